Source: an optimization exercise on an open RTL-to-GDS flow (aim: small area). Production flows keep margins and buffers that such runs may drop. RTL that was checked went through simulation tests only; none was proved equivalent to the original. The runs stand in the order in which they began. Some may have run side by side, so a run need not build on the results above it, and the first need not be the original design. Some runs may be left out. An edit can pass the tests and still lose a function that they never use. The RTL of run 2 was laid out without a check of its function. No activity file was given, so power comes from the tool's default toggle rates.

==> flow/design.v <==
module ppm_decoder(clk, rst, ppm, ch_flat);
input logic clk;
input logic rst;
input logic ppm;
output logic [155:0] ch_flat;
logic [11:0] ch [0:12];
logic [11:0] ch1 [0:12];
logic [11:0] ch2 [0:12];
logic [11:0] ch3 [0:12];
genvar gi;
generate
	for (gi = 0; gi < 13; gi = gi + 1) begin : g_flat
		assign ch_flat[gi*12 +: 12] = ch[gi];
	end
endgenerate
logic [63:0] micros;
logic [63:0] t0;
wire [63:0] dt = micros - t0;
logic last_ppm;
logic [3:0] chi;
integer i;
always @(posedge clk) begin
	if(~rst) begin
		for (i = 0; i < 13; i = i + 1) begin
			ch[i] <= 12'b0;
			ch1[i] <= 12'b0;
			ch2[i] <= 12'b0;
			ch3[i] <= 12'b0;
		end
		micros <= 64'b0;
		t0 <= 64'b0;
		last_ppm <= 1'b1;
		chi <= 4'b0;
	end else begin
		last_ppm <= ppm;
		if(ppm & ~last_ppm) begin
			t0 <= micros;
			if(dt > 5000) begin
				chi <= 4'b0;
			end else if(chi < 4'd13) begin
				ch[chi] <= (
					(ch1[chi] <= ch2[chi]) && (ch2[chi] <= ch3[chi]) ? ch2[chi] :
					(ch1[chi] <= ch3[chi]) && (ch3[chi] <= ch2[chi]) ? ch3[chi] :
					(ch2[chi] <= ch1[chi]) && (ch1[chi] <= ch3[chi]) ? ch1[chi] :
					(ch2[chi] <= ch3[chi]) && (ch3[chi] <= ch1[chi]) ? ch3[chi] :
					(ch3[chi] <= ch1[chi]) && (ch1[chi] <= ch2[chi]) ? ch1[chi] :
					                                                   ch2[chi]
				);
				ch1[chi] <= (
					dt[11:0] < 1000 ? 12'd0 :
					dt[11:0] >= 2000 ? 12'd999 :
					dt[11:0] - 1000
				);
				ch2[chi] <= ch1[chi];
				ch3[chi] <= ch2[chi];
				chi <= chi + 1;
			end else begin
				chi <= chi + 1;
			end
		end
		micros <= micros + 1;
	end
end
endmodule
==> flow/run.sh <==
#!/bin/bash
# synth_recipe.tcl (not shown) runs the flow's synth.tcl, then flattens the netlist and writes it again
# the make line also repeats each setting of config.mk as NAME=value (left out here)
make -C /OpenROAD-flow-scripts/flow DESIGN_CONFIG=/design/flow/config.mk WORK_HOME=/design/flow/orfs CLKGATE_MAP_FILE= SYNTH_SCRIPT=/design/flow/synth_recipe.tcl finish
==> flow/config.mk <==
export PLATFORM = sky130hd
export DESIGN_NAME = ppm_decoder
export DESIGN_NICKNAME = ppm_decoder
export VERILOG_FILES = /design/flow/design.v
export SDC_FILE = /design/flow/constraint.sdc
export NUM_CORES = 4
export LEC_CHECK = 0
export CAP_MARGIN = 20
export CORE_MARGIN = 2
export CORE_UTILIZATION = 40
export SLEW_MARGIN = 20
==> flow/constraint.sdc <==
create_clock -name core_clock -period 10.0 [get_ports {clk}]
set_input_delay 2.0000 -clock core_clock [delete_from_list [all_inputs] [get_ports {clk}]]
set_output_delay 2.0000 -clock core_clock [all_outputs]
set_load 0.01 [all_outputs]
==> results of run 1 <==
==> Yosys cell counts (26+ instances only) <==
cell,number
a21oi_1,181
buf_2,48
clkbuf_1,210
dfxtp_1,137
edfxtp_1,732
ha_1,106
inv_1,150
mux2i_1,30
mux4_2,156
nand2_1,311
nand3_1,59
nand4_1,59
nor2_1,151
nor3_1,615
nor3_2,32
o21a_1,26
o21ai_0,102
o21ai_1,39
xnor2_1,37
xor2_1,45
==> cell families after synthesis <==
| family | Yosys count |
|---|---|
| AOI/OAI and AO/OA | 527 |
| muxes | 211 |
| adders and majority gates | 107 |
| other | 1 |
| DFF | 869 |
| buffers and inverters | 459 |
| xor gates and xnor gates | 82 |
| and+or+nand+nor | 1345 |
==> worst max path at each step <==
stage	to	cells after the start
5_1_grt	ch3[4][10]	15
4_1_cts	ch3[4][10]	15
3_3_place_gp	ch[0][3]	18
6_report	ch3[4][10]	15
2_1_floorplan	ch1[2][0]	16
3_5_place_dp	ch1[4][6]	15
==> power groups by stage <==
stage / sequential [mW] / clock [mW] / combinational, mW
4_1_cts: 4.08 / 3.33 / 0.659
6_report: 4.08 / 3.28 / 0.663
3_3_place_gp: 4.15 / 0 / 0.656
2_1_floorplan: 4.17 / 0 / 0.363
5_1_grt: 4.09 / 3.47 / 0.706
3_5_place_dp: 4.15 / 0 / 0.656
==> registers in the layout, summed over array words and instances, names as in the netlist, named ones only <==
signal	cells
ch2	192
micros	64
chi	4
ch1	192
t0	64
ch3	192
ch	156
last_ppm	1
==> final cells by class <==
type,instances,area share
well taps,1391,0.03586
repair buffers,240,0.04594
multi-input cells,2288,0.3381
flip-flops and latches,869,0.5097
inverters,150,0.01165
clock buffers,114,0.04934
clock inverters,54,0.009460
==> metrics by stage <==
stage	setup WS [ns]	total power [mW]	area, um2
floorplan	2.602	4.534	42800
global placement	3.372	4.807	45670
detailed placement	3.401	4.811	45680
CTS	3.364	8.063	48530
global route	2.863	8.262	48540
finish	3.232	8.021	48540
==> per-layer routing <==
layer	vias to the layer above	track usage	wire length, um
li1	13680	-	-
met1	15390	0.3334	54200
met2	1336	0.3690	60690
met3	235	0.03342	10000
met4	0	0.06884	3650
met5	-	0	0
==> worst max-delay path, delay by kind of cell, from the launching register on <==
family                     cells  cell delay [ns]
AOI/OAI and AO/OA              7             2.82
buffers and inverters          4             1.34
and+or+nand+nor                2             1.24
adders and majority gates      2             0.60
DFF                            1             0.34
==> results.json, run 1 <==
{
  "status": "no timing/DRC/antenna violations",
  "setup_viol": 0,
  "report.final.slew_viol_count": 0,
  "rrSetupSlack_ns": 3.23,
  "multi_input_area_mm2": 0.01641,
  "ant_nets": 0,
  "die_area_mm2": 0.1095,
  "final_cell_mix": "edfxtp_1, nor3_1, nand2_1",
  "p_sw_frac": 0.2421,
  "drive_gt1_frac": 0.1311,
  "max_slew_margin": 0.2579,
  "final.setup.tns_ns": 0,
  "fp.coreArea_mm2": 0.1057,
  "die_w_um": 330.9,
  "p_switching_mw": 1.942,
  "cts_buffers": 92,
  "htree_num_levels": 3,
  "grt_pass1_wl_mm": 192.2,
  "yosysSeqAreaShare": 0.5784,
  "synth_top_area_cell": "edfxtp_1",
  "wl_mm": 128.5,
  "synth_area_mm2": 0.04275,
  "firstDrtPassIters": 6,
  "synth_top_family_by_area": "simple AND/OR/NAND/NOR gates",
  "dp_hpwl_mm": 74.26,
  "worstPathRequired_ns": 10.30,
  "intPower_mw": 6.079,
  "final_nets": 3751,
  "synth_adder_area_share": 0.03150,
  "clock_skew_ns": 0.05686,
  "holdWs_ns": 0.4525,
  "clkSlewWorstSetupHoldPaths_ns": 0.06,
  "hold_depth": 2,
  "seq_area_mm2": 0.02474,
  "grt_use_total": 0.2329,
  "gp_congestion": 0.9801,
  "synth_compound_area_frac": 0.07757,
  "ioPinCount": 159,
  "post_cts_resized": 0,
  "dp_cells": 4938,
  "dr_total_vias": 30640,
  "synth-seq-cells": 869,
  "hold_start": "t0[10]",
  "yosys.area_share.simple": 0.1553,
  "wire_per_inst_um": 25.17,
  "synth_xor_area_frac": 0.01680,
  "cts_buffer_depth": 3,
  "root_buffer": "clkbuf_16",
  "die_h_um": 330.9,
  "p_comb_frac": 0.083,
  "cpPeakStageDelay_ns": 0.78,
  "synthesis.instances": 3601,
  "timing.fmax_ghz": 0.1478,
  "slowest_stage": "o21ai_4",
  "cp-end-kind": "flop",
  "synth_area_leaders": "edfxtp_1, mux4_2, nor3_1, dfxtp_1, ha_1",
  "hold_class": "flop to flop",
  "first_iter_violations": 3507,
  "p_clk_frac": 0.409,
  "hold_violations": 0,
  "portBuffers": 158,
  "num_rows": 119,
  "whs_endpoint": "t0[10]",
  "crit_arrival_ns": 7.07,
  "start_kind": "flop",
  "r2r_end": "ch3[4][10]",
  "ys_types": 84,
  "worst-r2r-cell-count": 15,
  "crit-reg2reg-launch": "micros[0]",
  "diodes": 0,
  "clock_latency_ns": 0.69,
  "worstPathCellList": "inv_1, ha_1, inv_1, fa_1, a211oi_1, o21ai_1, a22oi_1, a21oi_1, a2111oi_0, o2111ai_1, nor4_1, nand4_4, buf_4, o21ai_4, buf_4",
  "cellLeakagePower_nw": 15.87,
  "grt_max_degree": 210,
  "grt_pass1_vias": 29620,
  "synth_top_area_frac": 0.5142,
  "fin_crit_sh": 0.6768,
  "finalCriticalPeriod_ns": 6.768,
  "p_per_area_mw_per_mm2": 165.3,
  "cts_sinks": 869,
  "holdBufCountCts": 0,
  "cts_tree": "yes",
  "drc_errors": 0,
  "cp-startpoint": "micros[0]",
  "syn2layout_area_growth_pct": 13.55,
  "worstMarginPinSlew_ns": 1.113,
  "worstSetupPathType": "flop to flop",
  "vias_per_cell": 6.001,
  "final_util": 0.4591,
  "fill_cells": 9659,
  "syn_area_per_cell_um2": 11.87,
  "ys_async_sr_fraction": 0,
  "drv_cap": 0,
  "final_cells": 5106,
  "grt_overflow": 0,
  "worstPathMaxFanout": 69,
  "post_cts_buffers": 0,
  "synth_edf_count": 732,
  "synth_ff_type": "edfxtp_1",
  "rsz0062_at_grt": "false",
  "initial_utilization": 0.4044,
  "final_common_cell": "edfxtp_1",
  "yosys_warnings": 1,
  "antenna_found_initial": 1,
  "synth_mux_area_frac": 0.09580,
  "ir_drop_v": 0.0001581,
  "seqPwrFrac": 0.508
}
==> run 2, diff against run 1 <==
==> flow/design.v (replaced) <==
module ppm_decoder(clk, rst, ppm, ch_flat);
input logic clk;
input logic rst;
input logic ppm;
output logic [155:0] ch_flat;
logic [9:0] ch [0:12];
logic [9:0] pm [0:12];
logic [9:0] h1 [0:12];
logic [9:0] h2 [0:12];
genvar gi;
generate
	for (gi = 0; gi < 13; gi = gi + 1) begin : g_flat
		assign ch_flat[gi*12 +: 12] = {2'b00, ch[gi]};
	end
endgenerate
logic [12:0] dt;
logic last_ppm;
logic [3:0] chi;
wire edge_p = ppm & ~last_ppm;
wire sync = dt > 13'd5000;
wire we = edge_p & ~sync & (chi < 4'd13);
wire [11:0] d12 = dt[11:0];
wire [9:0] x = (d12 < 12'd1000) ? 10'd0 :
               (d12 >= 12'd2000) ? 10'd999 :
               d12[9:0] + 10'd24;  
wire [9:0] a = h1[chi];
wire [9:0] b = h2[chi];
wire ab = a <= b;
wire xa = x <= a;
wire xb = x <= b;
wire [9:0] med = (xa ^ xb) ? x : ((ab ^ xa) ? b : a);
wire [12:0] wr;
wire [12:0] keep;
genvar gc;
generate
	for (gc = 0; gc < 13; gc = gc + 1) begin : g_ch
		assign wr[gc] = rst & we & (chi == gc);
		assign keep[gc] = rst & ~(we & (chi == gc));
		always @(posedge clk) begin
			ch[gc] <= ({10{wr[gc]}} & pm[gc]) | ({10{keep[gc]}} & ch[gc]);
			pm[gc] <= ({10{wr[gc]}} & med) | ({10{keep[gc]}} & pm[gc]);
			h1[gc] <= ({10{wr[gc]}} & x) | ({10{keep[gc]}} & h1[gc]);
			h2[gc] <= ({10{wr[gc]}} & h1[gc]) | ({10{keep[gc]}} & h2[gc]);
		end
	end
endgenerate
always @(posedge clk) begin
	if (~rst) begin
		dt <= 13'd0;
		last_ppm <= 1'b1;
		chi <= 4'd0;
	end else begin
		last_ppm <= ppm;
		if (edge_p) begin
			dt <= 13'd1;
			if (sync) chi <= 4'd0;
			else chi <= chi + 4'd1;
		end else if (!sync) begin
			dt <= dt + 13'd1;
		end
	end
end
endmodule
==> results.json, run 2 <==
{
  "start_kind": "flop",
  "vias_per_cell": 5.897,
  "cpPeakStageDelay_ns": 1.10,
  "holdBufCountCts": 0,
  "drive_gt1_frac": 0.09305,
  "rsz0062_at_grt": "false",
  "cellLeakagePower_nw": 8.598,
  "clock_latency_ns": 0.63,
  "yosys_warnings": 5,
  "grt_use_total": 0.2666,
  "fp.coreArea_mm2": 0.04885,
  "slowest_stage": "dfxtp_1",
  "clock_skew_ns": 0.02281,
  "wl_mm": 68.59,
  "place_area_mm2": 0.02178,
  "syn_area_per_cell_um2": 10.09,
  "finalPower_mw": 4.309,
  "hold_violations": 0,
  "dp_hpwl_mm": 44.36,
  "synth.most_common_cell": "dfxtp_1",
  "worstPathCellList": "nand3b_1, o41ai_2, buf_4, a221oi_1, o211ai_1, ha_1, and3_1, a221o_1, a21oi_1, o31ai_1, a211oi_2, a41oi_4, mux2i_2, a222oi_1, buf_4, o21ai_0",
  "crit_arrival_ns": 6.98,
  "grt_pass1_vias": 15400,
  "cp-end-kind": "flop",
  "cts_buffer_depth": 3,
  "worstPathMaxFanout": 22,
  "post-route-cell-area_mm2": 0.02361,
  "worstSetupPathType": "flop to flop",
  "cts_sinks": 538,
  "antenna_found_initial": 1,
  "grt_overflow": 0,
  "final_common_cell": "dfxtp_1",
  "root_buffer": "clkbuf_16",
  "ys_async_sr_fraction": 0,
  "rrSetupSlack_ns": 3.48,
  "synth_area_leaders": "dfxtp_1, a22o_1, nand2_1, o21ai_0, clkbuf_1",
  "max_slew_margin": 0.2179,
  "worst-r2r-cell-count": 16,
  "holdWs_ns": 0.4453,
  "yosysSeqAreaShare": 0.5454,
  "synth-seq-cells": 538,
  "synth_ff_type": "dfxtp_1",
  "gp_congestion": 0.9159,
  "synthesis.instances": 1958,
  "die_w_um": 226.2,
  "htree_num_levels": 2,
  "portBuffers": 132,
  "initial_utilization": 0.4042,
  "die_h_um": 226.2,
  "diodes": 0,
  "wire_per_inst_um": 24.95,
  "worstMarginPinSlew_ns": 1.172,
  "hold_start": "pm[8][1]",
  "fin_crit_sh": 0.6521,
  "post_cts_resized": 0,
  "yosys-top-cells-count": "dfxtp_1, a22o_1, nand2_1, clkbuf_1, o21ai_0",
  "die_area_mm2": 0.05116,
  "synth_top_area_cell": "dfxtp_1",
  "setup_viol": 0,
  "crit-reg2reg-launch": "chi[3]",
  "drc_errors": 0,
  "grt_max_degree": 41,
  "critPathCapture": "pm[12][9]",
  "report.final.slew_viol_count": 0,
  "clkSlewWorstSetupHoldPaths_ns": 0.06,
  "worstPathRequired_ns": 10.46,
  "ir_drop_v": 0.0001282,
  "dr_total_vias": 16210,
  "final.setup.tns_ns": 0,
  "post_cts_buffers": 0,
  "syn2layout_area_growth_pct": 19.55,
  "firstDrtPassIters": 8,
  "status": "no timing/DRC/antenna violations",
  "hold_class": "flop to flop",
  "cts_tree": "yes",
  "r2r_end": "pm[12][9]",
  "grt_pass1_wl_mm": 101.4,
  "synth_edf_count": 0,
  "first_iter_violations": 1588,
  "finalCriticalPeriod_ns": 6.521,
  "cp_common_cell": "buf_4",
  "p_per_area_mw_per_mm2": 182.5,
  "ys_types": 68,
  "final_cell_mix": "dfxtp_1, a22o_1, nand2_1",
  "drv_cap": 0,
  "synth_area_mm2": 0.01975,
  "num_rows": 81,
  "ioPinCount": 159,
  "final_nets": 2082,
  "cts_buffers": 55,
  "synth_top_area_frac": 0.5454,
  "cp-startpoint": "chi[3]",
  "ant_nets": 0,
  "timing.fmax_ghz": 0.1534
}
[run 2: power by group]
group          total, mW  switching, mW  internal (mW)
Combinational     0.0809         0.0686         0.0122
Sequential          2.15        0.00179           2.14
Clock               2.08          0.899           1.18
[run 2: final cells by class]
cell class                 count  area (um2)
clock buffer                  73        1524
clock inverter                27       292.8
tap                          664       830.8
sequential                   538       10770
multi-input combinational   1214        8252
inverter                      35       131.4
fill                        4597       25240
timing repair buffer         198        1807
[run 2: worst min-delay path by stage]
stage               depth (start not counted)       end
CTS                                         2  pm[8][9]
global route                                2  pm[3][9]
detailed placement                          2  pm[8][9]
global placement                            2  pm[1][5]
finish                                      2  pm[8][1]
floorplan                                   2  pm[0][0]
[run 2: cell families (layout without fill, tap and decap cells)]
group / after synthesis / in the layout / share of synthesized area
other: 1 / 26 / 0.0001899
buffers and inverters: 231 / 333 / 0.05221
muxes: 10 / 10 / 0.005576
xor gates and xnor gates: 17 / 17 / 0.007540
DFF: 538 / 538 / 0.5454
and+or+nand+nor: 390 / 390 / 0.08858
AOI/OAI and AO/OA: 734 / 734 / 0.2770
adders and majority gates: 37 / 37 / 0.02344
[run 2: through the flow]
| stage | setup slack, ns | instances | util |
|---|---|---|---|
| 5_1_grt | 3.137 | 2749 | 0.4833 |
| 4_1_cts | 3.256 | 2748 | 0.4830 |
| 3_3_place_gp | 2.622 | 2645 | 0.4455 |
| 2_1_floorplan | 5.363 | 1983 | - |
| 3_5_place_dp | 3.253 | 2648 | 0.4458 |
| 6_report | 3.479 | 2749 | 0.4833 |
[run 2: per-layer routing]
layer	wire [um]	part of all wire	GRT usage
met2	30340	0.44	0.4117
met5	13	0.00019	0
met3	6211	0.091	0.05686
met1	29280	0.43	0.3614
met4	2747	0.040	0.1099
[run 2: critical path: cells and delay by family (launching register included)]
kind / cells / cell delay [ns]
buf+inv: 2 / 0.77
flops: 1 / 1.10
compound gates: 10 / 2.68
simple gates: 2 / 1.15
fa+ha+maj: 1 / 0.36
mux: 1 / 0.27
==> run 3, diff against run 2 <==
--- a/flow/design.v
+++ b/flow/design.v
@@ -13,21 +13,29 @@
 		assign ch_flat[gi*12 +: 12] = {2'b00, ch[gi]};
 	end
 endgenerate
-logic [12:0] dt;
+logic [9:0] v;
+logic [2:0] ph;
 logic last_ppm;
 logic [3:0] chi;
 wire edge_p = ppm & ~last_ppm;
-wire sync = dt > 13'd5000;
+wire sync = ph[2] & ph[1];
 wire we = edge_p & ~sync & (chi < 4'd13);
-wire [11:0] d12 = dt[11:0];
-wire [9:0] x = (d12 < 12'd1000) ? 10'd0 :
-               (d12 >= 12'd2000) ? 10'd999 :
-               d12[9:0] + 10'd24;  
+wire v_wrap = (v == 10'd999) | (ph == 3'd5);
+wire x_hi = (ph == 3'd2) | (ph == 3'd3) | ((ph == 3'd4) & (v < 10'd96));
+wire [9:0] x = (ph == 3'd1) ? v : (x_hi ? 10'd999 : 10'd0);
 wire [9:0] a = h1[chi];
 wire [9:0] b = h2[chi];
-wire ab = a <= b;
-wire xa = x <= a;
-wire xb = x <= b;
+function automatic logic le10(input logic [9:0] p, input logic [9:0] q);
+	logic r;
+	integer k;
+	r = 1'b1;
+	for (k = 0; k < 10; k = k + 1)
+		r = (p[k] == q[k]) ? r : q[k];
+	le10 = r;
+endfunction
+wire ab = le10(a, b);
+wire xa = le10(x, a);
+wire xb = le10(x, b);
 wire [9:0] med = (xa ^ xb) ? x : ((ab ^ xa) ? b : a);
 wire [12:0] wr;
 wire [12:0] keep;
@@ -46,17 +54,24 @@
 endgenerate
 always @(posedge clk) begin
 	if (~rst) begin
-		dt <= 13'd0;
+		v <= 10'd0;
+		ph <= 3'd0;
 		last_ppm <= 1'b1;
 		chi <= 4'd0;
 	end else begin
 		last_ppm <= ppm;
 		if (edge_p) begin
-			dt <= 13'd1;
+			v <= 10'd1;
+			ph <= 3'd0;
 			if (sync) chi <= 4'd0;
 			else chi <= chi + 4'd1;
 		end else if (!sync) begin
-			dt <= dt + 13'd1;
+			if (v_wrap) begin
+				v <= 10'd0;
+				ph <= ph + 3'd1;
+			end else begin
+				v <= v + 10'd1;
+			end
 		end
 	end
 end
==> flow/flow/run.sh (new file) <==
#!/bin/bash
# Own layout flow: the standard flow (standard.sh) with
#  - synthesis mapped by an area-oriented ABC script (flow/synth.tcl, flow/abc.script),
#  - minimum-size buffers on the ports,
#  - a clock tree of small buffers without dummy loads.
# Each tool's full output is in the ORFS logs under orfs/logs; make's own output is in
# flow_make.log in the work folder.
set -euo pipefail
W=$(pwd)
export OWN_WORK=$W
export OWN_ABC_SCRIPT=$W/flow/abc.script
CTS="-sink_clustering_enable -repair_clock_nets -dont_use_dummy_load"
CTS="$CTS -buf_list sky130_fd_sc_hd__clkbuf_4 -sink_clustering_size 8 -sink_clustering_max_diameter 40"
bash standard.sh \
  SYNTH_SCRIPT=$W/flow/synth.tcl \
  "BUFFER_PORTS_ARGS=-buffer_cell sky130_fd_sc_hd__buf_1" \
  "CTS_ARGS=$CTS" \
  finish > $W/flow_make.log 2>&1
==> flow/flow/abc.script (new file) <==
&get -n
&st
&dch
&nf -R 1000
&put
topo
dnsize -c
==> flow/flow/synth.tcl (new file) <==
# The standard synthesis (synth_recipe.tcl, unchanged), with ABC run on an
# area-oriented mapping script instead of ORFS's speed script. Only the
# combinational mapping differs: registers, their names and cells are the
# standard synthesis's.
proc abc {args} {
  set i [lsearch -exact $args -script]
  if {$i >= 0 && [info exists ::env(OWN_ABC_SCRIPT)]} {
    lset args [expr {$i + 1}] $::env(OWN_ABC_SCRIPT)
  }
  yosys abc {*}$args
}
source $::env(OWN_WORK)/synth_recipe.tcl
==> flow/standard.sh (new file) <==
#!/bin/bash
# synth_recipe.tcl (not shown) runs the flow's synth.tcl, then flattens the netlist and writes it again
# the make line also repeats each setting of config.mk as NAME=value (left out here)
make -C /OpenROAD-flow-scripts/flow DESIGN_CONFIG=/design/flow/config.mk WORK_HOME=/design/flow/orfs CLKGATE_MAP_FILE= SYNTH_SCRIPT=/design/flow/synth_recipe.tcl "${@:-finish}"
--- a/flow/config.mk
+++ b/flow/config.mk
@@ -7,5 +7,5 @@
 export LEC_CHECK = 0
 export CAP_MARGIN = 20
 export CORE_MARGIN = 2
-export CORE_UTILIZATION = 40
+export CORE_UTILIZATION = 45
 export SLEW_MARGIN = 20
removed: flow/run.sh
==> results.json, run 3 <==
{
  "status": "no timing/DRC/antenna violations",
  "p_per_area_mw_per_mm2": 166.3,
  "p_sw_frac": 0.2503,
  "fp.coreArea_mm2": 0.03982,
  "drv_cap": 0,
  "ys_types": 37,
  "clkSlewWorstSetupHoldPaths_ns": 0.09,
  "clock_latency_ns": 0.78,
  "clock_skew_ns": 0.05923,
  "finalCriticalPeriod_ns": 8.058,
  "syn2layout_area_growth_pct": 12.18,
  "p_clk_frac": 0.312,
  "start_kind": "flop",
  "dp_cells": 2461,
  "max_slew_margin": 0.1904,
  "die_area_mm2": 0.04213,
  "final_common_cell": "dfxtp_1",
  "grt_pass1_vias": 13980,
  "final_cell_mix": "dfxtp_1, nand2_1, a22o_1",
  "num_rows": 73,
  "dp_hpwl_mm": 35.97,
  "holdBufCountCts": 0,
  "cp-end-kind": "flop",
  "final_cells": 2542,
  "seqPwrFrac": 0.631,
  "ys_async_sr_fraction": 0,
  "fin_crit_sh": 0.8058,
  "worstSetupPathType": "flop to flop",
  "wl_mm": 57.25,
  "worstMarginPinSlew_ns": 1.214,
  "setup_viol": 0,
  "intPower_mw": 2.549,
  "synth_edf_count": 0,
  "synth-seq-cells": 538,
  "synth.most_common_cell": "dfxtp_1",
  "gp_congestion": 0.9736,
  "wire_per_inst_um": 22.52,
  "hold_class": "flop to flop",
  "grt_max_degree": 41,
  "ioPinCount": 159,
  "cts_tree": "yes",
  "post_cts_buffers": 0,
  "die_h_um": 205.3,
  "drive_gt1_frac": 0.07937,
  "syn_area_per_cell_um2": 10.40,
  "ir_drop_v": 0.00007713,
  "yosysSeqAreaShare": 0.5909,
  "synth_area_mm2": 0.01823,
  "synth_ff_type": "dfxtp_1",
  "grt_overflow": 0,
  "cts_buffer_depth": 3,
  "grt_use_total": 0.2711,
  "p_comb_frac": 0.057,
  "final_nets": 2031,
  "p_switching_mw": 0.8509,
  "cellLeakagePower_nw": 7.350,
  "cts_buffers": 79,
  "final.setup.tns_ns": 0,
  "synthesis.instances": 1752,
  "portBuffers": 132,
  "dr_total_vias": 15030,
  "crit_arrival_ns": 8.67,
  "initial_utilization": 0.4577,
  "firstDrtPassIters": 8,
  "first_iter_violations": 1402,
  "synth_area_leaders": "dfxtp_1, a22o_1, o21ai_0, nand2_1, a222oi_1",
  "ant_nets": 0,
  "drc_errors": 0,
  "timing.fmax_ghz": 0.1241,
  "grt_pass1_wl_mm": 87.13,
  "antenna_found_initial": 4,
  "cts_sinks": 538,
  "worstPathMaxFanout": 27,
  "hold_violations": 0,
  "synth_top_area_frac": 0.5909,
  "yosys-top-cells-count": "dfxtp_1, nand2_1, a22o_1, o21ai_0, a21oi_1",
  "post_cts_resized": 0,
  "htree_num_levels": 3,
  "synth_top_area_cell": "dfxtp_1",
  "root_buffer": "clkbuf_4",
  "yosys_warnings": 5,
  "rsz0062_at_grt": "false",
  "worstPathRequired_ns": 10.61,
  "report.final.slew_viol_count": 0,
  "vias_per_cell": 5.911,
  "die_w_um": 205.3
}
[run 3: cell count changes in the layout (fill, tap and decap cells not counted), sizes merged, moves of 27 or more]
cell and delta:
o21ai +45, a22o -51, buf +121, inv -39, a222oi +27, nand2 +49, ha -27, clkdlybuf4s50 -132
[run 3: power by group through the flow]
stage / Clock (mW) / Sequential, mW / Combinational, mW
2_1_floorplan: 0 / 2.20 / 0.0936
3_3_place_gp: 0 / 2.20 / 0.189
3_5_place_dp: 0 / 2.20 / 0.193
4_1_cts: 1.09 / 2.15 / 0.193
5_1_grt: 1.19 / 2.15 / 0.205
6_report: 1.06 / 2.15 / 0.195
[run 3: path summary, 6_finish.rpt]
check,from,endpoint,slack (ns),cells after the start
worst max-delay path,chi[0],pm[0][8],1.94,23
worst min-delay path,pm[12][4],ch[12][4],0.45,1
worst min register to register,pm[12][4],ch[12][4],0.45,1
worst max register to register,chi[0],pm[0][8],1.94,23
[run 3: cells by family after synthesis]
group | share of synthesized area
xor+xnor | 0.003844
mux | 0.004393
simple gates | 0.09720
other cells | 0.0002057
buf+inv | 0.01462
flops | 0.5909
fa+ha+maj | 0.01181
compound gates | 0.2770
[run 3: layout make-up]
cell class	instances	area (um2)
Multi-Input combinational cell	1194	7412
Sequential cell	538	10770
Antenna cell	1	2.502
Tap cell	525	656.9
Clock buffer	79	593.1
Timing Repair Buffer	186	940.9
Fill cell	3801	19380
Inverter	19	71.32
[run 3: layer usage]
layer | vias up | wire [um] | GRT usage
met3 | 90 | 4200 | 0.04815
met1 | 7221 | 26380 | 0.3874
li1 | 7116 | - | -
met5 | - | 0 | 0
met4 | 0 | 1403 | 0.09712
met2 | 600 | 25260 | 0.4106
[run 3: through the flow]
step / worst slack (ns) / util / instance area (um2) / power, mW / hold WS (ns)
2_1_floorplan: 2.469 / - / 18320 / 2.289 / 0.4249
3_3_place_gp: 2.200 / 0.4970 / 19790 / 2.385 / 0.4333
3_5_place_dp: 2.091 / 0.4977 / 19820 / 2.388 / 0.4419
4_1_cts: 2.034 / 0.5126 / 20410 / 3.433 / 0.4462
5_1_grt: 1.555 / 0.5134 / 20450 / 3.546 / 0.4638
6_report: 1.942 / 0.5134 / 20450 / 3.400 / 0.4481
[run 3: worst max-delay path, stage by stage (launching register included)]
cell and delay, ns:
dfxtp_1 0.42, clkinv_1 0.15, ha_1 0.32, and3_1 0.43, buf_4 0.29, nor4_1 0.29, nand3_1 0.74, a21oi_1 0.49
nand2b_1 0.09, maj3_1 0.35, maj3_1 0.36, maj3_1 0.37, maj3_1 0.36, maj3_1 0.36, maj3_1 0.36, maj3_1 0.36
maj3_1 0.36, maj3_1 0.37, xor2_1 0.15, buf_4 0.21, mux2i_1 0.15, a21oi_2 0.47, buf_4 0.31, o21ai_0 0.11
==> run 4, diff against run 3 <==
==> flow/design.v (replaced) <==
module ppm_decoder(clk, rst, ppm, ch_flat);
input logic clk;
input logic rst;
input logic ppm;
output logic [155:0] ch_flat;
logic [9:0] ch [0:12];
logic [9:0] pm [0:12];
logic [19:0] ring [0:12];  
genvar gi;
generate
	for (gi = 0; gi < 13; gi = gi + 1) begin : g_flat
		assign ch_flat[gi*12 +: 12] = {2'b00, ch[gi]};
	end
endgenerate
logic [9:0] v;
logic [2:0] ph;
logic last_ppm;
logic [3:0] chi;
wire edge_p = ppm & ~last_ppm;
wire sync = ph[2] & ph[1];
wire we = edge_p & ~sync & (chi < 4'd13);
wire v_wrap = (v == 10'd999) | (ph == 3'd5);
wire x_hi = (ph == 3'd2) | (ph == 3'd3) | ((ph == 3'd4) & (v < 10'd96));
wire [9:0] x = (ph == 3'd1) ? v : (x_hi ? 10'd999 : 10'd0);
logic [3:0] phase;
logic [3:0] sp;
logic sweep;
wire [3:0] rq = (chi < 4'd13) ? chi : 4'd0;
wire svc = (sp != rq) & (phase == sp);
wire [9:0] r_h1 = sweep ? 10'd0 : ring[0][9:0];
wire [9:0] r_h2 = sweep ? 10'd0 : ring[0][19:10];
wire [9:0] px = pm[phase];
function automatic logic le10(input logic [9:0] p, input logic [9:0] q);
	logic r;
	integer k;
	r = 1'b1;
	for (k = 0; k < 10; k = k + 1)
		r = (p[k] == q[k]) ? r : q[k];
	le10 = r;
endfunction
wire ab = le10(r_h1, r_h2);
wire xa = le10(px, r_h1);
wire xb = le10(px, r_h2);
wire [9:0] med = (xa ^ xb) ? px : ((ab ^ xa) ? r_h2 : r_h1);
wire [12:0] wr;
wire [12:0] sv;
wire [12:0] kc;
wire [12:0] kp;
genvar gc;
generate
	for (gc = 0; gc < 13; gc = gc + 1) begin : g_ch
		assign wr[gc] = rst & we & (chi == gc);
		assign sv[gc] = rst & svc & (phase == gc);
		assign kc[gc] = rst & ~(we & (chi == gc));
		assign kp[gc] = rst & ~(we & (chi == gc)) & ~(svc & (phase == gc));
		always @(posedge clk) begin
			ch[gc] <= ({10{wr[gc]}} & pm[gc]) | ({10{kc[gc]}} & ch[gc]);
			pm[gc] <= ({10{wr[gc]}} & x) | ({10{sv[gc]}} & med) | ({10{kp[gc]}} & pm[gc]);
		end
	end
endgenerate
integer k;
always @(posedge clk) begin
	for (k = 0; k < 12; k = k + 1)
		ring[k] <= ring[k + 1];
	ring[12] <= svc ? {r_h1, px} : {r_h2, r_h1};
end
always @(posedge clk) begin
	if (~rst) begin
		v <= 10'd0;
		ph <= 3'd0;
		last_ppm <= 1'b1;
		chi <= 4'd0;
		phase <= 4'd0;
		sp <= 4'd0;
		sweep <= 1'b1;
	end else begin
		last_ppm <= ppm;
		phase <= (phase == 4'd12) ? 4'd0 : phase + 4'd1;
		if (phase == 4'd12) sweep <= 1'b0;
		if (edge_p) begin
			v <= 10'd1;
			ph <= 3'd0;
			if (sync) begin
				chi <= 4'd0;
				sp <= 4'd0;
			end else begin
				chi <= chi + 4'd1;
			end
		end else if (!sync) begin
			if (v_wrap) begin
				v <= 10'd0;
				ph <= ph + 3'd1;
			end else begin
				v <= v + 10'd1;
			end
		end
		if (svc) sp <= (sp == 4'd12) ? 4'd0 : sp + 4'd1;
	end
end
endmodule
==> results.json, run 4 <==
{
  "syn2layout_area_growth_pct": 11.90,
  "cp_common_cell": "a21oi_1",
  "num_rows": 71,
  "yosysSeqAreaShare": 0.6441,
  "place_area_mm2": 0.01832,
  "p_comb_frac": 0.075,
  "final_util": 0.5086,
  "status": "no timing/DRC/antenna violations",
  "dpl_worst_slack_ns": 3.702,
  "die_area_mm2": 0.03935,
  "final_cell_mix": "dfxtp_1, nor2_1, a22o_1",
  "cts_buffers": 83,
  "synth_top_area_frac": 0.6441,
  "grt_overflow": 0,
  "ir_drop_v": 0.00009510,
  "setup_viol": 0,
  "crit_buf_inv": 2,
  "synth-seq-cells": 547,
  "worstMarginPinSlew_ns": 1.194,
  "first_iter_violations": 1287,
  "final_common_cell": "dfxtp_1",
  "ys_async_sr_fraction": 0,
  "cp-end-kind": "flop",
  "grt_pass1_vias": 12170,
  "grt_max_degree": 65,
  "slowest_stage": "o21ai_0",
  "ant_nets": 0,
  "final_nets": 1706,
  "final.setup.tns_ns": 0,
  "crit-reg2reg-launch": "phase[0]",
  "synth.most_common_cell": "dfxtp_1",
  "clock_skew_ns": 0.07981,
  "rsz0062_at_grt": "false",
  "vias_per_cell": 5.866,
  "holdWs_ns": 0.2828,
  "antenna_found_initial": 1,
  "syn_area_per_cell_um2": 11.83,
  "yosys-top-cells-count": "dfxtp_1, nor2_1, a22o_1, a221o_1, nand2_1",
  "yosys_warnings": 4,
  "largest_reg_flops": 260,
  "synth_top_area_cell": "dfxtp_1",
  "top_register": "ring",
  "cts_sinks": 547,
  "dp_hpwl_mm": 32.86,
  "ioPinCount": 159,
  "clock_latency_ns": 0.79,
  "critPathCapture": "pm[6][6]",
  "post_cts_buffers": 0,
  "portBuffers": 132,
  "worst-r2r-cell-count": 19,
  "die_h_um": 198.4,
  "cp_num_cells": 19,
  "worstPathRequired_ns": 10.64,
  "cts_tree": "yes",
  "p_switching_mw": 0.9440,
  "p_sw_frac": 0.2513,
  "max_slew_margin": 0.2043,
  "firstDrtPassIters": 8,
  "cp-startpoint": "phase[0]",
  "ys_types": 40,
  "synth_area_leaders": "dfxtp_1, a221o_1, a22o_1, nor2_1, a21oi_1",
  "hold_violations": 0,
  "hold_class": "flop to flop",
  "p_clk_frac": 0.284,
  "drive_gt1_frac": 0.08017,
  "report.final.slew_viol_count": 0,
  "holdBufCountCts": 0,
  "worstPathCellList": "clkinv_1, ha_1, and2_0, nor4_1, nand3_1, o21ai_0, a22oi_1, a21oi_1, a221oi_1, o21ai_0, o221ai_1, a21oi_1, a21oi_1, xor2_2, mux2_1, nand2_1, o21ai_1, buf_4, a221o_1",
  "synthesis.instances": 1437,
  "p_per_area_mw_per_mm2": 197.5,
  "start_kind": "flop",
  "die_w_um": 198.4,
  "rrSetupSlack_ns": 4.03,
  "critPathTopFamily": "compound AO/OA/AOI/OAI gates",
  "grt_pass1_wl_mm": 72.39,
  "reg_top3": "ring x260, ch x130, pm x130",
  "drc_errors": 0,
  "cellLeakagePower_nw": 7.075,
  "r2r_end": "pm[6][6]",
  "wl_mm": 48.47,
  "fin_crit_sh": 0.5975,
  "crit_arrival_ns": 6.62,
  "seqPwrFrac": 0.641,
  "post-route-cell-area_mm2": 0.01902,
  "drv_cap": 0,
  "synth_area_mm2": 0.01700,
  "dr_total_vias": 12880,
  "grt_use_total": 0.2451,
  "worstPathMaxFanout": 20,
  "synth_edf_count": 0,
  "root_buffer": "clkbuf_4",
  "fp.coreArea_mm2": 0.03740,
  "layout_setup_ws_ns": 4.025,
  "synth_ff_type": "dfxtp_1",
  "clkSlewWorstSetupHoldPaths_ns": 0.10,
  "wire_per_inst_um": 22.07,
  "post_cts_resized": 0,
  "finalCriticalPeriod_ns": 5.975,
  "worstSetupPathType": "flop to flop",
  "cts_buffer_depth": 3,
  "cpPeakStageDelay_ns": 0.77,
  "gp_congestion": 0.8888,
  "initial_utilization": 0.4546,
  "intPower_mw": 2.813,
  "htree_num_levels": 3,
  "timing.fmax_ghz": 0.1674
}
==> run 4: changes by cell type in the layout (fill, tap and decap cells not counted), sizes merged, moves of 13 or more <==
| cell | change |
|---|---|
| a221o | +129 |
| a222oi | -21 |
| a22o | -150 |
| a22oi | -13 |
| buf | -22 |
| nand2 | -253 |
| nor2 | +149 |
| nor2b | +23 |
| nor3 | +15 |
| o21ai | -244 |
==> run 4: cell type report <==
cell class / instances / area, um2
Inverter: 17 / 63.81
Timing Repair Buffer: 165 / 738.2
Fill cell: 3451 / 18380
Antenna cell: 1 / 2.502
Clock buffer: 83 / 623.1
Tap cell: 511 / 639.4
Multi-Input combinational cell: 872 / 6006
Sequential cell: 547 / 10950
==> run 4: per-layer routing <==
layer / GRT usage / part of all wire
met1: 0.3422 / 0.44
met2: 0.3496 / 0.42
met3: 0.06830 / 0.096
met4: 0.1142 / 0.042
met5: 0 / 0
==> run 4: cells by family (layout without fill, tap and decap cells) <==
logic type / count (synthesis) / after routing / share of synthesized area
DFF: 547 / 547 / 0.6441
AOI/OAI and AO/OA: 431 / 431 / 0.2116
and+or+nand+nor: 360 / 360 / 0.09524
buffers and inverters: 43 / 265 / 0.01524
adders and majority gates: 25 / 25 / 0.01722
xor gates and xnor gates: 19 / 19 / 0.009789
muxes: 11 / 11 / 0.006551
other: 1 / 27 / 0.0002206
==> run 4: how the worst min path moves through the flow <==
stage / from / to / slack, ns / cells after the start
floorplan: ring[1][0] / ring[0][0] / 0.31 / 0
global placement: ring[11][3] / ring[10][3] / 0.31 / 0
detailed placement: ring[1][8] / ring[0][8] / 0.31 / 0
CTS: ring[11][8] / ring[10][8] / 0.28 / 0
global route: ring[1][10] / ring[0][10] / 0.28 / 0
finish: ring[11][8] / ring[10][8] / 0.28 / 0
==> run 4: power by group through the flow <==
stage | clock network, mW | logic, mW | registers (mW)
after floorplan | 0 | 0.162 | 2.44
after global placement | 0 | 0.267 | 2.45
after detailed placement | 0 | 0.271 | 2.46
after CTS | 1.10 | 0.272 | 2.41
after global routing | 1.20 | 0.296 | 2.43
final | 1.07 | 0.282 | 2.41
==> run 4: stage by stage <==
stage	power, mW	instances
floorplan	2.600	1462
global placement	2.720	2109
detailed placement	2.730	2110
CTS	3.783	2193
global route	3.917	2196
finish	3.757	2196
==> run 5, diff against run 4 <==
==> flow/flow/run.sh (replaced) <==
#!/bin/bash
# Own layout flow: the standard flow (standard.sh) with
#  - synthesis mapped by an area-oriented ABC script (flow/synth.tcl, flow/abc.script);
#    registers, their names and cells are the standard synthesis's,
#  - the constant-0 outputs driven by one tie cell instead of one per port
#    (flow/merge_ties.tcl, run on the floorplan),
#  - minimum-size buffers on the ports,
#  - a clock tree of small buffers without dummy loads.
# Logs: make's output in flow_make_*.log, the tie step's in merge_ties.log, and each
# ORFS tool's full log under orfs/logs.
set -euo pipefail
W=$(pwd)
export OWN_WORK=$W
export OWN_ABC_SCRIPT=$W/flow/abc.script
CTS="-sink_clustering_enable -repair_clock_nets -dont_use_dummy_load"
CTS="$CTS -buf_list sky130_fd_sc_hd__clkbuf_4 -sink_clustering_size 9 -sink_clustering_max_diameter 45"
ARGS=(SYNTH_SCRIPT=$W/flow/synth.tcl
  "BUFFER_PORTS_ARGS=-buffer_cell sky130_fd_sc_hd__buf_1"
  "CTS_ARGS=$CTS")
bash standard.sh "${ARGS[@]}" floorplan > $W/flow_make_1.log 2>&1
R=$W/orfs/results/sky130hd/ppm_decoder/base
ODB_IN=$R/2_floorplan.odb ODB_OUT=$R/2_floorplan.odb \
  openroad -no_init -exit $W/flow/merge_ties.tcl > $W/merge_ties.log 2>&1
bash standard.sh "${ARGS[@]}" finish > $W/flow_make_2.log 2>&1
==> flow/flow/merge_ties.tcl (new file) <==
# Drive every constant-0 output from one tie cell instead of one tie cell per port.
read_db $::env(ODB_IN)
set block [ord::get_db_block]
set ties {}
foreach inst [$block getInsts] {
  if {[[$inst getMaster] getName] eq "sky130_fd_sc_hd__conb_1"} { lappend ties $inst }
}
puts "tie cells: [llength $ties]"
if {[llength $ties] > 1} {
  set keep [lindex $ties 0]
  set keepnet [[$keep findITerm LO] getNet]
  foreach t [lrange $ties 1 end] {
    set it [$t findITerm HI]
    if {$it ne "NULL" && [$it getNet] ne "NULL"} { puts "skip [$t getName]: HI used"; continue }
    set net [[$t findITerm LO] getNet]
    foreach bt [$net getBTerms] { $bt connect $keepnet }
    foreach it [$net getITerms] {
      if {[$it getInst] ne $t} { $it connect $keepnet }
    }
    odb::dbInst_destroy $t
    odb::dbNet_destroy $net
  }
}
set n 0
foreach inst [$block getInsts] { if {[[$inst getMaster] getName] eq "sky130_fd_sc_hd__conb_1"} { incr n } }
puts "tie cells now: $n, ports on tie net: [llength [$keepnet getBTerms]]"
write_db $::env(ODB_OUT)
--- a/flow/config.mk
+++ b/flow/config.mk
@@ -7,5 +7,5 @@
 export LEC_CHECK = 0
 export CAP_MARGIN = 20
 export CORE_MARGIN = 2
-export CORE_UTILIZATION = 45
+export CORE_UTILIZATION = 50
 export SLEW_MARGIN = 20
==> results.json, run 5 <==
{
  "status": "no timing/DRC/antenna violations",
  "dr_total_vias": 12650,
  "die_h_um": 188.4,
  "worstSetupPathType": "flop to flop",
  "wl_mm": 47.02,
  "ys_types": 40,
  "yosys-top-cells-count": "dfxtp_1, nor2_1, a22o_1, a221o_1, nand2_1",
  "cts_buffer_depth": 3,
  "report.final.slew_viol_count": 0,
  "use_met2": 0.3761,
  "p_per_area_mw_per_mm2": 196.4,
  "drv_cap": 0,
  "critPathTopFamily": "compound AO/OA/AOI/OAI gates",
  "cellLeakagePower_nw": 6.927,
  "die_w_um": 188.4,
  "ant_nets": 0,
  "ys_async_sr_fraction": 0,
  "clock_latency_ns": 0.75,
  "timing.fmax_ghz": 0.1681,
  "dp_hpwl_mm": 31.68,
  "htree_num_levels": 3,
  "synth_area_leaders": "dfxtp_1, a221o_1, a22o_1, nor2_1, a21oi_1",
  "grt_use_total": 0.2612,
  "gp_congestion": 0.8953,
  "worstPathRequired_ns": 10.61,
  "drive_gt1_frac": 0.07365,
  "ioPinCount": 159,
  "dp_cells": 2019,
  "initial_utilization": 0.5070,
  "crit_buf_inv": 2,
  "grt_pass1_vias": 11670,
  "worstPathMaxFanout": 20,
  "start_kind": "flop",
  "final_cells": 2093,
  "reg_top3": "ring x260, ch x130, pm x130",
  "clock_skew_ns": 0.05478,
  "hold_violations": 0,
  "final.setup.tns_ns": 0,
  "yosys_warnings": 4,
  "fp.coreArea_mm2": 0.03353,
  "synth_ff_type": "dfxtp_1",
  "ir_drop_v": 0.0001044,
  "root_buffer": "clkbuf_4",
  "holdBufCountCts": 0,
  "clkSlewWorstSetupHoldPaths_ns": 0.09,
  "finalCriticalPeriod_ns": 5.949,
  "final_cell_mix": "dfxtp_1, nor2_1, a22o_1",
  "synth-seq-cells": 547,
  "num_rows": 67,
  "cts_buffers": 72,
  "post_cts_buffers": 0,
  "hold_class": "flop to flop",
  "grt_overflow": 0,
  "synth_area_mm2": 0.01700,
  "syn_area_per_cell_um2": 11.83,
  "setup_viol": 0,
  "synthesis.instances": 1437,
  "slowest_stage": "o21ai_0",
  "final_nets": 1665,
  "yosysSeqAreaShare": 0.6441,
  "wire_per_inst_um": 22.46,
  "fin_crit_sh": 0.5949,
  "gr-usage-met3": 0.06742,
  "vias_per_cell": 6.045,
  "cts_sinks": 547,
  "post_cts_resized": 0,
  "cpPeakStageDelay_ns": 0.77,
  "syn2layout_area_growth_pct": 10.32,
  "worstMarginPinSlew_ns": 1.269,
  "grt_pass1_wl_mm": 70.81,
  "cp_common_cell": "a21oi_1",
  "final_common_cell": "dfxtp_1",
  "cts_tree": "yes",
  "crit_arrival_ns": 6.56,
  "antenna_found_initial": 2,
  "worstPathCellList": "clkinv_1, ha_1, and2_0, nor4_1, nand3_1, o21ai_0, a22oi_1, a21oi_1, a221oi_1, o21ai_0, o221ai_1, a21oi_1, a21oi_1, xor2_2, mux2_1, nand2_1, o21ai_1, buf_4, a221o_1",
  "grt_max_degree": 52,
  "drc_errors": 0,
  "rsz0062_at_grt": "false",
  "first_iter_violations": 1352,
  "die_area_mm2": 0.03549,
  "grtUsageMet1": 0.3814,
  "portBuffers": 132,
  "top_register": "ring",
  "synth_top_area_frac": 0.6441,
  "firstDrtPassIters": 8,
  "synth_top_area_cell": "dfxtp_1",
  "synth_edf_count": 0,
  "synth.most_common_cell": "dfxtp_1",
  "cp-end-kind": "flop",
  "max_slew_margin": 0.1539,
  "largest_reg_flops": 260,
  "top_usage_layer": "met1"
}
run 5: changes by cell type in the layout (fill, tap and decap cells not counted), sizes merged:
cell | before | now
buf | 164 | 160
diode | 1 | 2
conb | 26 | 1
clkbuf | 84 | 72
run 5: worst paths after layout:
check        cells after the start         from  slack (ns)     endpoint
min reg2reg                      0  ring[5][15]        0.32  ring[4][15]
max reg2reg                     19     phase[0]        4.05    pm[11][6]
max                             19     phase[0]        4.05    pm[11][6]
min                              0  ring[5][15]        0.32  ring[4][15]
run 5: kinds of logic after synthesis:
logic type	synth area share
adders and majority gates	0.01722
DFF	0.6441
muxes	0.006551
xor gates and xnor gates	0.009789
buffers and inverters	0.01524
and+or+nand+nor	0.09524
AOI/OAI and AO/OA	0.2116
other	0.0002206
run 5: layout make-up:
cell class | instances | area, um2
Antenna cell | 2 | 5.005
Clock buffer | 72 | 540.5
Fill cell | 2965 | 14780
Inverter | 17 | 63.81
Multi-Input combinational cell | 847 | 5923
Sequential cell | 547 | 10950
Tap cell | 448 | 560.5
Timing Repair Buffer | 160 | 710.7
run 5: worst reg2reg max path, delay by kind of cell (launching register included):
| kind | cells | cell delay, ns |
|---|---|---|
| AOI/OAI and AO/OA | 10 | 2.23 |
| xor gates and xnor gates | 1 | 0.63 |
| adders and majority gates | 1 | 0.23 |
| buffers and inverters | 2 | 0.36 |
| DFF | 1 | 0.45 |
| muxes | 1 | 0.38 |
| and+or+nand+nor | 4 | 1.56 |
run 5: where the power goes:
| group | total (mW) | internal (mW) | switching [mW] | leakage (nW) |
|---|---|---|---|---|
| clock network | 0.991 | 0.333 | 0.658 | 0.331 |
| registers | 2.41 | 2.36 | 0.0462 | 4.43 |
| logic | 0.284 | 0.0692 | 0.215 | 2.16 |
run 5: per-layer routing:
metal  up-vias  routed length [um]  share of wire
li1       5841                   -              -
met1      6081               21470           0.46
met2       633               19870           0.42
met3        97                4434          0.094
met4         0                1238          0.026
met5         -                   0              0
run 5: metrics by stage:
| stage | power [mW] | utilization | cell area (um2) | setup slack [ns] | hold slack [ns] |
|---|---|---|---|---|---|
| 4_1_cts | 3.711 | 0.5575 | 18690 | 3.720 | 0.3256 |
| 2_1_floorplan | 2.600 | - | 17090 | 4.324 | 0.3096 |
| 6_report | 3.683 | 0.5593 | 18750 | 4.051 | 0.3234 |
| 3_3_place_gp | 2.722 | 0.5401 | 18110 | 3.828 | 0.3098 |
| 3_5_place_dp | 2.733 | 0.5414 | 18150 | 3.769 | 0.3121 |
| 5_1_grt | 3.838 | 0.5593 | 18750 | 3.561 | 0.3217 |
==> run 6, diff against run 5 <==
--- a/flow/design.v
+++ b/flow/design.v
@@ -41,7 +41,10 @@
 wire ab = le10(r_h1, r_h2);
 wire xa = le10(px, r_h1);
 wire xb = le10(px, r_h2);
-wire [9:0] med = (xa ^ xb) ? px : ((ab ^ xa) ? r_h2 : r_h1);
+wire m_x = xa ^ xb;
+wire m_2 = ~m_x & (ab ^ xa);
+wire m_1 = ~m_x & ~(ab ^ xa);
+wire [9:0] med = ({10{m_x}} & px) | ({10{m_2}} & r_h2) | ({10{m_1}} & r_h1);
 wire [12:0] wr;
 wire [12:0] sv;
 wire [12:0] kc;
==> results.json, run 6 <==
{
  "status": "no timing/DRC/antenna violations",
  "post_cts_buffers": 0,
  "top_register": "ring",
  "worstPathRequired_ns": 10.58,
  "p_clk_frac": 0.273,
  "holdBufCountCts": 0,
  "grt_max_degree": 56,
  "ioPinCount": 159,
  "worst-r2r-cell-count": 17,
  "p_sw_frac": 0.2408,
  "yosys-top-cells-count": "dfxtp_1, nor2_1, a22o_1, a221o_1, nand2_1",
  "fill_cells": 2936,
  "ys_async_sr_fraction": 0,
  "final_util": 0.5581,
  "initial_utilization": 0.5069,
  "cts_tree": "yes",
  "seq_area_mm2": 0.01095,
  "synth_top_area_cell": "dfxtp_1",
  "intPower_mw": 2.743,
  "clock_latency_ns": 0.74,
  "yosys_warnings": 4,
  "rrSetupSlack_ns": 3.03,
  "cp_num_cells": 17,
  "grt_pass1_vias": 11870,
  "synth.most_common_cell": "dfxtp_1",
  "final.setup.tns_ns": 0,
  "max_slew_margin": 0.2610,
  "synth_edf_count": 0,
  "dp_cells": 2008,
  "vias_per_cell": 6.132,
  "cp-end-kind": "flop",
  "worstSetupPathType": "flop to flop",
  "fin_crit_sh": 0.6974,
  "synthesis.instances": 1428,
  "report.final.slew_viol_count": 0,
  "cpPeakStageDelay_ns": 0.78,
  "cp-startpoint": "sweep",
  "synth_top_area_frac": 0.6459,
  "critPathTopFamily": "adder cells",
  "rsz0062_at_grt": "false",
  "ir_drop_v": 0.0001016,
  "layout_setup_ws_ns": 3.026,
  "finalCriticalPeriod_ns": 6.974,
  "wire_per_inst_um": 23.09,
  "cellLeakagePower_nw": 6.811,
  "synth_area_mm2": 0.01696,
  "syn2layout_area_growth_pct": 10.10,
  "root_buffer": "clkbuf_4",
  "clock_skew_ns": 0.05500,
  "whs_endpoint": "ring[8][16]",
  "cp_common_cell": "maj3_1",
  "worstPathCellList": "clkinv_1, nand2_1, nand2_1, maj3_1, maj3_1, maj3_1, maj3_1, maj3_1, maj3_1, maj3_1, maj3_1, maj3_1, xor2_1, nor2_1, a22oi_1, o21ai_2, a221o_1",
  "yosysSeqAreaShare": 0.6459,
  "worstMarginPinSlew_ns": 1.109,
  "firstDrtPassIters": 6,
  "synth-seq-cells": 547,
  "synth_ff_type": "dfxtp_1",
  "hold_class": "flop to flop",
  "timing.fmax_ghz": 0.1434,
  "worstPathMaxFanout": 20,
  "p_switching_mw": 0.8702,
  "final_common_cell": "dfxtp_1",
  "cts_sinks": 547,
  "die_w_um": 188.1,
  "dp_hpwl_mm": 31.84,
  "p_per_area_mw_per_mm2": 193.6,
  "final_cells": 2083,
  "p_comb_frac": 0.061,
  "crit_arrival_ns": 7.56,
  "clkSlewWorstSetupHoldPaths_ns": 0.09,
  "htree_num_levels": 3,
  "dpl_worst_slack_ns": 3.237,
  "grt_pass1_wl_mm": 72.04,
  "multi_input_area_mm2": 0.005861,
  "hold_depth": 0,
  "cts_buffer_depth": 3,
  "num_rows": 67,
  "crit-reg2reg-launch": "sweep",
  "grt_use_total": 0.2675,
  "drc_errors": 0,
  "wl_mm": 48.11,
  "largest_reg_flops": 260,
  "ys_types": 41,
  "ant_nets": 0,
  "setup_viol": 0,
  "start_kind": "flop",
  "first_iter_violations": 1444,
  "gp_congestion": 0.9243,
  "fp.coreArea_mm2": 0.03345,
  "syn_area_per_cell_um2": 11.87,
  "antenna_found_initial": 3,
  "synth_area_leaders": "dfxtp_1, a221o_1, a22o_1, nor2_1, ha_1",
  "die_area_mm2": 0.03540,
  "hold_start": "ring[9][16]",
  "dr_total_vias": 12770,
  "cts_buffers": 72,
  "portBuffers": 132,
  "drv_cap": 0,
  "slowest_stage": "dfxtp_1",
  "r2r_end": "pm[10][3]",
  "hold_violations": 0,
  "final_cell_mix": "dfxtp_1, nor2_1, a22o_1",
  "die_h_um": 188.1,
  "grt_overflow": 0,
  "post_cts_resized": 0,
  "drive_gt1_frac": 0.07169,
  "crit_buf_inv": 1,
  "final_nets": 1654,
  "reg_top3": "ring x260, ch x130, pm x130",
  "seqPwrFrac": 0.666
}
==> run 6: worst max-delay path by stage <==
stage                      to  slack (ns)
floorplan           pm[10][0]        3.87
global placement    pm[10][3]        3.35
detailed placement  pm[10][3]        3.24
CTS                 pm[10][3]        3.17
global route         pm[0][5]        2.69
finish              pm[10][3]        3.03
==> run 6: routing by layer <==
metal  share of wire  vias to the layer above  global-route usage  routed length (um)
li1                -                     5837                   -                   -
met1            0.46                     6119              0.3916               22120
met2            0.41                      702              0.3809               19830
met3           0.094                      114             0.06064                4535
met4           0.034                        0              0.1066                1620
met5               0                        -                   0                   0
==> run 6: cells by family after synthesis <==
family	share of synthesized area
AND/OR/NAND/NOR	0.09306
XOR/XNOR	0.01033
other	0.0002212
buffers and inverters	0.01483
multiplexers	0.001181
AO/OA/AOI/OAI	0.2167
flip-flops	0.6459
adder cells (fa/ha/maj)	0.01786
==> run 6: layout make-up <==
cell class                      instances  area share
Antenna cell                            3   0.0004022
Clock buffer                           72     0.02896
Inverter                               15    0.003016
Multi-Input combinational cell        840      0.3140
Sequential cell                       547      0.5866
Tap cell                              448     0.03003
Timing Repair Buffer                  158     0.03700
==> run 6: power groups by stage <==
stage	Combinational, mW	Clock (mW)	Sequential [mW]
2_1_floorplan	0.137	0	2.44
3_3_place_gp	0.213	0	2.45
3_5_place_dp	0.213	0	2.46
4_1_cts	0.214	1.03	2.41
5_1_grt	0.235	1.12	2.43
6_report	0.222	0.986	2.41
==> run 6: worst reg2reg max path, cell delays in order (launching register included) <==
cell	delay [ns]
dfxtp_1	0.78
clkinv_1	0.50
nand2_1	0.22
nand2_1	0.07
maj3_1	0.37
maj3_1	0.36
maj3_1	0.37
maj3_1	0.37
maj3_1	0.36
maj3_1	0.37
maj3_1	0.34
maj3_1	0.36
maj3_1	0.37
xor2_1	0.59
nor2_1	0.35
a22oi_1	0.26
o21ai_2	0.34
a221o_1	0.46
==> run 6: stage by stage <==
stage | hold slack [ns] | total power [mW] | instance area, um2
after CTS | 0.2949 | 3.648 | 18620
after global placement | 0.3096 | 2.664 | 18080
after global routing | 0.3045 | 3.781 | 18660
after floorplan | 0.3096 | 2.574 | 17050
after detailed placement | 0.3121 | 2.673 | 18080
final | 0.3079 | 3.614 | 18670
==> run 7, diff against run 6 <==
--- a/flow/config.mk
+++ b/flow/config.mk
@@ -8,4 +8,5 @@
 export CAP_MARGIN = 20
 export CORE_MARGIN = 2
 export CORE_UTILIZATION = 50
+export PLACE_DENSITY = 0.75
 export SLEW_MARGIN = 20
==> results.json, run 7 <==
{
  "cts_sinks": 547,
  "root_buffer": "clkbuf_4",
  "first_iter_violations": 1705,
  "grt_overflow": 0,
  "post-route-cell-area_mm2": 0.01864,
  "num_rows": 67,
  "final_nets": 1650,
  "ant_nets": 0,
  "ys_types": 41,
  "seq_area_mm2": 0.01095,
  "place_area_mm2": 0.01805,
  "worstPathRequired_ns": 10.61,
  "final.setup.tns_ns": 0,
  "clkSlewWorstSetupHoldPaths_ns": 0.10,
  "final_cell_mix": "dfxtp_1, nor2_1, a22o_1",
  "finalPower_mw": 3.616,
  "clock_latency_ns": 0.79,
  "max_slew_margin": 0.2347,
  "die_area_mm2": 0.03540,
  "firstDrtPassIters": 10,
  "drc_errors": 0,
  "worstMarginPinSlew_ns": 1.143,
  "timing.fmax_ghz": 0.1443,
  "holdBufCountCts": 0,
  "wl_mm": 46.92,
  "post_cts_resized": 0,
  "largest_reg_flops": 260,
  "drive_gt1_frac": 0.06880,
  "fin_crit_sh": 0.6932,
  "final_util": 0.5572,
  "hold_class": "flop to flop",
  "htree_num_levels": 3,
  "reg_top3": "ring x260, ch x130, pm x130",
  "clock_skew_ns": 0.08305,
  "rsz0062_at_grt": "false",
  "synth_area_leaders": "dfxtp_1, a221o_1, a22o_1, nor2_1, ha_1",
  "grt_pass1_vias": 12020,
  "gp_congestion": 0.9227,
  "fp.coreArea_mm2": 0.03345,
  "setup_viol": 0,
  "post_cts_buffers": 0,
  "cts_tree": "yes",
  "vias_per_cell": 6.187,
  "synth-seq-cells": 547,
  "grt_max_degree": 58,
  "synth_ff_type": "dfxtp_1",
  "yosys_warnings": 4,
  "report.final.slew_viol_count": 0,
  "ir_drop_v": 0.0001018,
  "crit_arrival_ns": 7.54,
  "finalCriticalPeriod_ns": 6.932,
  "drv_cap": 0,
  "start_kind": "flop",
  "ys_async_sr_fraction": 0,
  "worstSetupPathType": "flop to flop",
  "initial_utilization": 0.5069,
  "final_common_cell": "dfxtp_1",
  "dp_hpwl_mm": 31.90,
  "dr_total_vias": 12860,
  "yosys-top-cells-count": "dfxtp_1, nor2_1, a22o_1, a221o_1, nand2_1",
  "cts_buffers": 71,
  "grt_use_total": 0.2590,
  "fill_cells": 2873,
  "wire_per_inst_um": 22.58,
  "die_w_um": 188.1,
  "cts_buffer_depth": 3,
  "p_per_area_mw_per_mm2": 194.0,
  "holdWs_ns": 0.3155,
  "antenna_found_initial": 2,
  "ioPinCount": 159,
  "synth_top_area_cell": "dfxtp_1",
  "multi_input_area_mm2": 0.005843,
  "syn_area_per_cell_um2": 11.87,
  "synth_top_area_frac": 0.6459,
  "synth_edf_count": 0,
  "status": "no timing/DRC/antenna violations",
  "worstPathMaxFanout": 20,
  "portBuffers": 132,
  "grt_pass1_wl_mm": 70.56,
  "synth_area_mm2": 0.01696,
  "cellLeakagePower_nw": 6.793,
  "top_register": "ring",
  "synthesis.instances": 1428,
  "hold_violations": 0,
  "syn2layout_area_growth_pct": 9.918,
  "die_h_um": 188.1,
  "yosysSeqAreaShare": 0.6459,
  "cp-end-kind": "flop",
  "synth.most_common_cell": "dfxtp_1"
}
==> run 7: layout make-up <==
type | instances | area share
diodes | 2 | 0.0002685
clock buffers | 71 | 0.02860
inverters | 15 | 0.003021
multi-input cells | 840 | 0.3135
flip-flops and latches | 547 | 0.5876
well taps | 448 | 0.03008
repair buffers | 155 | 0.03693
==> run 7: worst paths after layout <==
path                   start         end  cells past startpoint  slack, ns
setup / recovery       sweep    pm[7][3]                     17       3.07
hold / removal    ring[7][5]  ring[6][5]                      0       0.32
setup reg to reg       sweep    pm[7][3]                     17       3.07
hold reg to reg   ring[7][5]  ring[6][5]                      0       0.32
==> run 7: report_power, final <==
part | switching [mW] | internal, mW | leakage [nW]
Sequential | 0.0540 | 2.36 | 4.43
Combinational | 0.164 | 0.0512 | 2.03
Clock | 0.659 | 0.328 | 0.327
==> run 7: metrics by stage <==
stage,std cells,worst slack [ns]
after floorplan,1453,3.874
final,2078,3.068
after global placement,2004,3.345
after CTS,2075,3.185
after global routing,2078,2.737
after detailed placement,2004,3.267
==> run 7: layer usage <==
metal | vias up | part of all wire | GRT usage
met2 | 740 | 0.44 | 0.3842
met5 | - | 0 | 0
met3 | 140 | 0.099 | 0.06064
met4 | 0 | 0.041 | 0.1187
met1 | 6158 | 0.42 | 0.3591
li1 | 5818 | - | -
==> run 7: logic make-up after synthesis <==
family          synth area share
compound gates            0.2167
xor+xnor                 0.01033
fa+ha+maj                0.01786
buf+inv                  0.01483
flops                     0.6459
mux                     0.001181
other cells            0.0002212
simple gates             0.09306
==> run 7: critical path: stages, from the launching register on <==
cell and delay [ns]:
dfxtp_1 0.77, clkinv_1 0.51, nand2_1 0.22, nand2_1 0.07, maj3_1 0.37, maj3_1 0.36
maj3_1 0.36, maj3_1 0.36, maj3_1 0.36, maj3_1 0.35, maj3_1 0.34, maj3_1 0.38
maj3_1 0.38, xor2_1 0.58, nor2_1 0.33, a22oi_1 0.25, o21ai_2 0.32, a221o_1 0.43
==> run 8, diff against run 7 <==
--- a/flow/design.v
+++ b/flow/design.v
@@ -27,8 +27,8 @@
 logic sweep;
 wire [3:0] rq = (chi < 4'd13) ? chi : 4'd0;
 wire svc = (sp != rq) & (phase == sp);
-wire [9:0] r_h1 = sweep ? 10'd0 : ring[0][9:0];
-wire [9:0] r_h2 = sweep ? 10'd0 : ring[0][19:10];
+wire [9:0] r_h1 = ring[0][9:0];
+wire [9:0] r_h2 = ring[0][19:10];
 wire [9:0] px = pm[phase];
 function automatic logic le10(input logic [9:0] p, input logic [9:0] q);
 	logic r;
@@ -66,7 +66,7 @@
 always @(posedge clk) begin
 	for (k = 0; k < 12; k = k + 1)
 		ring[k] <= ring[k + 1];
-	ring[12] <= svc ? {r_h1, px} : {r_h2, r_h1};
+	ring[12] <= svc ? {r_h1, px} : (sweep ? 20'd0 : ring[0]);
 end
 always @(posedge clk) begin
 	if (~rst) begin
==> results.json, run 8 <==
{
  "status": "no timing/DRC/antenna violations",
  "synth_top_area_cell": "dfxtp_1",
  "antenna_found_initial": 1,
  "worstPathRequired_ns": 10.58,
  "final_util": 0.5564,
  "grt_pass1_vias": 12050,
  "root_buffer": "clkbuf_4",
  "multi_input_area_mm2": 0.005739,
  "place_area_mm2": 0.01800,
  "ir_drop_v": 0.00009456,
  "synth-seq-cells": 547,
  "cts_buffers": 74,
  "worstSetupPathType": "flop to flop",
  "final_cell_mix": "dfxtp_1, nor2_1, a22o_1",
  "synth_ff_type": "dfxtp_1",
  "rrSetupSlack_ns": 3.02,
  "die_area_mm2": 0.03534,
  "start_kind": "flop",
  "critPathCapture": "pm[4][4]",
  "ys_types": 39,
  "crit_arrival_ns": 7.55,
  "drc_errors": 0,
  "cp-end-kind": "flop",
  "hold_violations": 0,
  "clkSlewWorstSetupHoldPaths_ns": 0.10,
  "final.setup.tns_ns": 0,
  "cts_tree": "yes",
  "grt_pass1_wl_mm": 70.59,
  "fp.coreArea_mm2": 0.03345,
  "cts_buffer_depth": 3,
  "firstDrtPassIters": 10,
  "holdBufCountCts": 0,
  "cp-startpoint": "phase[0]",
  "grt_overflow": 0,
  "synth_area_leaders": "dfxtp_1, a221o_1, a22o_1, nor2_1, a22oi_1",
  "die_h_um": 188.0,
  "grt_use_total": 0.2584,
  "grt_max_degree": 53,
  "p_per_area_mw_per_mm2": 191.1,
  "finalCriticalPeriod_ns": 6.978,
  "synthesis.instances": 1426,
  "wl_mm": 46.92,
  "cts_sinks": 547,
  "post_cts_resized": 0,
  "num_rows": 67,
  "finalPower_mw": 3.557,
  "worstPathMaxFanout": 20,
  "htree_num_levels": 3,
  "syn_area_per_cell_um2": 11.87,
  "portBuffers": 132,
  "dr_total_vias": 12930,
  "holdWs_ns": 0.2819,
  "seq_area_mm2": 0.01095,
  "top_register": "ring",
  "cellLeakagePower_nw": 6.725,
  "final_common_cell": "dfxtp_1",
  "dp_hpwl_mm": 32.03,
  "vias_per_cell": 6.226,
  "ys_async_sr_fraction": 0,
  "synth.most_common_cell": "dfxtp_1",
  "hold_class": "flop to flop",
  "die_w_um": 188.0,
  "first_iter_violations": 1851,
  "fill_cells": 2828,
  "dp_cells": 2001,
  "reg_top3": "ring x260, ch x130, pm x130",
  "gp_congestion": 1.026,
  "fin_crit_sh": 0.6978,
  "largest_reg_flops": 260,
  "layout_setup_ws_ns": 3.022,
  "wire_per_inst_um": 22.59,
  "worst-r2r-cell-count": 20,
  "post_cts_buffers": 0,
  "yosys_warnings": 4,
  "clock_latency_ns": 0.76,
  "syn2layout_area_growth_pct": 9.950,
  "post-route-cell-area_mm2": 0.01861,
  "crit-reg2reg-launch": "phase[0]",
  "initial_utilization": 0.5060,
  "max_slew_margin": 0.1920,
  "rsz0062_at_grt": "false",
  "ioPinCount": 159,
  "final_cells": 2077,
  "synth_area_mm2": 0.01692,
  "r2r_end": "pm[4][4]",
  "dpl_worst_slack_ns": 3.541,
  "drv_cap": 0,
  "final_nets": 1650,
  "ant_nets": 0,
  "yosysSeqAreaShare": 0.6470,
  "worstMarginPinSlew_ns": 1.212,
  "drive_gt1_frac": 0.06757,
  "timing.fmax_ghz": 0.1433,
  "synth_top_area_frac": 0.6470,
  "yosys-top-cells-count": "dfxtp_1, nor2_1, a22o_1, a221o_1, nand2_1",
  "report.final.slew_viol_count": 0,
  "clock_skew_ns": 0.1038,
  "synth_edf_count": 0,
  "setup_viol": 0
}
run 8: worst min-delay path by stage:
stage / endpoint / startpoint / cells past startpoint / slack [ns]
after detailed placement: ring[0][13] / ring[1][13] / 0 / 0.31
after floorplan: ring[0][0] / ring[1][0] / 0 / 0.31
after CTS: ring[9][1] / ring[10][1] / 0 / 0.28
after global placement: ring[7][17] / ring[8][17] / 0 / 0.31
final: ring[9][1] / ring[10][1] / 0 / 0.28
after global routing: ring[9][1] / ring[10][1] / 0 / 0.28
run 8: area by class of cell:
cell class              instances  share of cell area
flip-flops and latches        547              0.5884
well taps                     448             0.03012
inverters                      32            0.006455
diodes                          1           0.0001345
multi-input cells             821              0.3084
repair buffers                154             0.03658
clock buffers                  74             0.02985
run 8: per-layer routing:
| layer | up-vias | part of all wire | GRT usage |
|---|---|---|---|
| met5 | - | 0 | 0 |
| met4 | 0 | 0.047 | 0.1248 |
| met3 | 166 | 0.11 | 0.06289 |
| met2 | 859 | 0.43 | 0.3870 |
| met1 | 6107 | 0.41 | 0.3507 |
| li1 | 5800 | - | - |
run 8: worst max-delay path: stages (launching register included):
cell	delay, ns
dfxtp_1	0.47
clkinv_1	0.14
ha_1	0.28
and2_0	0.41
nor4_1	0.40
nand3_1	0.61
o21ai_0	0.82
a22oi_1	0.26
a21oi_1	0.25
a221oi_1	0.07
o21ai_0	0.21
o221ai_1	0.13
a21oi_1	0.17
a21oi_1	0.09
xnor2_1	0.76
nor2b_1	0.61
a22oi_1	0.13
o21ai_1	0.40
buf_4	0.35
clkinv_1	0.08
o21ai_0	0.14
run 8: power breakdown:
| part | leakage, nW | switching [mW] | internal, mW |
|---|---|---|---|
| sequential | 4.41 | 0.0256 | 2.23 |
| clock | 0.340 | 0.653 | 0.341 |
| combinational | 1.97 | 0.232 | 0.0745 |
run 8: cell families after synthesis:
| family | synth area share |
|---|---|
| other cells | 0.0002216 |
| compound gates | 0.2153 |
| fa+ha+maj | 0.01789 |
| xor+xnor | 0.01035 |
| mux | 0.005323 |
| simple gates | 0.08531 |
| buf+inv | 0.01863 |
| flops | 0.6470 |
==> run 9, diff against run 8 <==
--- a/flow/design.v
+++ b/flow/design.v
@@ -90,13 +90,11 @@
 			end else begin
 				chi <= chi + 4'd1;
 			end
-		end else if (!sync) begin
-			if (v_wrap) begin
-				v <= 10'd0;
-				ph <= ph + 3'd1;
-			end else begin
-				v <= v + 10'd1;
-			end
+		end else if (v_wrap) begin
+			v <= 10'd0;
+			if (!sync) ph <= ph + 3'd1;
+		end else begin
+			v <= v + 10'd1;
 		end
 		if (svc) sp <= (sp == 4'd12) ? 4'd0 : sp + 4'd1;
 	end
==> results.json, run 9 <==
{
  "synth_compound_area_frac": 0.2146,
  "worst-r2r-cell-count": 17,
  "dr_wl_met2_mm": 20.46,
  "synth.most_common_cell": "dfxtp_1",
  "report.final.slew_viol_count": 0,
  "synth_top_area_cell": "dfxtp_1",
  "synth_xor_area_frac": 0.01091,
  "syn2layout_area_growth_pct": 9.763,
  "clkSlewWorstSetupHoldPaths_ns": 0.10,
  "largest_reg_flops": 260,
  "cts_buffers": 72,
  "synth_top_family_by_area": "compound AO/OA/AOI/OAI gates",
  "final.setup.tns_ns": 0,
  "ys_types": 39,
  "cts_buffer_depth": 3,
  "ys_async_sr_fraction": 0,
  "cts_sinks": 547,
  "drv_cap": 0,
  "holdBufCountCts": 0,
  "top_register": "ring",
  "final_cell_mix": "dfxtp_1, nor2_1, a22o_1",
  "vias_per_cell": 6.305,
  "dp_cells": 1979,
  "seq_area_mm2": 0.01095,
  "grt_max_degree": 45,
  "firstDrtPassIters": 7,
  "hold_depth": 0,
  "die_w_um": 187.7,
  "grt_use_total": 0.2568,
  "multi_input_area_mm2": 0.005732,
  "place_area_mm2": 0.01794,
  "synth_edf_count": 0,
  "wl_mm": 46.61,
  "clock_latency_ns": 0.74,
  "setup_viol": 0,
  "gp_congestion": 1.042,
  "die_h_um": 187.7,
  "antenna_found_initial": 1,
  "cts_tree": "yes",
  "synth_adder_area_share": 0.01795,
  "p_per_area_mw_per_mm2": 193.3,
  "finalCriticalPeriod_ns": 6.678,
  "dr.max_layer_used": "met4",
  "fp.coreArea_mm2": 0.03336,
  "portBuffers": 132,
  "drc_errors": 0,
  "synthesis.instances": 1405,
  "dr_total_vias": 12940,
  "cp-end-kind": "flop",
  "drive_gt1_frac": 0.06987,
  "yosys-top-cells-count": "dfxtp_1, nor2_1, a22o_1, a221o_1, nand2_1",
  "finalPower_mw": 3.579,
  "status": "no timing/DRC/antenna violations",
  "grt_overflow": 0,
  "crit_arrival_ns": 7.33,
  "clock_skew_ns": 0.06358,
  "met1Wirelength_mm": 18.37,
  "initial_utilization": 0.5055,
  "hold_violations": 0,
  "reg_top3": "ring x260, ch x130, pm x130",
  "timing.fmax_ghz": 0.1498,
  "grt_pass1_wl_mm": 70.44,
  "synth_area_mm2": 0.01686,
  "worstMarginPinSlew_ns": 1.237,
  "yosys_warnings": 4,
  "synth_ff_type": "dfxtp_1",
  "dp_hpwl_mm": 31.36,
  "ioPinCount": 159,
  "first_iter_violations": 1827,
  "ant_nets": 0,
  "root_buffer": "clkbuf_4",
  "final_common_cell": "dfxtp_1",
  "dr_wl_met3_mm": 5.420,
  "synth_mux_area_frac": 0.004748,
  "post-route-cell-area_mm2": 0.01851,
  "fin_crit_sh": 0.6678,
  "worstPathRequired_ns": 10.65,
  "worstPathMaxFanout": 20,
  "die_area_mm2": 0.03521,
  "grt_pass1_vias": 12260,
  "yosysSeqAreaShare": 0.6493,
  "rsz0062_at_grt": "false",
  "cellLeakagePower_nw": 6.718,
  "yosys.area_share.simple": 0.08576,
  "synth_area_leaders": "dfxtp_1, a221o_1, a22o_1, nor2_1, nand2_1",
  "final_cells": 2052,
  "syn_area_per_cell_um2": 12.00,
  "htree_num_levels": 3,
  "start_kind": "flop",
  "num_rows": 67,
  "post_cts_buffers": 0,
  "post_cts_resized": 0,
  "final_nets": 1625,
  "wire_per_inst_um": 22.71,
  "max_slew_margin": 0.1756,
  "ir_drop_v": 0.0001043,
  "worstSetupPathType": "flop to flop",
  "hold_class": "flop to flop",
  "fill_cells": 2870,
  "synth_top_area_frac": 0.6493,
  "synth-seq-cells": 547
}
## run 9: cell types whose count changed after synthesis, sizes merged, moves of 3 or more
cell and change:
a221o +10, nor2 +3, o21ai -14, clkinv -10, nand2 +5, a222oi -3
and4 -3, a22o +3, a21oi -12, nand3 -3
## run 9: final timing paths
path	startpoint	endpoint	slack (ns)
max	phase[0]	pm[2][9]	3.32
min	ring[2][16]	ring[1][16]	0.31
max reg2reg	phase[0]	pm[2][9]	3.32
min reg2reg	ring[2][16]	ring[1][16]	0.31
## run 9: kinds of logic after synthesis
logic type | count (synthesis)
other cells | 1
mux | 8
compound gates | 428
buf+inv | 48
flops | 547
xor+xnor | 21
fa+ha+maj | 26
simple gates | 326
## run 9: per-stage QoR
| step | setup slack, ns | hold WS, ns | util |
|---|---|---|---|
| 2_1_floorplan | 2.271 | 0.3096 | - |
| 3_3_place_gp | 3.974 | 0.3098 | 0.5366 |
| 4_1_cts | 3.600 | 0.2887 | 0.5538 |
| 5_1_grt | 2.900 | 0.3035 | 0.5548 |
| 6_report | 3.322 | 0.3088 | 0.5548 |
| 3_5_place_dp | 3.639 | 0.3121 | 0.5376 |
## run 9: metal layers
| layer | track usage | vias up |
|---|---|---|
| met1 | 0.3423 | 6128 |
| met4 | 0.1296 | 0 |
| met3 | 0.05802 | 187 |
| met5 | 0 | - |
| met2 | 0.3939 | 880 |
| li1 | - | 5742 |
## run 9: where the power goes
part	total (mW)	switching [mW]	internal (mW)
Clock	0.994	0.661	0.333
Sequential	2.27	0.0291	2.24
Combinational	0.318	0.241	0.0772
## run 9: cell type report
type,instances,area share
antenna,1,0.0001352
clock buffer,72,0.02920
inverter,22,0.004461
multi-input combinational,810,0.3096
sequential,547,0.5916
tap,448,0.03028
timing repair buffer,152,0.03474
## run 9: worst max-delay path: stages, from the launching register on
cell and delay [ns]:
dfxtp_1 0.46, clkinv_1 0.15, ha_1 0.29, and2_0 0.38, nor4_1 0.42, nand3_1 0.58
o21ai_0 0.78, a22oi_1 0.18, a21oi_1 0.19, a221oi_1 0.06, o21ai_0 0.20, o221ai_1 0.13
a21oi_1 0.17, a21oi_1 0.10, xnor2_1 0.79, nor2b_1 0.62, a221o_1 0.82, a221o_1 0.27

-- separate check: timing with driven ports --
In the flow no input, the clock included, has a driving cell. The finished layouts below were timed again as built, in two steps. Step 1, drivers: a clkbuf_16 drives clk and a buf_2 each remaining input, both assumed. Step 2 also shifts input and output timing later by t, the mid clock arrival at the registers, as if the neighbouring blocks saw the same clock. Three values: no drivers, after step 1, after step 2; two values: the first two.
run	shift t [ns]	slack for setup (ns)	worst setup path after step 2	latest minus earliest clock arrival (ns)	slew at the worst register clock pin (ns)
run 1	0.730	3.232 / 3.232 / 3.232	register to register	0.057 / 0.057	0.06 / 0.06
run 2	0.677	3.479 / 3.479 / 3.479	register to register	0.024 / 0.023	0.07 / 0.07
run 3	0.804	1.942 / 1.942 / 1.942	register to register	0.060 / 0.060	0.10 / 0.10
run 4	0.798	4.025 / 4.025 / 4.025	register to register	0.096 / 0.096	0.10 / 0.10
run 5	0.775	4.051 / 4.051 / 4.051	register to register	0.057 / 0.058	0.11 / 0.11
run 6	0.756	3.026 / 3.026 / 3.026	register to register	0.060 / 0.060	0.11 / 0.11
run 7	0.798	3.068 / 3.068 / 3.068	register to register	0.083 / 0.083	0.11 / 0.11
run 8	0.746	3.022 / 3.022 / 3.022	register to register	0.129 / 0.129	0.11 / 0.11
run 9	0.758	3.322 / 3.322 / 3.322	register to register	0.063 / 0.063	0.11 / 0.11
After both steps setup and hold are still met in every run listed.
